This is an optimization exercise on Yosys and OpenROAD, whose aim is small area, not a production implementation.
At most, simulation tests tie the RTL to the original design; equivalence was not proved.
Order is by start time. A run may have started before the one above it ended, and the first run may already hold edits.
The series may have gaps, and a smaller design here may also do less where the tests do not look.
No functional check of the RTL was part of runs 3, 7, 9 and 10.
Power is estimated from default activity; no workload was simulated.

`flow/run.sh`:
```
#!/bin/bash
# synth_recipe.tcl (not shown) runs the flow's synth.tcl, then flattens the netlist and writes it again
# the make line also repeats each setting of config.mk as NAME=value (left out here)
make -C /OpenROAD-flow-scripts/flow DESIGN_CONFIG=/design/flow/config.mk WORK_HOME=/design/flow/orfs CLKGATE_MAP_FILE= SYNTH_SCRIPT=/design/flow/synth_recipe.tcl finish
```
`flow/config.mk`:
```
export PLATFORM = sky130hd
export DESIGN_NAME = sys_ref_core
export DESIGN_NICKNAME = sys_ref_core
export VERILOG_FILES = /design/flow/design.v
export SDC_FILE = /design/flow/constraint.sdc
export NUM_CORES = 4
export LEC_CHECK = 0
export CAP_MARGIN = 20
export CORE_MARGIN = 2
export CORE_UTILIZATION = 40
export PLACE_DENSITY = 0.6
export SLEW_MARGIN = 20
```
`flow/constraint.sdc`:
```
create_clock -name core_clock -period 30.0 [get_ports {CLK}]
set_input_delay 6.0000 -clock core_clock [delete_from_list [all_inputs] [get_ports {CLK}]]
set_output_delay 6.0000 -clock core_clock [all_outputs]
set_load 0.01 [all_outputs]
```
`flow/design.v`:
```
module SYS_CTRL #( parameter ADDR_WIDTH = 4, DATA_WIDTH = 8) (
	input	wire							CLK,
	input	wire							RST,
	input	wire	[DATA_WIDTH-1:0]		UART_RX_DATA,   	 
	input	wire							UART_RX_Valid,		 
	input	wire							FIFO_FULL,
	output	reg		[DATA_WIDTH-1:0]		FIFO_WR_DATA,
	output	reg								FIFO_WR_INC,    
	input	wire	[DATA_WIDTH*2-1:0]		ALU_OUT,      
	input	wire							ALU_OUT_Valid, 
	output	reg								ALU_EN,  
	output	reg		[3:0]					ALU_FUN,     
	output	reg								CLKG_EN,    
	output	reg 							CLKDIV_EN,
	input	wire	[DATA_WIDTH-1:0]		Rd_Reg,       
	input	wire							Rd_Reg_Valid, 
	output	reg		[DATA_WIDTH-1:0]		Wr_Reg,   
	output	reg 	[ADDR_WIDTH-1:0]		Addr,  
	output	reg 							RdEn,  
	output	reg 							WrEn
	);
typedef enum bit [3:0] {
		IDLE        	= 4'b0000,
		RF_Wr_Addr 		= 4'b0001,
		RF_Wr_Data  	= 4'b0011,
		RF_Rd_Addr  	= 4'b0010,
		FIFO_WRITE_RF 	= 4'b0110,
		Operand_A   	= 4'b0111,
		Operand_B 		= 4'b0101,
		FUN_of_ALU  	= 4'b0100,
		ALU_Save_OUT    = 4'b1100,
		ALU_1st_Byte    = 4'b1101,
		ALU_2nd_Byte    = 4'b1111
} state;						
state 	current_state, next_state;
reg [ADDR_WIDTH-1:0] 	ADDR_REG; 
reg 					ADDR_REG_CHECK;   
reg [DATA_WIDTH*2-1:0]	ALU_OUT_REG;
reg 					ALU_OUT_REG_CHECK;   
always@(posedge CLK or negedge RST) 
 begin
	if (!RST) 
	 begin
	  current_state <= IDLE;		
	 end
	else 
	 begin
	  current_state <= next_state;
	 end
 end
always@(*)
 begin
 	next_state = IDLE;
 	WrEn        = 1'b0;
 	RdEn        = 1'b0;
 	CLKG_EN     = 1'b0;
 	CLKDIV_EN   = 1'b1;
 	ALU_EN      = 1'b0;
 	FIFO_WR_INC = 1'b0;
 	Addr          = 'b0;
 	Wr_Reg        = 'b0;
 	ALU_FUN       = 'b0;
 	FIFO_WR_DATA  = 'b0;
 	ALU_OUT_REG_CHECK = 1'b0;
 	ADDR_REG_CHECK    = 1'b0;
 	case (current_state)
 	 IDLE : begin
 	 		 if (UART_RX_Valid)
 	 		  begin
 	 		   case (UART_RX_DATA)
 	 		    'hAA : begin
 	 		  		    next_state = RF_Wr_Addr;
 	 		  		   end
 	 		    'hBB : begin
 	 		  		    next_state = RF_Rd_Addr; 
 	 		  		   end
 	 		    'hCC : begin
 	 		  		    next_state = Operand_A; 
 	 		  		   end
 	 		    'hDD : begin
 	 		  		    next_state = FUN_of_ALU; 
 	 		  		   end
 	 		  	default: begin
 	 		  			  next_state = IDLE;
 	 		  			 end
 	 		   endcase
 	 		  end
 	 		end
 	 RF_Wr_Addr : begin
 	 			   if (UART_RX_Valid)
 	 			    begin
 	 			     ADDR_REG_CHECK = 1'b1;
 	 			     next_state = RF_Wr_Data;
 	 			    end
 	 			   else
 	 			    begin
 	 			     ADDR_REG_CHECK = 1'b0;
 	 			     next_state = RF_Wr_Addr;
 	 			    end
 	 			  end
 	 RF_Wr_Data : begin
 	 			   if (UART_RX_Valid)
 	 			    begin
 	 			     WrEn = 1'b1;
 	 			     Addr = ADDR_REG;
 	 			     Wr_Reg = UART_RX_DATA;
 	 			     next_state = IDLE;	
 	 			    end
 	 			   else
 	 			    begin
 	 			     next_state = RF_Wr_Data;
 	 			    end
 	 			  end
 	 RF_Rd_Addr : begin
 	 			   if (UART_RX_Valid)
 	 			    begin
 	 			     RdEn = 1;
 	 			     Addr = UART_RX_DATA[ADDR_WIDTH-1:0];
 	 			     next_state = FIFO_WRITE_RF; 	 			     
 	 			    end
 	 			   else
 	 			    begin
 	 			     next_state = RF_Rd_Addr;
 	 			    end
 	 			  end
  	 FIFO_WRITE_RF : begin
 	 			   if (!FIFO_FULL)    
 	 			    begin
 	 			     FIFO_WR_DATA = Rd_Reg;
 	 			     FIFO_WR_INC = 1'b1;
 	 			     next_state = IDLE; 	 			     
 	 			    end
 	 			   else
 	 			    begin
 	 			     next_state = FIFO_WRITE_RF;
 	 			    end
 	 			  end
 	 Operand_A : begin
 	 			   if (UART_RX_Valid)
 	 			    begin
 	 			     WrEn = 1'b1;
 	 			     Addr = 'b0;
 	 			     Wr_Reg = UART_RX_DATA;
 	 			     next_state = Operand_B;	
 	 			    end
 	 			   else
 	 			    begin
 	 			     next_state = Operand_A;
 	 			    end
 	 			 end
 	 Operand_B : begin
 	 			   if (UART_RX_Valid)
 	 			    begin
 	 			     WrEn = 1'b1;
 	 			     Addr = 'b1;
 	 			     Wr_Reg = UART_RX_DATA;
 	 			     next_state = FUN_of_ALU;	
 	 			    end
 	 			   else
 	 			    begin
 	 			     next_state = Operand_B;
 	 			    end
 	 			 end
 	 FUN_of_ALU : begin
 	 			   CLKG_EN = 1'b1;
 	 			   if (UART_RX_Valid)
 	 			    begin
 	 			     ALU_EN = 1'b1;
 	 			     ALU_FUN = UART_RX_DATA[3:0];
 	 			     next_state = ALU_Save_OUT;
 	 			    end
 	 			   else
 	 			    begin
 	 			     next_state = FUN_of_ALU;
 	 			    end
 	 			 end
 	 ALU_Save_OUT : begin
	 	 			  CLKG_EN = 1'b1;
	 	 			  if (ALU_OUT_Valid)
	 	 			   begin
	 	 			    ALU_OUT_REG_CHECK = 1'b1;
	 	 			    next_state = ALU_1st_Byte;
	 	 			   end
	 	 			  else
	 	 			   begin
	 	 			   	ALU_OUT_REG_CHECK = 1'b0;
	 	 			    next_state = ALU_Save_OUT;
	 	 			   end
 	 			     end
 	 ALU_1st_Byte : begin
 	 				 CLKG_EN = 1'b1;
	 	 			 if (!FIFO_FULL)
	 	 			  begin
	 	 			   FIFO_WR_INC = 1'b1;
	 	 			   FIFO_WR_DATA = ALU_OUT_REG[DATA_WIDTH-1:0];
	 	 			   next_state = ALU_2nd_Byte;
	 	 			  end
	 	 			 else
	 	 			  begin
	 	 			   next_state = ALU_1st_Byte;
	 	 			  end
	 	 			end
 	 ALU_2nd_Byte : begin
 	 				 CLKG_EN = 1'b1;
	 	 			 if (!FIFO_FULL)
	 	 			  begin
	 	 			   FIFO_WR_INC = 1'b1;
	 	 			   FIFO_WR_DATA = ALU_OUT_REG[2*DATA_WIDTH-1:DATA_WIDTH];
	 	 			   next_state = IDLE;
	 	 			  end
	 	 			 else
	 	 			  begin
	 	 			   next_state = ALU_2nd_Byte;
	 	 			  end
	 	 			end
 	 default : begin
 	 			next_state = IDLE;
 	 		   end
 	endcase
 end
always@(posedge CLK or negedge RST)
 begin
 	if (!RST)
 	 begin
 	 	ADDR_REG <= 'b0;
 	 end
 	else if (ADDR_REG_CHECK)
 	 begin
 	 	ADDR_REG <= UART_RX_DATA[ADDR_WIDTH-1:0];
 	 end
 end
always@(posedge CLK or negedge RST)
 begin
 	if (!RST)
 	 begin
 	 	ALU_OUT_REG <= 'b0;
 	 end
 	else if (ALU_OUT_REG_CHECK)
 	 begin
 	 	ALU_OUT_REG <= ALU_OUT;
 	 end
 end
endmodule
module Register_File #( parameter ADDR_WIDTH = 4, DATA_WIDTH = 8, MEM_DEPTH = 16) (
	input	wire 	[DATA_WIDTH-1:0]		WrData,
	input	wire 	[ADDR_WIDTH-1:0]		Adresss,
	input 	wire 							WrEn,
	input	wire 							RdEn,
	input 	wire 							CLK,
	input 	wire 							RST,
	output 	reg 	[DATA_WIDTH-1:0]		RdData,
	output	reg 							RdData_Valid,
	output	wire 	[DATA_WIDTH-1:0]		REG0,
	output	wire 	[DATA_WIDTH-1:0]		REG1,
	output	wire 	[DATA_WIDTH-1:0]		REG2,
	output	wire 	[DATA_WIDTH-1:0]		REG3 
	);
reg [DATA_WIDTH-1:0] Memory [MEM_DEPTH-1:0];
integer i;
always@(posedge CLK or negedge RST)
 begin
 	if (!RST)
 	 begin
 	 	RdData <= 'b0;
 	 	RdData_Valid <= 1'b0;
 	 	for (i=0; i<MEM_DEPTH; i=i+1)
 	 	 begin
 	 	  if(i == 2)
 	 	  	Memory[i] <= 'b10000001;    
 	 	  else if (i == 3)
 	 	  	Memory[i] <= 'b00100000;      
 	 	  else
 	 	  	Memory[i] <= 'b0;
 	 	 end
 	 end
 	else
 	 begin
 	 	if (WrEn && !RdEn)
 	 	 begin
 	 	 	Memory[Adresss] <= WrData;
 	 	 end
 	 	else if (RdEn && !WrEn)
 	 	 begin
 	 	 	RdData <= Memory[Adresss];
 	 	 	RdData_Valid <= 1'b1;
 	 	 end
 	 	else
 	 	 begin
 	 	 	RdData_Valid <= 1'b0;
 	 	 end
 	 end
 end
assign REG0 = Memory[0];
assign REG1 = Memory[1];
assign REG2 = Memory[2];
assign REG3 = Memory[3];
 endmodule
module ALU_16B #( parameter OPER_WIDTH = 8, OUT_WIDTH = OPER_WIDTH*2) (
input		wire		[OPER_WIDTH-1:0]		A,
input		wire		[OPER_WIDTH-1:0]		B,
input		wire												EN,
input		wire		[3:0]								ALU_FUN,
input		wire												CLK,
input		wire												CLK_EN,    
input		wire												RST,
output	reg			[OUT_WIDTH-1:0]			ALU_OUT,
output	reg													OUT_VALID
	);
reg [OUT_WIDTH-1:0] ALU_OUT_Comb;
reg                 OUT_VALID_Comb;
always @(posedge CLK or negedge RST)
 begin
  if(!RST)
   begin
    ALU_OUT   <= 'b0;
    OUT_VALID <= 1'b0;	
   end
  else if (CLK_EN)
   begin  
    ALU_OUT   <= ALU_OUT_Comb;
    OUT_VALID <= OUT_VALID_Comb;
   end	
 end 
always@(*)
 begin
   OUT_VALID_Comb = 1'b0;
   ALU_OUT_Comb   = 'b0;
   if(EN)
    begin
     OUT_VALID_Comb = 1'b1;
		 case (ALU_FUN)
		 4'b0000 : begin
		 						ALU_OUT_Comb = A + B; 							 
		           end 
		4'b0001 : begin
		 						ALU_OUT_Comb = A - B;       				 
			      	end
		 4'b0010 : begin
								ALU_OUT_Comb = A * B;       				 
	   			  	 end
		 4'b0011 : begin
		 						ALU_OUT_Comb = (B == 8'b0) ? 16'b0 : A / B;       				 
		 	 	   		 end
		 4'b0100 : begin
								ALU_OUT_Comb = A & B;      				   
				   		 end
		 4'b0101 : begin
								ALU_OUT_Comb = A | B;       				 
			  	  	 end
		 4'b0110 : begin
								ALU_OUT_Comb = ~ (A & B);      			 
				   		 end
		 4'b0111 : begin
								ALU_OUT_Comb = ~ (A | B);      			 
			 	   		 end
		 4'b1000 : begin
								ALU_OUT_Comb = A ^ B;       				 
				   		 end
		 4'b1001 : begin
								ALU_OUT_Comb = ~(A ^ B);      			 
				   		 end
		 4'b1010 : begin
								if (A == B)             						 
								 begin
								  ALU_OUT_Comb = 'd1;
								 end
								else 
								 begin
								  ALU_OUT_Comb = 'd0;
								 end
				   		 end
		 4'b1011 : begin
								if (A > B)              						 
								 begin
								  ALU_OUT_Comb = 'd2;
								 end
								else
								 begin
								  ALU_OUT_Comb = 'd0;
								 end
				   		 end
		 4'b1100 : begin
						    if (A < B)              						 
							   begin
							    ALU_OUT_Comb = 'd3;
							   end
							  else
							   begin
							    ALU_OUT_Comb = 'd0;
							   end
				   	   end
		 4'b1101 : begin
						    ALU_OUT_Comb = A >> 1;      				 
						   end
		 4'b1110 : begin
								ALU_OUT_Comb = A << 1;     			 		 
						   end
		 default : begin
								ALU_OUT_Comb = 'b0;
							 end
		 endcase
		end
   else 
    begin
   	 OUT_VALID_Comb = 1'b0;
    end
 end
endmodule
module sys_ref_core #(parameter DATA_WIDTH = 8, ADDR_WIDTH = 4)
(
 input   wire                      CLK,
 input   wire                      RST,             
 input   wire  [DATA_WIDTH-1:0]    UART_RX_DATA,
 input   wire                      UART_RX_Valid,
 input   wire                      FIFO_FULL,
 output  wire  [DATA_WIDTH-1:0]    FIFO_WR_DATA,
 output  wire                      FIFO_WR_INC,
 output  wire  [DATA_WIDTH-1:0]    UART_Config,
 output  wire  [DATA_WIDTH-1:0]    Div_Ratio,
 output  wire                      CLKDIV_EN
);
wire                      WrEn;
wire                      RdEn;
wire  [ADDR_WIDTH-1:0]    Addr;
wire  [DATA_WIDTH-1:0]    Wr_Reg;
wire  [DATA_WIDTH-1:0]    Rd_Reg;
wire                      Rd_Reg_Valid;
wire  [DATA_WIDTH-1:0]    Operand_A;
wire  [DATA_WIDTH-1:0]    Operand_B;
wire  [3:0]               ALU_FUN;
wire                      ALU_EN;
wire                      CLKG_EN;
wire  [DATA_WIDTH*2-1:0]  ALU_OUT;
wire                      ALU_OUT_Valid;
SYS_CTRL U0_SYS_CTRL (
	.CLK(CLK),
	.RST(RST),
	.UART_RX_DATA(UART_RX_DATA),
	.UART_RX_Valid(UART_RX_Valid),
	.FIFO_FULL(FIFO_FULL),
	.FIFO_WR_DATA(FIFO_WR_DATA),
	.FIFO_WR_INC(FIFO_WR_INC),
	.ALU_OUT(ALU_OUT),
	.ALU_OUT_Valid(ALU_OUT_Valid),
	.ALU_EN(ALU_EN),
	.ALU_FUN(ALU_FUN),
	.CLKG_EN(CLKG_EN),
	.CLKDIV_EN(CLKDIV_EN),
	.Rd_Reg(Rd_Reg),
	.Rd_Reg_Valid(Rd_Reg_Valid),
	.Wr_Reg(Wr_Reg),
	.Addr(Addr),
	.RdEn(RdEn),
	.WrEn(WrEn)
	);
Register_File U0_Register_File (
	.WrData(Wr_Reg),
	.Adresss(Addr),
	.WrEn(WrEn),
	.RdEn(RdEn),
	.CLK(CLK),
	.RST(RST),
	.RdData(Rd_Reg),
	.RdData_Valid(Rd_Reg_Valid),
	.REG0(Operand_A),
	.REG1(Operand_B),
	.REG2(UART_Config),
	.REG3(Div_Ratio)
	);
ALU_16B U0_ALU_16B (
	.A(Operand_A),
	.B(Operand_B),
	.EN(ALU_EN),
	.ALU_FUN(ALU_FUN),
	.CLK(CLK),
	.CLK_EN(CLKG_EN),
	.RST(RST),
	.ALU_OUT(ALU_OUT),
	.OUT_VALID(ALU_OUT_Valid)
	);
endmodule
```
==> results of run 1 <==
tightest hold or removal path, cell delays in order, from the launching register on:
cell and delay (ps):
dfrtp_1 340, nand2_1 40, o21ai_0 60
cell usage after synthesis, types with 38 or more instances:
cell | instances | area (um^2)
nor2_1 | 170 | 638.1
dfrtp_1 | 174 | 4354
fa_1 | 38 | 760.7
nor3_1 | 60 | 300.3
a21oi_1 | 110 | 550.5
o21a_1 | 45 | 337.8
nand3_1 | 43 | 215.2
o21ai_0 | 223 | 1116
nand2_1 | 277 | 1040
inv_1 | 112 | 420.4
ha_1 | 162 | 2027
clkbuf_1 | 70 | 262.8
mux2_2 | 50 | 563.0
flip-flops by register name, indices dropped and copies added, names as in the netlist:
| name | flops |
|---|---|
| U0_ALU_16B.ALU_OUT | 16 |
| U0_Register_File.RdData | 8 |
| U0_SYS_CTRL.ADDR_REG | 4 |
| U0_ALU_16B.OUT_VALID | 1 |
| U0_SYS_CTRL.current_state | 4 |
| U0_SYS_CTRL.ALU_OUT_REG | 16 |
| U0_Register_File.Memory | 128 |
area by class of cell:
cell class | instances | area (um^2)
Multi-Input combinational cell | 1630 | 11430
Inverter | 113 | 424.2
Clock buffer | 19 | 442.9
Fill cell | 3984 | 22670
Clock inverter | 12 | 170.2
Sequential cell | 177 | 4437
Tap cell | 532 | 665.6
Timing Repair Buffer | 65 | 593.1
cells by family (layout without fill, tap and decap cells):
kind of cell	after synthesis	count (layout)	share of synthesized area [%]
mux	99	99	7.262
xor+xnor	56	56	3.007
fa+ha+maj	201	201	16.90
compound gates	600	600	23.18
flops	177	177	26.77
buf+inv	202	209	4.828
other cells	2	9	0.04535
simple gates	665	665	18.01
per-stage QoR:
stage          cell area (um^2)  hold WS [ps]  utilization (%)  worst slack, ps
2_1_floorplan             16580         444.4                -             4133
3_3_place_gp              17440         456.4            42.72             2045
3_5_place_dp              17450         468.3            42.75             1050
4_1_cts                   18070         485.0            44.25            969.2
5_1_grt                   18160         498.9            44.48           -101.6
6_report                  18160         481.0            44.48             2148
worst min path at each step:
stage | endpoint | slack (ps) | depth (start not counted)
after floorplan | U0_ALU_16B.ALU_OUT[2] | 440 | 2
after global placement | U0_Register_File.Memory[13][0] | 460 | 2
after detailed placement | U0_Register_File.Memory[15][7] | 470 | 2
after CTS | U0_Register_File.Memory[15][7] | 490 | 2
after global routing | U0_Register_File.Memory[7][0] | 500 | 2
final | U0_Register_File.Memory[9][6] | 480 | 2
metal layers:
| metal | part of all wire [%] | track usage (%) | vias to the layer above |
|---|---|---|---|
| met5 | 0 | 0 | - |
| met4 | 3.4 | 7.906 | 0 |
| met2 | 47 | 38.20 | 432 |
| li1 | - | - | 7182 |
| met3 | 4.6 | 3.253 | 98 |
| met1 | 45 | 31.64 | 7342 |
repair_timing:
action / in CTS / in global routing
setup endpoints to repair: 0 / 1
gates resized for setup: 0 / 14
buffers inserted: 0 / 2
==> qor.txt, run 1 <==
routed len/inst: 19.85 um
commonest non-fill, non-tap cell in the layout: nand2_1
worst setup path end: U0_ALU_16B.ALU_OUT[0]
via count: 15050
IO Pins: 38
Critical R2R Launch: U0_Register_File.Memory[1][2]
most used cell, CP: o21a_1
worst reg2reg endpoint: U0_ALU_16B.ALU_OUT[0]
Distinct cells, synth: 101
CP Max Fanout: 21
Post-Syn Area: 16560 um^2
Clock Tree Buf Depth: 2
type of origin of the critical path: flop
CTS Buf Count: 17
maximum number of pins on one net before global-route repair: 97
post-route DRC violation count: 0
Initial Util: 40.55%
outcome: timing/DRC/antenna clean
Critical Path Source: U0_Register_File.Memory[1][2]
Post-synth ARST share: 100.0%
Final Slew Violations: 0
Synthesis Warnings: 4
via count of the first global-routing pass: 14540
Vias/cell: 5.908
max-cap violations: 0
hold buffers post-CTS: 0
n_diodes: 0
first-pass GRT wire length: 81030 um
Worst path top cell family by delay: compound AO/OA/AOI/OAI gates
GR Overflow Total: 0
commonest cells after routing, fill and taps aside: nand2_1 (277), o21ai_0 (223), dfrtp_1 (171)
min cycle time layout: 27850 ps
data arrival time of the worst path: 28160 ps
nets@finish: 2216
Worst-path clk slew: 70 ps
Critical-path top delay cell: dfrtp_2
Worst Skew: 8.224 ps
hold path startpoint: U0_Register_File.Memory[9][6]
kind of critical path: flop to flop
initial DRC count: 1384
number of buffers and inverters on the critical path: 4
hpwl dp: 37430 um
Slew HR: 37.53%
CP Depth: 130
post-synthesis instance total: 2002
Routed WL: 50570 um
gr usage total: 23.32%
root buffer cell: clkbuf_16
Routed Antenna Nets: 0
Reg2Reg Setup Slack: 2150 ps
R2R cell count: 130
Critical Path RT: 30310 ps
max incr delay on CP: 490 ps
placement row count: 74
Primary FF master, synth: dfrtp_1
endpoints failing hold: 0
Least-Margin Pin Slew: 913.5 ps
CTS tree: done
sequential area share after synthesis: 26.77%
Synth Register Bits: 177
die area: 43040 um^2
Inst Count DP: 2515
initial antenna violation count: 0
core area: 40830 um^2
Avg Cell Area, Syn: 8.271 um^2
Max H-tree Level: 4
PortBufs: 36
gpl congestion: 0.9361
period utilisation layout: 92.84%
CTS sink cnt: 177
layout cells sized above 1: 8.631%
Crit. End Element: flop
Peak Freq: 0.03590 GHz
Die W: 207.5 um
worst hold path type: flop to flop
Clock Latency Late Sink: 440 ps
setup TNS: 0 ps
chip height: 207.5 um
Layout area overhead: 9.680%
Final Non-Filler Cells: 2548
number of synthesized flops with an enable pin: 0
# setup viols final: 0
drt pass-1 iters: 9
Power of run 1 is not shown: default switching activity piles up to over one toggle a cycle in this logic, so the estimate is an artifact.
==> inputs of run 2 (changes only) <==
==> flow/design.v (replaced) <==
module sys_ref_core
(
 input   wire        CLK,
 input   wire        RST,             
 input   wire  [7:0] UART_RX_DATA,
 input   wire        UART_RX_Valid,
 input   wire        FIFO_FULL,
 output  reg   [7:0] FIFO_WR_DATA,
 output  reg         FIFO_WR_INC,
 output  wire  [7:0] UART_Config,
 output  wire  [7:0] Div_Ratio,
 output  wire        CLKDIV_EN
);
localparam [3:0] S_IDLE = 4'd0,
                 S_WA   = 4'd1,
                 S_WD   = 4'd2,
                 S_RA   = 4'd3,
                 S_OA   = 4'd4,
                 S_OB   = 4'd5,
                 S_FN   = 4'd6,
                 S_BUSY = 4'd7,
                 S_R1   = 4'd8,
                 S_R2   = 4'd9,
                 S_RD   = 4'd10;
reg [3:0] st;
reg [3:0] ar;         
reg [2:0] cnt;
reg [7:0] H, L;       
reg [7:0] mem [0:15];
wire v = UART_RX_Valid;
wire [7:0] d = UART_RX_DATA;
wire [7:0] A = mem[0];
wire [7:0] B = mem[1];
assign UART_Config = mem[2];
assign Div_Ratio   = mem[3];
assign CLKDIV_EN   = 1'b1;
integer i;
always @(posedge CLK or negedge RST)
  if (!RST) begin
    for (i = 0; i < 16; i = i + 1)
      mem[i] <= (i == 2) ? 8'h81 : (i == 3) ? 8'h20 : 8'h00;
  end else if (v) begin
    if (st == S_WD) mem[ar] <= d;
    else if (st == S_OA) mem[0] <= d;
    else if (st == S_OB) mem[1] <= d;
  end
always @(posedge CLK)
  if (v) ar <= d[3:0];
wire [3:0] f    = ar;
wire f_mul = (f == 4'd2);
wire f_div = (f == 4'd3);
wire f_inv = (f == 4'd1) | f_div | (f == 4'd10) | (f == 4'd11) | (f == 4'd12);
wire [8:0] X  = f_div ? {H, L[7]} : {1'b0, H};
wire [8:0] Y  = {1'b0, B & {8{~f_mul | L[0]}}};
wire [8:0] S  = X + (Y ^ {9{f_inv}}) + {8'b0, f_inv};
wire       lt = S[8];
wire fn_mul = (d[3:0] == 4'd2);
wire fn_div = (d[3:0] == 4'd3);
always @(posedge CLK)
  if (st == S_FN) begin
    H <= (fn_mul | fn_div) ? 8'h00 : A;
    L <= A;
  end else if (st == S_BUSY) begin
    if (f_mul) begin
      H <= S[8:1];
      L <= {S[0], L[7:1]};
    end else if (f_div) begin
      H <= lt ? X[7:0] : S[7:0];
      L <= {L[6:0], ~lt};
    end
  end
always @(posedge CLK or negedge RST)
  if (!RST) cnt <= 3'd0;
  else if (st == S_BUSY) cnt <= cnt + 3'd1;
wire bz = (B == 8'h00);
wire eq = (A == B);
reg [7:0] lo, hi;
always @(*) begin
  lo = 8'h00;
  hi = 8'h00;
  case (f)
    4'd0:  begin lo = S[7:0]; hi = {7'b0, S[8]}; end
    4'd1:  begin lo = S[7:0]; hi = {8{S[8]}}; end
    4'd2:  begin lo = L; hi = H; end
    4'd3:  begin lo = bz ? 8'h00 : L; end
    4'd4:  lo = A & B;
    4'd5:  lo = A | B;
    4'd6:  begin lo = ~(A & B); hi = 8'hFF; end
    4'd7:  begin lo = ~(A | B); hi = 8'hFF; end
    4'd8:  lo = A ^ B;
    4'd9:  begin lo = ~(A ^ B); hi = 8'hFF; end
    4'd10: lo = {7'b0, eq};
    4'd11: lo = {6'b0, ~lt & ~eq, 1'b0};
    4'd12: lo = {6'b0, lt, lt};
    4'd13: lo = {1'b0, A[7:1]};
    4'd14: begin lo = {A[6:0], 1'b0}; hi = {7'b0, A[7]}; end
    default: ;
  endcase
end
always @(*) begin
  FIFO_WR_INC  = 1'b0;
  FIFO_WR_DATA = lo;
  case (st)
    S_R1: FIFO_WR_INC = ~FIFO_FULL;
    S_R2: begin FIFO_WR_INC = ~FIFO_FULL; FIFO_WR_DATA = hi; end
    S_RD: begin FIFO_WR_INC = ~FIFO_FULL; FIFO_WR_DATA = mem[ar]; end
    default: ;
  endcase
end
always @(posedge CLK or negedge RST)
  if (!RST) st <= S_IDLE;
  else case (st)
    S_IDLE: if (v) begin
              if (d == 8'hAA) st <= S_WA;
              else if (d == 8'hBB) st <= S_RA;
              else if (d == 8'hCC) st <= S_OA;
              else if (d == 8'hDD) st <= S_FN;
            end
    S_WA:   if (v) st <= S_WD;
    S_WD:   if (v) st <= S_IDLE;
    S_RA:   if (v) st <= S_RD;
    S_OA:   if (v) st <= S_OB;
    S_OB:   if (v) st <= S_FN;
    S_FN:   if (v) st <= S_BUSY;
    S_BUSY: if (cnt == 3'd7) st <= S_R1;
    S_R1:   if (!FIFO_FULL) st <= S_R2;
    S_R2:   if (!FIFO_FULL) st <= S_IDLE;
    S_RD:   if (!FIFO_FULL) st <= S_IDLE;
    default: st <= S_IDLE;
  endcase
endmodule
--- a/flow/config.mk
+++ b/flow/config.mk
@@ -5,6 +5,7 @@
 export SDC_FILE = /design/flow/constraint.sdc
 export NUM_CORES = 4
 export LEC_CHECK = 0
+export ABC_AREA = 1
 export CAP_MARGIN = 20
 export CORE_MARGIN = 2
 export CORE_UTILIZATION = 40
==> qor.txt, run 2 <==
most used cell, CP: clkdlybuf4s50_1
P per Cell Area: 98.50 nW/um^2
count leader, synth: nand2_1
largest registers: mem x128, H x8, L x8
Synthesis Warnings: 2
Distinct cells, synth: 46
Routed WL: 29230 um
GR Overflow Total: 0
worst hold path type: flop to flop
Least-Margin Pin Slew: 1038 ps
commonest non-fill, non-tap cell in the layout: nand2_1
outcome: timing/DRC/antenna clean
Clock Latency Late Sink: 430 ps
Vias/cell: 5.518
# setup viols final: 0
post-synthesis instance total: 1198
max-cap violations: 0
hold buffers post-CTS: 0
nets@finish: 1256
Worst path top cell family by delay: buffers and inverters
data arrival time of the worst path: 7120 ps
Routed Antenna Nets: 0
Worst Skew: 11.54 ps
die area: 23610 um^2
Synth Register Bits: 155
FF/Latch Area: 3983 um^2
CP Cell Sequence: clkdlybuf4s50_1 > a21oi_1 > clkdlybuf4s50_1
chip height: 153.7 um
kind of critical path: primary input to output port
min cycle time layout: 13120 ps
Die W: 153.7 um
part of the power in the clock network: 21.6%
Worst VDD drop: 0.00003735 V
Layout area overhead: 13.03%
Critical-path top delay cell: clkdlybuf4s50_1
commonest cells after routing, fill and taps aside: nand2_1 (338), o21ai_0 (178), inv_1 (145)
CTS sink cnt: 155
Static Leakage: 4.791 nW
Primary FF master, synth: dfrtp_1
initial DRC count: 811
RSZ-0062 raised after global routing: false
PortBufs: 36
via count of the first global-routing pass: 7914
type of origin of the critical path: primary input
Crit. End Element: output port
core area: 21890 um^2
IO Pins: 38
CTS tree: done
Max H-tree Level: 4
Yosys top cell area share: 36.87%
Final Slew Violations: 0
post-route DRC violation count: 0
routed len/inst: 19.37 um
sequential area share after synthesis: 44.45%
placement row count: 54
post-CTS setup buffer count: 0
Peak Freq: 0.07623 GHz
Post-Syn Area: 8960 um^2
setup slack at placement: 16880 ps
gr usage total: 25.29%
period utilisation layout: 43.73%
Pint: 0.5944 mW
# resized after CTS: 0
P_sw: 0.4031 mW
leading area contributor after synthesis: dfrtp_1
root buffer cell: clkbuf_16
setup TNS: 0 ps
Worst-path clk slew: 60 ps
CP Max Fanout: 2
Initial Util: 40.93%
area of the multi-input gates: 4230 um^2
endpoints failing hold: 0
maximum number of pins on one net before global-route repair: 72
Slew HR: 30.56%
Avg Cell Area, Syn: 7.479 um^2
number of buffers and inverters on the critical path: 2
switching share of total power: 40.41%
gpl congestion: 0.8964
max reg flops: 128
Synth area leaders: dfrtp_1 (37%), nand2_1 (14%), o21ai_0 (9.9%), edfxtp_1 (6.7%), inv_1 (6.1%)
Comb power frac: 41.4%
number of synthesized flops with an enable pin: 20
CTS Buf Count: 17
Most flops, register: mem
Reg power frac: 37.1%
initial antenna violation count: 0
Critical Path RT: 24000 ps
Clock Tree Buf Depth: 2
Fillers: 2247
drt pass-1 iters: 5
via count: 8327
layout cells sized above 1: 5.533%
max incr delay on CP: 560 ps
n_diodes: 0
final core occ: 46.26%
post-route setup slack: 16880 ps
Commonest cells post-synth: nand2_1 (338), o21ai_0 (178), inv_1 (145), dfrtp_1 (132), nor2_1 (77)
hpwl dp: 20720 um
Post-synth ARST share: 87.10%
first-pass GRT wire length: 46270 um
==> run 2: cell type report <==
class | instances | share of cell area (%)
Tap cell | 280 | 3.459
Inverter | 152 | 5.634
Clock inverter | 8 | 0.9266
Sequential cell | 155 | 39.33
Multi-Input combinational cell | 847 | 41.77
Timing Repair Buffer | 44 | 4.164
Clock buffer | 23 | 4.720
==> run 2: worst paths after layout <==
kind | slack, ps | depth (start not counted) | end | start
min in group asynchronous | 5560 | 1 | mem[9][6] | RST
min | 480 | 1 | cnt[0] | cnt[0]
max | 16880 | 3 | FIFO_WR_INC | FIFO_FULL
max reg2reg | 26260 | 18 | H[0] | ar[0]
max in group asynchronous | 23100 | 2 | mem[5][6] | RST
min reg2reg | 480 | 1 | cnt[0] | cnt[0]
==> run 2: cell families after synthesis <==
group | count (synthesis) | share of synthesized area, %
AO/OA/AOI/OAI | 295 | 18.39
XOR/XNOR | 12 | 1.173
adder cells (fa/ha/maj) | 27 | 3.854
buffers and inverters | 196 | 8.476
flip-flops | 155 | 44.45
other | 1 | 0.04185
AND/OR/NAND/NOR | 512 | 23.61
==> run 2: metrics by stage <==
step / power (mW) / hold WS, ps / instance area, um^2 / instances
floorplan: 0.6397 / 445.9 / 8960 / 1198
global placement: 0.7687 / 460.9 / 9548 / 1478
detailed placement: 0.7777 / 467.0 / 9550 / 1478
CTS: 0.9937 / 482.4 / 10120 / 1509
global route: 1.077 / 494.5 / 10130 / 1509
finish: 0.9975 / 476.8 / 10130 / 1509
==> run 2: power groups by stage <==
| stage | clock (mW) | combinational (mW) | sequential (mW) |
|---|---|---|---|
| floorplan | 0 | 0.282 | 0.358 |
| global placement | 0 | 0.399 | 0.370 |
| detailed placement | 0 | 0.406 | 0.371 |
| CTS | 0.216 | 0.409 | 0.369 |
| global route | 0.224 | 0.473 | 0.380 |
| finish | 0.215 | 0.413 | 0.370 |
==> run 2: per-layer routing <==
metal | GRT usage [%] | vias up | wire [um]
li1 | - | 3978 | -
met1 | 37.31 | 3998 | 13390
met2 | 38.35 | 313 | 13050
met3 | 4.791 | 38 | 2230
met4 | 6.422 | 0 | 563
met5 | 0 | - | 0
==> run 2: worst reg2reg max path, stage by stage (launching register included) <==
cell and delay (ps):
edfxtp_1 500, nand2_1 250, inv_2 60, nand2_2 400, nand2_1 160, nand2_1 140, nand2_1 80, and2_4 150
fa_1 470, nand3_1 100, nand3_1 130, a21oi_1 280, inv_1 90, nand2_1 110, nand2_2 140, nand2_1 90
nand3_1 110, nand3_1 100, o21ai_0 110
==> inputs of run 3 (changes only) <==
--- a/flow/design.v
+++ b/flow/design.v
@@ -21,29 +21,71 @@
                  S_BUSY = 4'd7,
                  S_R1   = 4'd8,
                  S_R2   = 4'd9,
-                 S_RD   = 4'd10;
+                 S_RD   = 4'd10,
+                 S_RW   = 4'd11;
 reg [3:0] st;
 reg [3:0] ar;         
 reg [2:0] cnt;
 reg [7:0] H, L;       
-reg [7:0] mem [0:15];
+reg [7:0] WB;         
+reg [1:0] pc;         
+reg [1:0] pp;         
+reg [7:0] r0, r1, r2, r3;
+reg [7:0] ring [0:11];
+reg [1:0] p3, p4;
 wire v = UART_RX_Valid;
 wire [7:0] d = UART_RX_DATA;
-wire [7:0] A = mem[0];
-wire [7:0] B = mem[1];
-assign UART_Config = mem[2];
-assign Div_Ratio   = mem[3];
+wire [7:0] A = r0;
+wire [7:0] B = r1;
+assign UART_Config = r2;
+assign Div_Ratio   = r3;
 assign CLKDIV_EN   = 1'b1;
-integer i;
+wire wfix = v & (st == S_WD) & (ar[3:2] == 2'b00);
 always @(posedge CLK or negedge RST)
   if (!RST) begin
-    for (i = 0; i < 16; i = i + 1)
-      mem[i] <= (i == 2) ? 8'h81 : (i == 3) ? 8'h20 : 8'h00;
-  end else if (v) begin
-    if (st == S_WD) mem[ar] <= d;
-    else if (st == S_OA) mem[0] <= d;
-    else if (st == S_OB) mem[1] <= d;
+    r0 <= 8'h00; r1 <= 8'h00; r2 <= 8'h81; r3 <= 8'h20;
+  end else begin
+    if ((wfix & (ar[1:0] == 2'd0)) | (v & (st == S_OA))) r0 <= d;
+    if ((wfix & (ar[1:0] == 2'd1)) | (v & (st == S_OB))) r1 <= d;
+    if (wfix & (ar[1:0] == 2'd2)) r2 <= d;
+    if (wfix & (ar[1:0] == 2'd3)) r3 <= d;
   end
+always @(posedge CLK or negedge RST)
+  if (!RST) begin
+    p3 <= 2'd0; p4 <= 2'd0;
+  end else begin
+    p3 <= (p3 == 2'd2) ? 2'd0 : p3 + 2'd1;
+    p4 <= p4 + 2'd1;
+  end
+wire       pend = (pc != 2'd0);
+wire [1:0] w3  = (ar[3:2] == 2'd3) ? 2'd0 : ar[3:2];
+wire [2:0] s3x = w3 + p3;
+wire [1:0] s3  = (s3x >= 3'd3) ? s3x - 3'd3 : s3x[1:0];   
+wire [1:0] s4  = ar[1:0] + p4;                           
+wire       at_port = (s3 == 2'd2);
+wire [1:0] port    = ~s4;                                
+wire       at_rd   = (s3 == 2'd1) & (s4 == 2'd1);
+integer k;
+always @(posedge CLK or negedge RST)
+  if (!RST) begin
+    for (k = 0; k < 12; k = k + 1) ring[k] <= 8'h00;
+  end else begin
+    for (k = 0; k < 12; k = k + 1)
+      if ((k % 3 == 0) && (pc == 2'd1) && (pp == k / 3))
+        ring[k] <= WB;
+      else
+        ring[k] <= ring[(k + 11) % 12];
+  end
+wire [1:0] dl  = (s3 == 2'd0) ? 2'd1 : (s3 == 2'd1) ? 2'd0 : 2'd2;
+always @(posedge CLK or negedge RST)
+  if (!RST) pc <= 2'd0;
+  else if (v & (st == S_WD) & (ar[3:2] != 2'b00)) pc <= dl + 2'd1;
+  else if (pend) pc <= pc - 2'd1;
+always @(posedge CLK)
+  if (v & (st == S_WD)) pp <= ~(s4 + dl + 2'd1);
+always @(posedge CLK)
+  if (v & (st == S_WD)) WB <= d;
+  else if ((st == S_RW) & at_rd & ~pend) WB <= ring[1];
 always @(posedge CLK)
   if (v) ar <= d[3:0];
 wire [3:0] f    = ar;
@@ -97,13 +139,21 @@
     default: ;
   endcase
 end
+reg [7:0] fixrd;
+always @(*)
+  case (ar[1:0])
+    2'd0: fixrd = r0;
+    2'd1: fixrd = r1;
+    2'd2: fixrd = r2;
+    default: fixrd = r3;
+  endcase
 always @(*) begin
   FIFO_WR_INC  = 1'b0;
   FIFO_WR_DATA = lo;
   case (st)
     S_R1: FIFO_WR_INC = ~FIFO_FULL;
     S_R2: begin FIFO_WR_INC = ~FIFO_FULL; FIFO_WR_DATA = hi; end
-    S_RD: begin FIFO_WR_INC = ~FIFO_FULL; FIFO_WR_DATA = mem[ar]; end
+    S_RD: begin FIFO_WR_INC = ~FIFO_FULL; FIFO_WR_DATA = (ar[3:2] == 2'b00) ? fixrd : WB; end
     default: ;
   endcase
 end
@@ -118,7 +168,8 @@
             end
     S_WA:   if (v) st <= S_WD;
     S_WD:   if (v) st <= S_IDLE;
-    S_RA:   if (v) st <= S_RD;
+    S_RA:   if (v) st <= (d[3:2] == 2'b00) ? S_RD : S_RW;
+    S_RW:   if (at_rd & ~pend) st <= S_RD;
     S_OA:   if (v) st <= S_OB;
     S_OB:   if (v) st <= S_FN;
     S_FN:   if (v) st <= S_BUSY;
==> qor.txt, run 3 <==
outcome: timing/DRC/antenna clean
min cycle time layout: 13170 ps
Synth Register Bits: 171
first-pass GRT wire length: 36270 um
Least-Margin Pin Slew: 892.5 ps
grt peak-use layer: met2
# setup viols final: 0
Routed WL: 23010 um
max reg flops: 96
Synth area leaders: dfrtp_1 (41%), nand2_1 (11%), edfxtp_1 (11%), o21ai_0 (6.6%), inv_1 (4.8%)
Die W: 148.7 um
Max H-tree Level: 4
Critical-path top delay cell: clkdlybuf4s50_1
core area: 20360 um^2
Synthesis Warnings: 2
Critical Path RT: 24000 ps
post-CTS setup buffer count: 0
CTS tree: done
sequential area share after synthesis: 52.94%
PortBufs: 36
chip height: 148.7 um
via count: 6711
n_diodes: 0
Final Slew Violations: 0
post-route DRC violation count: 0
kind of critical path: primary input to output port
endpoints failing hold: 0
maximum number of pins on one net before global-route repair: 79
Fillers: 1971
gpl congestion: 0.9804
gr usage total: 21.77%
commonest non-fill, non-tap cell in the layout: nand2_1
hpwl dp: 16590 um
root buffer cell: clkbuf_16
max-cap violations: 0
Post-synth ARST share: 82.46%
Static Leakage: 4.504 nW
Most flops, register: ring
setup slack at placement: 16830 ps
placement row count: 52
post-route setup slack: 16830 ps
met2 GRT Util: 32.92%
final core occ: 47.47%
IO Pins: 38
Critical Path Source: FIFO_FULL
Tot Pwr: 1.027 mW
hold buffers post-CTS: 0
Peak Freq: 0.07596 GHz
commonest cells after routing, fill and taps aside: nand2_1 (245), dfrtp_1 (138), o21ai_0 (110)
Worst VDD drop: 0.00004491 V
period utilisation layout: 43.89%
P per Cell Area: 106.2 nW/um^2
setup TNS: 0 ps
Yosys top cell area share: 41.24%
# resized after CTS: 0
GR Overflow Total: 0
Worst Skew: 13.16 ps
data arrival time of the worst path: 7170 ps
initial antenna violation count: 0
nets@finish: 1037
Post-Syn Area: 8374 um^2
worst hold path type: flop to flop
layout cells sized above 1: 6.368%
post-synthesis instance total: 956
routed len/inst: 18.05 um
Commonest cells post-synth: nand2_1 (245), dfrtp_1 (138), o21ai_0 (110), inv_1 (107), nor2_1 (62)
drt pass-1 iters: 5
CP Max Fanout: 2
CTS Buf Count: 17
Layout area overhead: 15.43%
met1 usage: 31.74%
initial DRC count: 653
Worst-path clk slew: 80 ps
via count of the first global-routing pass: 6307
Clock Latency Late Sink: 450 ps
most used cell, CP: clkdlybuf4s50_1
Primary FF master, synth: dfrtp_1
leading area contributor after synthesis: dfrtp_1
max incr delay on CP: 560 ps
count leader, synth: nand2_1
Critical R2R Launch: ar[1]
CP Cell Sequence: clkdlybuf4s50_1 > nor3_1 > clkdlybuf4s50_1
Vias/cell: 5.264
Routed Antenna Nets: 0
Initial Util: 41.12%
number of synthesized flops with an enable pin: 30
RSZ-0062 raised after global routing: false
type of origin of the critical path: primary input
met3 GRT Util: 3.834%
final hold slack: 339.9 ps
die area: 22110 um^2
hold path startpoint: ring[3][0]
Avg Cell Area, Syn: 8.760 um^2
Slew HR: 40.28%
CTS sink cnt: 171
Distinct cells, synth: 46
Crit. End Element: output port
Clock Tree Buf Depth: 2
run 3: cell count changes after synthesis, sizes merged, moves of 7 or more:
cell / previous run / this run
nand3: 52 / 44
o22ai: 26 / 11
a211oi: 13 / 6
nor3: 15 / 6
o21ai: 188 / 130
clkbuf: 30 / 17
a21oi: 35 / 28
nor2: 85 / 66
nand2: 346 / 247
xnor2: 0 / 12
inv: 148 / 112
edfxtp: 20 / 30
run 3: through the flow:
| step | area [um^2] | std cells |
|---|---|---|
| after floorplan | 8374 | 956 |
| after CTS | 9657 | 1275 |
| after global placement | 9015 | 1243 |
| final | 9667 | 1275 |
| after detailed placement | 9015 | 1243 |
| after global routing | 9667 | 1275 |
run 3: report_power, final:
group / internal, mW / switching [mW] / total [mW]
sequential: 0.337 / 0.0639 / 0.401
combinational: 0.152 / 0.243 / 0.395
clock: 0.116 / 0.114 / 0.230
total: 0.606 / 0.421 / 1.03
run 3: cells by family after synthesis:
group / after synthesis / synth area share, %
adder cells (fa/ha/maj): 33 / 5.110
multiplexers: 1 / 0.1345
flip-flops: 171 / 52.94
AO/OA/AOI/OAI: 208 / 13.98
other: 1 / 0.04478
buffers and inverters: 137 / 6.320
AND/OR/NAND/NOR: 382 / 18.89
XOR/XNOR: 23 / 2.585
run 3: critical path: cells and delay by family:
kind / cells / cell delay [ps]
buffers and inverters: 2 / 980
AND/OR/NAND/NOR: 1 / 190
run 3: path summary, 6_finish.rpt:
path                               end  slack (ps)  depth (start not counted)
max in group asynchronous   ring[6][5]       23380                          2
min reg2reg                 ring[4][0]         340                          0
min in group asynchronous  ring[10][2]        5530                          1
min                         ring[4][0]         340                          0
max reg2reg                       H[2]       25790                         16
max                        FIFO_WR_INC       16830                          3
run 3: per-layer routing:
| layer | wire length [um] | vias to the layer above | part of all wire [%] |
|---|---|---|---|
| li1 | - | 3241 | - |
| met1 | 10490 | 3190 | 46 |
| met2 | 10470 | 245 | 46 |
| met3 | 1521 | 35 | 6.6 |
| met4 | 524 | 0 | 2.3 |
| met5 | 0 | - | 0 |
run 3: cell type report:
type / instances / area (um^2) / share of cell area, %
clock buffer: 17 / 425.4 / 4.401
tap: 270 / 337.8 / 3.495
inverter: 112 / 420.4 / 4.349
timing repair buffer: 42 / 410.4 / 4.245
sequential: 171 / 4433 / 45.86
clock inverter: 15 / 216.5 / 2.239
multi-input combinational: 648 / 3423 / 35.41
==> inputs of run 4 (changes only) <==
==> flow/design.v (replaced) <==
module sys_ref_core
(
 input   wire        CLK,
 input   wire        RST,             
 input   wire  [7:0] UART_RX_DATA,
 input   wire        UART_RX_Valid,
 input   wire        FIFO_FULL,
 output  reg   [7:0] FIFO_WR_DATA,
 output  reg         FIFO_WR_INC,
 output  wire  [7:0] UART_Config,
 output  wire  [7:0] Div_Ratio,
 output  wire        CLKDIV_EN
);
localparam [3:0] S_IDLE = 4'd0,
                 S_WA   = 4'd1,
                 S_WD   = 4'd2,
                 S_RA   = 4'd3,
                 S_OA   = 4'd4,
                 S_OB   = 4'd5,
                 S_FN   = 4'd6,
                 S_BUSY = 4'd7,
                 S_R1   = 4'd8,
                 S_R2   = 4'd9,
                 S_RD   = 4'd10,
                 S_RW   = 4'd11;
reg [3:0] st;
reg [3:0] ar;         
reg [2:0] cnt;
reg [7:0] H, L;       
reg       C;          
reg [7:0] WB;         
reg [1:0] pc;         
reg [1:0] pp;         
reg [7:0] r0, r1, r2, r3;
reg [7:0] ring [0:11];
reg [1:0] p3, p4;
reg [1:0] clr;        
wire v = UART_RX_Valid;
wire [7:0] d = UART_RX_DATA;
wire [7:0] A = r0;
wire [7:0] B = r1;
assign UART_Config = r2;
assign Div_Ratio   = r3;
assign CLKDIV_EN   = 1'b1;
wire wfix = v & (st == S_WD) & (ar[3:2] == 2'b00);
always @(posedge CLK or negedge RST)
  if (!RST) begin
    r0 <= 8'h00; r1 <= 8'h00; r2 <= 8'h81; r3 <= 8'h20;
  end else begin
    if ((wfix & (ar[1:0] == 2'd0)) | (v & (st == S_OA))) r0 <= d;
    if ((wfix & (ar[1:0] == 2'd1)) | (v & (st == S_OB))) r1 <= d;
    if (wfix & (ar[1:0] == 2'd2)) r2 <= d;
    if (wfix & (ar[1:0] == 2'd3)) r3 <= d;
  end
always @(posedge CLK or negedge RST)
  if (!RST) begin
    p3 <= 2'd0; p4 <= 2'd0;
  end else begin
    p3 <= (p3 == 2'd2) ? 2'd0 : p3 + 2'd1;
    p4 <= p4 + 2'd1;
  end
wire [1:0] w3  = (ar[3:2] == 2'd3) ? 2'd0 : ar[3:2];
wire [2:0] s3x = w3 + p3;
wire [1:0] s3  = (s3x >= 3'd3) ? s3x - 3'd3 : s3x[1:0];   
wire [1:0] s4  = ar[1:0] + p4;                           
wire       at_rd = (s3 == 2'd1) & (s4 == 2'd1);          
wire       pend  = (pc != 2'd0);
wire [1:0] dl  = (s3 == 2'd0) ? 2'd1 : (s3 == 2'd1) ? 2'd0 : 2'd2;
always @(posedge CLK or negedge RST)
  if (!RST) clr <= 2'd0;
  else if (clr != 2'd3) clr <= clr + 2'd1;
wire clearing = (clr != 2'd3);
integer k;
always @(posedge CLK)
  begin
    for (k = 0; k < 12; k = k + 1)
      if ((k % 3 == 0) && (clearing || ((pc == 2'd1) && (pp == k / 3))))
        ring[k] <= WB;
      else
        ring[k] <= ring[(k + 11) % 12];
  end
always @(posedge CLK or negedge RST)
  if (!RST) pc <= 2'd0;
  else if (v & (st == S_WD) & (ar[3:2] != 2'b00)) pc <= dl + 2'd1;
  else if (pend) pc <= pc - 2'd1;
always @(posedge CLK or negedge RST)
  if (!RST) WB <= 8'h00;
  else if (v & (st == S_WD)) WB <= d;
always @(posedge CLK)
  if (v & (st == S_WD)) pp <= ~(s4 + dl + 2'd1);
always @(posedge CLK)
  if (v) ar <= d[3:0];
wire [3:0] f    = ar;
wire f_mul = (f == 4'd2);
wire f_div = (f == 4'd3);
wire f_sub = (f == 4'd1) | (f == 4'd10) | (f == 4'd11) | (f == 4'd12);
wire f_shl = (f == 4'd14);
wire f_shr = (f == 4'd13);
wire [8:0] X  = f_div ? {H, L[7]} : {1'b0, H};
wire [8:0] Y  = {1'b0, B & {8{f_div | (f_mul & L[0])}}};
wire [8:0] S  = X + (Y ^ {9{f_div}}) + {8'b0, f_div};
wire       lt = S[8];
wire a = L[0];
wire b = H[0] ^ f_sub;
reg  [3:0] tt;        
always @(*)
  case (f[2:0])
    3'd4:    tt = 4'b1000;    
    3'd5:    tt = 4'b1110;    
    3'd6:    tt = 4'b0111;    
    3'd7:    tt = 4'b0001;    
    3'd0:    tt = 4'b0110;    
    default: tt = 4'b1001;    
  endcase
wire last = (cnt == 3'd7);
reg  r;               
always @(*)
  if (f_mul)                               r = S[0];
  else if ((f == 4'd0) | f_sub)            r = a ^ b ^ C;
  else if (f_shl)                          r = C;
  else if (f_shr)                          r = L[1] & ~last;
  else if ((f[3:2] == 2'b01) | (f[3:1] == 3'b100)) r = tt[{a, b}];
  else                                     r = 1'b0;
wire fn_mul = (d[3:0] == 4'd2);
wire fn_div = (d[3:0] == 4'd3);
wire fn_sub = (d[3:0] == 4'd1) | (d[3:0] == 4'd10) | (d[3:0] == 4'd11) | (d[3:0] == 4'd12);
reg [7:0] fixrd;
always @(*)
  case (ar[1:0])
    2'd0: fixrd = r0;
    2'd1: fixrd = r1;
    2'd2: fixrd = r2;
    default: fixrd = r3;
  endcase
always @(posedge CLK)
  if (st == S_FN) begin
    H <= (fn_mul | fn_div) ? 8'h00 : B;
    L <= A;
    C <= fn_sub;
  end else if (st == S_BUSY) begin
    if (f_div) begin
      H <= lt ? X[7:0] : S[7:0];
      L <= {L[6:0], ~lt};
    end else begin
      H <= S[8:1];
      L <= {r, L[7:1]};
      C <= f_shl ? a : ((a & b) | (a & C) | (b & C));
    end
  end else if (st == S_RW) begin
    if (ar[3:2] == 2'b00) L <= fixrd;
    else L <= ring[1];
  end
always @(posedge CLK or negedge RST)
  if (!RST) cnt <= 3'd0;
  else if (st == S_BUSY) cnt <= cnt + 3'd1;
wire bz = (B == 8'h00);
wire eq = (L == 8'h00) & C;      
wire kill = (f == 4'd15) | (f_div & bz) | (f[3:2] == 2'b10 & f[1]) | (f == 4'd12);
wire [7:0] lo = ({8{~kill}} & L)
              | {6'b0, (f == 4'd11) & C & ~eq, ((f == 4'd10) & eq) | ((f == 4'd12) & ~C)}
              | {6'b0, (f == 4'd12) & ~C, 1'b0};
wire hfill = (f == 4'd6) | (f == 4'd7) | (f == 4'd9) | ((f == 4'd1) & ~C);
wire [7:0] hi = {8{hfill}} | ({8{f_mul}} & H) | {7'b0, ((f == 4'd0) | f_shl) & C};
always @(*) begin
  FIFO_WR_INC  = 1'b0;
  FIFO_WR_DATA = lo;
  case (st)
    S_R1: FIFO_WR_INC = ~FIFO_FULL;
    S_R2: begin FIFO_WR_INC = ~FIFO_FULL; FIFO_WR_DATA = hi; end
    S_RD: begin FIFO_WR_INC = ~FIFO_FULL; FIFO_WR_DATA = L; end
    default: ;
  endcase
end
always @(posedge CLK or negedge RST)
  if (!RST) st <= S_IDLE;
  else case (st)
    S_IDLE: if (v) begin
              if (d == 8'hAA) st <= S_WA;
              else if (d == 8'hBB) st <= S_RA;
              else if (d == 8'hCC) st <= S_OA;
              else if (d == 8'hDD) st <= S_FN;
            end
    S_WA:   if (v) st <= S_WD;
    S_WD:   if (v) st <= S_IDLE;
    S_RA:   if (v) st <= S_RW;
    S_RW:   if ((ar[3:2] == 2'b00) | (at_rd & ~pend)) st <= S_RD;
    S_OA:   if (v) st <= S_OB;
    S_OB:   if (v) st <= S_FN;
    S_FN:   if (v) st <= S_BUSY;
    S_BUSY: if (last) st <= S_R1;
    S_R1:   if (!FIFO_FULL) st <= S_R2;
    S_R2:   if (!FIFO_FULL) st <= S_IDLE;
    S_RD:   if (!FIFO_FULL) st <= S_IDLE;
    default: st <= S_IDLE;
  endcase
endmodule
==> qor.txt, run 4 <==
layout cells sized above 1: 7.269%
# resized after CTS: 0
initial DRC count: 593
via count: 5967
period utilisation layout: 43.95%
post-synthesis instance total: 856
Least-Margin Pin Slew: 858.6 ps
data arrival time of the worst path: 7190 ps
Placed Area: 8013 um^2
R2R cell count: 16
Die W: 140.3 um
maximum number of pins on one net before global-route repair: 56
Worst-path clk slew: 70 ps
Routed Antenna Nets: 0
commonest cells after routing, fill and taps aside: nand2_1 (143), inv_1 (101), nor2_1 (96), dfxtp_1 (96), a21oi_1 (85)
Yosys top cell area share: 25.88%
Critical-path top delay cell: clkdlybuf4s50_1
Most flops, register: ring
Slew HR: 42.55%
setup TNS: 0 ps
Synth area leaders: dfxtp_1 (26%), dfrtp_1 (18%), edfxtp_1 (9.3%), nand2_1 (7.2%), a21oi_1 (5.7%)
type of origin of the critical path: primary input
P per Cell Area: 103.1 nW/um^2
kind of critical path: primary input to output port
Critical Path Source: FIFO_FULL
n_diodes: 0
count leader, synth: nand2_1
Primary FF master, synth: dfxtp_1
Post-Syn Area: 7427 um^2
Layout area overhead: 16.56%
Tot Pwr: 0.8929 mW
CTS Buf Count: 17
core area: 18090 um^2
CP Cell Sequence: clkdlybuf4s50_1 > nor3_1 > clkdlybuf4s50_1
Worst VDD drop: 0.00006059 V
Synth Register Bits: 174
hpwl dp: 13730 um
Fillers: 1733
routed len/inst: 16.76 um
Final Slew Violations: 0
CTS sink cnt: 174
Commonest cells post-synth: nand2_1 (143), inv_1 (101), dfxtp_1 (96), nor2_1 (96), a21oi_1 (85)
max reg flops: 96
area of the multi-input gates: 2952 um^2
chip height: 140.3 um
CTS tree: done
Routed WL: 19050 um
most used cell, CP: clkdlybuf4s50_1
final core occ: 47.87%
hold path startpoint: ring[0][1]
worst hold path type: flop to flop
PortBufs: 36
gpl congestion: 0.8880
Avg Cell Area, Syn: 8.677 um^2
endpoints failing hold: 0
gr usage total: 19.86%
via count of the first global-routing pass: 5577
Crit. End Element: output port
hold buffers post-CTS: 0
outcome: timing/DRC/antenna clean
sequential area share after synthesis: 53.76%
max-cap violations: 0
FF/Latch Area: 3993 um^2
commonest non-fill, non-tap cell in the layout: nand2_1
Distinct cells, synth: 55
Max H-tree Level: 4
post-CTS setup buffer count: 0
Clock Tree Buf Depth: 2
fin area: 8657 um^2
number of synthesized flops with an enable pin: 23
CP Max Fanout: 2
worst setup path end: FIFO_WR_INC
worst reg2reg endpoint: H[0]
die area: 19670 um^2
nets@finish: 926
Static Leakage: 3.843 nW
Vias/cell: 5.248
IO Pins: 38
Synthesis Warnings: 2
Clock Latency Late Sink: 430 ps
Peak Freq: 0.07584 GHz
Reg2Reg Setup Slack: 25650 ps
Initial Util: 41.07%
Worst Skew: 7.870 ps
first-pass GRT wire length: 30320 um
max incr delay on CP: 550 ps
initial antenna violation count: 0
post-route DRC violation count: 0
drt pass-1 iters: 5
leading area contributor after synthesis: dfxtp_1
GR Overflow Total: 0
final hold slack: 325.1 ps
Critical R2R Launch: ar[0]
root buffer cell: clkbuf_16
min cycle time layout: 13190 ps
RSZ-0062 raised after global routing: false
placement row count: 49
# setup viols final: 0
Post-synth ARST share: 31.61%
Critical Path RT: 24000 ps
[run 4: cell count changes after synthesis, moves of 7 or more]
cell,before,now
nor2_1,62,96
edfxtp_1,30,23
nand3_1,42,35
a21oi_1,27,85
nand2_1,245,143
dfxtp_1,0,96
o21ai_0,110,83
ha_1,31,16
xnor2_1,11,3
o21ai_1,19,2
dfrtp_1,138,52
[run 4: kinds of logic after synthesis]
logic type	after synthesis	synth area share, %
AOI/OAI and AO/OA	217	16.53
xor gates and xnor gates	14	1.853
adders and majority gates	19	3.504
buffers and inverters	125	6.553
DFF	174	53.76
muxes	2	0.3032
other	1	0.05049
and+or+nand+nor	304	17.45
[run 4: worst min-delay path by stage]
stage	end	slack, ps	depth (start not counted)
finish	ring[1][1]	330	0
global route	ring[4][0]	330	0
CTS	ring[4][0]	330	0
detailed placement	ring[1][6]	310	0
global placement	ring[11][5]	310	0
floorplan	ring[10][0]	310	0
[run 4: cell type report]
cell class | count | area share [%]
clock buffers | 17 | 4.914
flip-flops and latches | 174 | 46.12
inverters | 105 | 4.625
clock inverters | 15 | 2.486
well taps | 229 | 3.310
repair buffers | 40 | 4.452
multi-input cells | 557 | 34.09
[run 4: per-layer routing]
layer	vias up	global-route usage [%]	part of all wire (%)
met5	-	0	0
met4	0	4.838	1.1
met3	18	3.795	4.8
met2	168	31.35	46
met1	2838	28.32	48
li1	2943	-	-
[run 4: metrics by stage]
stage                     worst slack, ps  cells
after CTS                           16800   1137
after global routing                16760   1137
after floorplan                     17700    856
after detailed placement            16810   1105
final                               16810   1137
after global placement              16810   1105
[run 4: report_power, final]
group	total, mW	internal [mW]	leakage, nW	switching (mW)
combinational	0.251	0.0974	1.83	0.154
clock	0.235	0.130	0.310	0.105
sequential	0.407	0.352	1.70	0.0549
total	0.893	0.579	3.84	0.314
[run 4: worst max-delay path: cells and delay by family]
family                 cells  cell delay, ps
buffers and inverters      2             990
and+or+nand+nor            1             190
==> inputs of run 5 (changes only) <==
==> flow/flow/run.sh (new file) <==
#!/bin/bash
# The standard layout (standard.sh), with two changes:
#  - the port buffers are sky130_fd_sc_hd__buf_1 instead of the flow's
#    default choice (every input and output still gets its buffer);
#  - clock tree synthesis inserts no dummy loads.
# The full output of the flow goes to standard.log in this folder.
set -euo pipefail
export BUFFER_PORTS_ARGS="-buffer_cell sky130_fd_sc_hd__buf_1"
export CTS_ARGS="-sink_clustering_enable -repair_clock_nets -dont_use_dummy_load"
bash standard.sh > standard.log 2>&1
==> flow/standard.sh (new file) <==
#!/bin/bash
# synth_recipe.tcl (not shown) runs the flow's synth.tcl, then flattens the netlist and writes it again
# the make line also repeats each setting of config.mk as NAME=value (left out here)
make -C /OpenROAD-flow-scripts/flow DESIGN_CONFIG=/design/flow/config.mk WORK_HOME=/design/flow/orfs CLKGATE_MAP_FILE= SYNTH_SCRIPT=/design/flow/synth_recipe.tcl "${@:-finish}"
removed: flow/run.sh
==> qor.txt, run 5 <==
outcome: timing/DRC/antenna clean
endpoints failing hold: 0
CTS Buf Count: 17
Yosys top cell area share: 25.88%
fin area: 8219 um^2
# setup viols final: 0
Synthesis Warnings: 2
area of the multi-input gates: 2948 um^2
die area: 19670 um^2
gr usage total: 20.41%
via count: 5953
kind of critical path: primary input to output port
Post-Syn Area: 7427 um^2
max reg flops: 96
commonest cells after routing, fill and taps aside: nand2_1 (143), inv_1 (101), nor2_1 (96), dfxtp_1 (96), a21oi_1 (85)
RSZ-0062 raised after global routing: false
count leader, synth: nand2_1
Peak Freq: 0.08045 GHz
Most flops, register: ring
Slew HR: 30.25%
GR Overflow Total: 0
Worst-path clk slew: 60 ps
part of the power in the clock network: 21.4%
max-cap violations: 0
drt pass-1 iters: 5
Reg power frac: 49.8%
post-route setup slack: 17570 ps
commonest non-fill, non-tap cell in the layout: nand2_1
Least-Margin Pin Slew: 1039 ps
post-CTS setup buffer count: 0
Placed Area: 7794 um^2
leading area contributor after synthesis: dfxtp_1
Critical Path RT: 24000 ps
worst hold path type: flop to flop
chip height: 140.3 um
switching share of total power: 34.85%
Worst Skew: 26.03 ps
Comb power frac: 28.7%
placement row count: 49
Fillers: 1809
Pint: 0.5333 mW
layout cells sized above 1: 5.599%
first-pass GRT wire length: 31170 um
# resized after CTS: 0
Max H-tree Level: 4
Synth Register Bits: 174
CTS sink cnt: 174
setup slack at placement: 17570 ps
Routed Antenna Nets: 0
n_diodes: 0
Static Leakage: 3.654 nW
hold path cells: 0
P_sw: 0.2852 mW
Routed WL: 18880 um
FF/Latch Area: 3993 um^2
Avg Cell Area, Syn: 8.677 um^2
post-route DRC violation count: 0
setup TNS: 0 ps
CP Max Fanout: 2
data arrival time of the worst path: 6430 ps
period utilisation layout: 41.44%
Clock Latency Late Sink: 430 ps
initial DRC count: 612
Vias/cell: 5.306
Worst VDD drop: 0.00006199 V
nets@finish: 926
CTS tree: done
Final Slew Violations: 0
root buffer cell: clkbuf_16
Synth area leaders: dfxtp_1 (26%), dfrtp_1 (18%), edfxtp_1 (9.3%), nand2_1 (7.2%), a21oi_1 (5.7%)
gpl congestion: 0.9007
core area: 18090 um^2
P per Cell Area: 99.58 nW/um^2
Initial Util: 41.07%
Die W: 140.3 um
Layout area overhead: 10.66%
Post-synth ARST share: 31.61%
routed len/inst: 16.82 um
number of synthesized flops with an enable pin: 23
sequential area share after synthesis: 53.76%
hold buffers post-CTS: 0
Commonest cells post-synth: nand2_1 (143), inv_1 (101), dfxtp_1 (96), nor2_1 (96), a21oi_1 (85)
min cycle time layout: 12430 ps
initial antenna violation count: 0
via count of the first global-routing pass: 5802
Tot Pwr: 0.8185 mW
Distinct cells, synth: 55
Clock Tree Buf Depth: 2
hpwl dp: 13740 um
Primary FF master, synth: dfxtp_1
PortBufs: 36
IO Pins: 38
maximum number of pins on one net before global-route repair: 56
type of origin of the critical path: primary input
Crit. End Element: output port
R2R cell count: 16
post-synthesis instance total: 856
final core occ: 45.44%
[run 5: cell count changes in the layout (fill, tap and decap cells not counted), sizes merged]
cell,previous run,this run
clkinvlp,1,0
bufinv,2,0
clkbuf,17,18
clkinv,6,3
clkdlybuf4s50,35,0
buf,5,39
inv,111,102
[run 5: kinds of logic (layout without fill, tap and decap cells)]
family	after synthesis	count (layout)	share of synthesized area (%)
and+or+nand+nor	304	304	17.45
AOI/OAI and AO/OA	217	217	16.53
DFF	174	174	53.76
buffers and inverters	125	162	6.553
adders and majority gates	19	19	3.504
xor gates and xnor gates	14	14	1.853
muxes	2	2	0.3032
other	1	1	0.05049
[run 5: power by group through the flow]
stage / sequential (mW) / clock, mW / combinational [mW]
6_report: 0.408 / 0.175 / 0.235
5_1_grt: 0.420 / 0.191 / 0.270
2_1_floorplan: 0.393 / 0 / 0.169
3_3_place_gp: 0.408 / 0 / 0.231
4_1_cts: 0.408 / 0.180 / 0.235
3_5_place_dp: 0.411 / 0 / 0.234
[run 5: final timing paths]
path / from / endpoint / slack, ps
hold / removal: ring[4][0] / ring[5][0] / 320
min in group asynchronous: RST / st[2] / 5710
max in group asynchronous: RST / r0[3] / 23770
hold reg to reg: ring[4][0] / ring[5][0] / 320
setup reg to reg: ar[2] / H[0] / 25590
setup / recovery: FIFO_FULL / FIFO_WR_INC / 17570
[run 5: metal layers]
layer	GRT usage [%]	share of wire (%)	wire length (um)
met1	28.85	47	8901
met2	31.32	45	8402
met3	4.274	6.5	1234
met4	6.805	1.8	338
met5	0	0	0
[run 5: worst max-delay path, cell delays in order]
cell and delay (ps):
buf_1 90, nor3_1 170, buf_1 170
[run 5: stage by stage]
| stage | hold slack [ps] | std cells |
|---|---|---|
| after detailed placement | 312.1 | 1105 |
| after CTS | 318.8 | 1122 |
| after floorplan | 309.6 | 856 |
| after global routing | 329.9 | 1122 |
| final | 321.6 | 1122 |
| after global placement | 310.0 | 1105 |
[run 5: final cells by class]
class | count | area share [%]
multi-input cells | 557 | 35.87
clock buffers | 17 | 5.176
repair buffers | 40 | 2.025
well taps | 229 | 3.486
inverters | 105 | 4.871
flip-flops and latches | 174 | 48.58
==> inputs of run 6 (changes only) <==
--- a/flow/flow/run.sh
+++ b/flow/flow/run.sh
@@ -6,5 +6,5 @@
 # The full output of the flow goes to standard.log in this folder.
 set -euo pipefail
 export BUFFER_PORTS_ARGS="-buffer_cell sky130_fd_sc_hd__buf_1"
-export CTS_ARGS="-sink_clustering_enable -repair_clock_nets -dont_use_dummy_load"
+export CTS_ARGS="-sink_clustering_enable -repair_clock_nets -dont_use_dummy_load -buf_list sky130_fd_sc_hd__clkbuf_8 -root_buf sky130_fd_sc_hd__clkbuf_8"
 bash standard.sh > standard.log 2>&1
==> qor.txt, run 6 <==
outcome: timing/DRC/antenna clean
Avg Cell Area, Syn: 8.677 um^2
via count: 5953
# resized after CTS: 0
Clock Tree Buf Depth: 2
data arrival time of the worst path: 6430 ps
final hold slack: 316.9 ps
Routed Antenna Nets: 0
leading area contributor after synthesis: dfxtp_1
Yosys top cell area share: 25.88%
routed len/inst: 16.85 um
Routed WL: 18910 um
first-pass GRT wire length: 31080 um
period utilisation layout: 41.44%
chip height: 140.3 um
placement row count: 49
number of synthesized flops with an enable pin: 23
Slew HR: 31.83%
min cycle time layout: 12430 ps
P per Cell Area: 95.08 nW/um^2
Layout area overhead: 8.086%
PortBufs: 36
type of origin of the critical path: primary input
final core occ: 44.39%
Post-Syn Area: 7427 um^2
gr usage total: 20.33%
IO Pins: 38
CTS tree: done
CP Max Fanout: 2
Synthesis Warnings: 2
most used cell, CP: buf_1
gpl congestion: 0.9007
Synth Register Bits: 174
initial antenna violation count: 0
max incr delay on CP: 170 ps
setup slack at placement: 17570 ps
Critical Path RT: 24000 ps
setup TNS: 0 ps
count leader, synth: nand2_1
via count of the first global-routing pass: 5760
die area: 19670 um^2
Worst path top cell family by delay: buffers and inverters
Worst Skew: 37.89 ps
GR Overflow Total: 0
root buffer cell: clkbuf_8
Static Leakage: 3.567 nW
# setup viols final: 0
maximum number of pins on one net before global-route repair: 56
Initial Util: 41.07%
n_diodes: 0
nets@finish: 926
Peak Freq: 0.08044 GHz
initial DRC count: 609
Synth area leaders: dfxtp_1 (26%), dfrtp_1 (18%), edfxtp_1 (9.3%), nand2_1 (7.2%), a21oi_1 (5.7%)
Worst-path clk slew: 80 ps
drt pass-1 iters: 6
Post-synth ARST share: 31.61%
commonest cells after routing, fill and taps aside: nand2_1 (143), inv_1 (101), nor2_1 (96), dfxtp_1 (96), a21oi_1 (85)
endpoints failing hold: 0
core area: 18090 um^2
Commonest cells post-synth: nand2_1 (143), inv_1 (101), dfxtp_1 (96), nor2_1 (96), a21oi_1 (85)
Least-Margin Pin Slew: 1016 ps
number of buffers and inverters on the critical path: 2
Vias/cell: 5.306
post-synthesis instance total: 856
sequential area share after synthesis: 53.76%
Most flops, register: ring
CP Cell Sequence: buf_1 > nor3_1 > buf_1
Clock Latency Late Sink: 470 ps
Worst VDD drop: 0.00004794 V
Critical-path top delay cell: nor3_1
CTS Buf Count: 17
max-cap violations: 0
Reg2Reg Setup Slack: 25560 ps
hold buffers post-CTS: 0
kind of critical path: primary input to output port
Distinct cells, synth: 55
post-route DRC violation count: 0
Primary FF master, synth: dfxtp_1
RSZ-0062 raised after global routing: false
CTS sink cnt: 174
worst hold path type: flop to flop
post-route setup slack: 17570 ps
post-CTS setup buffer count: 0
Final Slew Violations: 0
Crit. End Element: output port
max reg flops: 96
Max H-tree Level: 4
commonest non-fill, non-tap cell in the layout: nand2_1
Die W: 140.3 um
hpwl dp: 13740 um
layout cells sized above 1: 5.599%
run 6: cell counts after synthesis:
Identical to the previous run, type by type.
run 6: layout make-up:
cell class                      count  area (um^2)
Sequential cell                   174         3993
Fill cell                        1838        10060
Multi-Input combinational cell    557         2948
Inverter                          105        400.4
Timing Repair Buffer               40        166.4
Clock buffer                       17        234.0
Tap cell                          229        286.5
run 6: cell families (layout without fill, tap and decap cells):
group / after synthesis / count (layout) / synth area share (%)
simple gates: 304 / 304 / 17.45
compound gates: 217 / 217 / 16.53
flops: 174 / 174 / 53.76
buf+inv: 125 / 162 / 6.553
fa+ha+maj: 19 / 19 / 3.504
xor+xnor: 14 / 14 / 1.853
mux: 2 / 2 / 0.3032
other cells: 1 / 1 / 0.05049
run 6: through the flow:
stage               cell area, um^2  cells  power, mW
detailed placement             7794   1105     0.6446
global placement               7794   1105     0.6395
global route                   8028   1122     0.8241
finish                         8028   1122     0.7633
floorplan                      7427    856     0.5618
CTS                            8028   1122     0.7674
run 6: metal layers:
metal  track usage [%]  wire length (um)
met1             28.93              8973
met2             31.09              8340
met3             3.932              1183
met4             7.071               411
met5                 0                 0
run 6: where the power goes:
| group | switching, mW | internal, mW | leakage [nW] |
|---|---|---|---|
| Clock | 0.0706 | 0.0501 | 0.122 |
| Sequential | 0.0554 | 0.352 | 1.70 |
| Combinational | 0.153 | 0.0825 | 1.74 |
run 6: worst paths after layout:
check	from	to	depth (start not counted)
max in group asynchronous	RST	r0[3]	2
worst max-delay path	FIFO_FULL	FIFO_WR_INC	3
worst max register to register	ar[2]	H[0]	16
min in group asynchronous	RST	st[2]	2
worst min register to register	ring[4][0]	ring[5][0]	0
worst min-delay path	ring[4][0]	ring[5][0]	0
==> inputs of run 7 (changes only) <==
--- a/flow/design.v
+++ b/flow/design.v
@@ -6,7 +6,7 @@
  input   wire        UART_RX_Valid,
  input   wire        FIFO_FULL,
  output  reg   [7:0] FIFO_WR_DATA,
- output  reg         FIFO_WR_INC,
+ output  wire        FIFO_WR_INC,
  output  wire  [7:0] UART_Config,
  output  wire  [7:0] Div_Ratio,
  output  wire        CLKDIV_EN
@@ -18,23 +18,23 @@
                  S_OA   = 4'd4,
                  S_OB   = 4'd5,
                  S_FN   = 4'd6,
-                 S_BUSY = 4'd7,
-                 S_R1   = 4'd8,
-                 S_R2   = 4'd9,
-                 S_RD   = 4'd10,
-                 S_RW   = 4'd11;
+                 S_RW   = 4'd7,
+                 S_PRE  = 4'd8,
+                 S_BUSY = 4'd9,
+                 S_R1   = 4'd12,
+                 S_R2   = 4'd13,
+                 S_RD   = 4'd14;
 reg [3:0] st;
 reg [3:0] ar;         
 reg [2:0] cnt;
 reg [7:0] H, L;       
 reg       C;          
-reg [7:0] WB;         
 reg [1:0] pc;         
 reg [1:0] pp;         
 reg [7:0] r0, r1, r2, r3;
 reg [7:0] ring [0:11];
 reg [1:0] p3, p4;
-reg [1:0] clr;        
+reg       rdy;        
 wire v = UART_RX_Valid;
 wire [7:0] d = UART_RX_DATA;
 wire [7:0] A = r0;
@@ -54,10 +54,11 @@
   end
 always @(posedge CLK or negedge RST)
   if (!RST) begin
-    p3 <= 2'd0; p4 <= 2'd0;
+    p3 <= 2'd0; p4 <= 2'd0; rdy <= 1'b0;
   end else begin
     p3 <= (p3 == 2'd2) ? 2'd0 : p3 + 2'd1;
     p4 <= p4 + 2'd1;
+    if (p3 == 2'd2) rdy <= 1'b1;
   end
 wire [1:0] w3  = (ar[3:2] == 2'd3) ? 2'd0 : ar[3:2];
 wire [2:0] s3x = w3 + p3;
@@ -66,16 +67,13 @@
 wire       at_rd = (s3 == 2'd1) & (s4 == 2'd1);          
 wire       pend  = (pc != 2'd0);
 wire [1:0] dl  = (s3 == 2'd0) ? 2'd1 : (s3 == 2'd1) ? 2'd0 : 2'd2;
-always @(posedge CLK or negedge RST)
-  if (!RST) clr <= 2'd0;
-  else if (clr != 2'd3) clr <= clr + 2'd1;
-wire clearing = (clr != 2'd3);
+wire [7:0] wdat = H & {8{rdy}};
 integer k;
 always @(posedge CLK)
   begin
     for (k = 0; k < 12; k = k + 1)
-      if ((k % 3 == 0) && (clearing || ((pc == 2'd1) && (pp == k / 3))))
-        ring[k] <= WB;
+      if ((k % 3 == 0) && (!rdy || ((pc == 2'd1) && (pp == k / 3))))
+        ring[k] <= wdat;
       else
         ring[k] <= ring[(k + 11) % 12];
   end
@@ -83,9 +81,6 @@
   if (!RST) pc <= 2'd0;
   else if (v & (st == S_WD) & (ar[3:2] != 2'b00)) pc <= dl + 2'd1;
   else if (pend) pc <= pc - 2'd1;
-always @(posedge CLK or negedge RST)
-  if (!RST) WB <= 8'h00;
-  else if (v & (st == S_WD)) WB <= d;
 always @(posedge CLK)
   if (v & (st == S_WD)) pp <= ~(s4 + dl + 2'd1);
 always @(posedge CLK)
@@ -121,22 +116,24 @@
   else if (f_shr)                          r = L[1] & ~last;
   else if ((f[3:2] == 2'b01) | (f[3:1] == 3'b100)) r = tt[{a, b}];
   else                                     r = 1'b0;
-wire fn_mul = (d[3:0] == 4'd2);
-wire fn_div = (d[3:0] == 4'd3);
-wire fn_sub = (d[3:0] == 4'd1) | (d[3:0] == 4'd10) | (d[3:0] == 4'd11) | (d[3:0] == 4'd12);
+wire [1:0] idx = (st == S_PRE) ? 2'd0 : ar[1:0];
 reg [7:0] fixrd;
 always @(*)
-  case (ar[1:0])
+  case (idx)
     2'd0: fixrd = r0;
     2'd1: fixrd = r1;
     2'd2: fixrd = r2;
     default: fixrd = r3;
   endcase
 always @(posedge CLK)
-  if (st == S_FN) begin
-    H <= (fn_mul | fn_div) ? 8'h00 : B;
-    L <= A;
-    C <= fn_sub;
+  if (v & (st == S_WD)) begin
+    H <= d;
+  end else if (st == S_PRE) begin
+    if (!pend) begin
+      H <= (f_mul | f_div) ? 8'h00 : B;
+      L <= fixrd;
+      C <= f_sub;
+    end
   end else if (st == S_BUSY) begin
     if (f_div) begin
       H <= lt ? X[7:0] : S[7:0];
@@ -161,16 +158,13 @@
               | {6'b0, (f == 4'd12) & ~C, 1'b0};
 wire hfill = (f == 4'd6) | (f == 4'd7) | (f == 4'd9) | ((f == 4'd1) & ~C);
 wire [7:0] hi = {8{hfill}} | ({8{f_mul}} & H) | {7'b0, ((f == 4'd0) | f_shl) & C};
-always @(*) begin
-  FIFO_WR_INC  = 1'b0;
-  FIFO_WR_DATA = lo;
+assign FIFO_WR_INC = (st[3:2] == 2'b11) & ~FIFO_FULL;
+always @(*)
   case (st)
-    S_R1: FIFO_WR_INC = ~FIFO_FULL;
-    S_R2: begin FIFO_WR_INC = ~FIFO_FULL; FIFO_WR_DATA = hi; end
-    S_RD: begin FIFO_WR_INC = ~FIFO_FULL; FIFO_WR_DATA = L; end
-    default: ;
+    S_R2:    FIFO_WR_DATA = hi;
+    S_RD:    FIFO_WR_DATA = L;
+    default: FIFO_WR_DATA = lo;
   endcase
-end
 always @(posedge CLK or negedge RST)
   if (!RST) st <= S_IDLE;
   else case (st)
@@ -186,7 +180,8 @@
     S_RW:   if ((ar[3:2] == 2'b00) | (at_rd & ~pend)) st <= S_RD;
     S_OA:   if (v) st <= S_OB;
     S_OB:   if (v) st <= S_FN;
-    S_FN:   if (v) st <= S_BUSY;
+    S_FN:   if (v) st <= S_PRE;
+    S_PRE:  if (!pend) st <= S_BUSY;
     S_BUSY: if (last) st <= S_R1;
     S_R1:   if (!FIFO_FULL) st <= S_R2;
     S_R2:   if (!FIFO_FULL) st <= S_IDLE;
--- a/flow/flow/run.sh
+++ b/flow/flow/run.sh
@@ -6,5 +6,5 @@
 # The full output of the flow goes to standard.log in this folder.
 set -euo pipefail
 export BUFFER_PORTS_ARGS="-buffer_cell sky130_fd_sc_hd__buf_1"
-export CTS_ARGS="-sink_clustering_enable -repair_clock_nets -dont_use_dummy_load -buf_list sky130_fd_sc_hd__clkbuf_8 -root_buf sky130_fd_sc_hd__clkbuf_8"
+export CTS_ARGS="-sink_clustering_enable -repair_clock_nets -dont_use_dummy_load -buf_list {sky130_fd_sc_hd__clkbuf_4 sky130_fd_sc_hd__clkbuf_8} -root_buf sky130_fd_sc_hd__clkbuf_8 -sink_clustering_size 24 -sink_clustering_max_diameter 80"
 bash standard.sh > standard.log 2>&1
==> qor.txt, run 7 <==
Worst Skew: 40.95 ps
CTS Buf Count: 17
worst reg2reg endpoint: H[3]
layout cells sized above 1: 5.811%
Post-Syn Area: 7322 um^2
endpoints failing hold: 0
worst hold path type: flop to flop
Reg2Reg Setup Slack: 25570 ps
gr usage total: 19.52%
leading area contributor after synthesis: dfxtp_1
Peak Freq: 0.08110 GHz
Clock Tree Buf Depth: 2
kind of critical path: primary input to output port
sequential area share after synthesis: 51.45%
outcome: timing/DRC/antenna clean
CTS sink cnt: 165
n_diodes: 0
Post-synth ARST share: 27.88%
commonest cells after routing, fill and taps aside: nand2_1 (173), o21ai_0 (116), inv_1 (103)
via count: 6038
root buffer cell: clkbuf_8
post-synthesis instance total: 882
P per Cell Area: 86.71 nW/um^2
Final Slew Violations: 0
Static Leakage: 3.638 nW
GR Overflow Total: 0
max-cap violations: 0
Routed Antenna Nets: 0
Initial Util: 40.76%
Synth Register Bits: 165
hold buffers post-CTS: 0
PortBufs: 36
chip height: 139.3 um
hpwl dp: 13870 um
Commonest cells post-synth: nand2_1 (173), o21ai_0 (116), inv_1 (103), dfxtp_1 (96), nand3_1 (71)
Routed WL: 18960 um
CTS tree: done
routed len/inst: 16.61 um
Critical Path RT: 24000 ps
Fillers: 1791
R2R cell count: 17
# resized after CTS: 0
Least-Margin Pin Slew: 980.5 ps
placement row count: 49
IO Pins: 38
# setup viols final: 0
Crit. End Element: output port
Max H-tree Level: 4
min cycle time layout: 12330 ps
commonest non-fill, non-tap cell in the layout: nand2_1
Layout area overhead: 7.656%
Synth area leaders: dfxtp_1 (26%), dfrtp_1 (15%), edfxtp_1 (9.4%), nand2_1 (8.9%), o21ai_0 (7.9%)
via count of the first global-routing pass: 5578
type of origin of the critical path: primary input
hold path startpoint: ring[4][6]
die area: 19400 um^2
Die W: 139.3 um
count leader, synth: nand2_1
hold path cells: 0
Primary FF master, synth: dfxtp_1
nets@finish: 944
hold endpoint: ring[5][6]
post-CTS setup buffer count: 0
first-pass GRT wire length: 29840 um
Most flops, register: ring
data arrival time of the worst path: 6330 ps
Synthesis Warnings: 2
RSZ-0062 raised after global routing: false
Avg Cell Area, Syn: 8.302 um^2
final core occ: 43.88%
Critical R2R Launch: ar[2]
Vias/cell: 5.292
Slew HR: 34.19%
Yosys top cell area share: 26.25%
maximum number of pins on one net before global-route repair: 47
period utilisation layout: 41.10%
Clock Latency Late Sink: 470 ps
initial antenna violation count: 0
core area: 17960 um^2
Distinct cells, synth: 52
drt pass-1 iters: 7
gpl congestion: 0.9085
initial DRC count: 554
setup TNS: 0 ps
CP Max Fanout: 2
post-route DRC violation count: 0
number of synthesized flops with an enable pin: 23
Worst-path clk slew: 100 ps
Worst VDD drop: 0.00004665 V
max reg flops: 96
## run 7: changes by cell type after synthesis, sizes merged, moves of 8 or more
cell and delta:
nand2 +34, a21oi -50, o21ai +36, nor2 -32
dfrtp -9, inv +8, a31oi +8, nand3 +33
## run 7: worst max path at each step
stage,start,to,cells after the start
global placement,FIFO_FULL,FIFO_WR_INC,3
detailed placement,FIFO_FULL,FIFO_WR_INC,3
finish,FIFO_FULL,FIFO_WR_INC,3
CTS,FIFO_FULL,FIFO_WR_INC,3
global route,FIFO_FULL,FIFO_WR_INC,3
floorplan,FIFO_FULL,FIFO_WR_INC,1
## run 7: cell families after synthesis
kind of cell               count (synthesis)  synth area share, %
AOI/OAI and AO/OA                        195                14.56
DFF                                      165                51.45
muxes                                      7               0.9740
xor gates and xnor gates                  11                1.316
other                                      1              0.05122
and+or+nand+nor                          348                20.90
buffers and inverters                    137                7.365
adders and majority gates                 18                3.383
## run 7: per-layer routing
| layer | share of wire, % | GRT usage [%] | up-vias |
|---|---|---|---|
| met5 | 0 | 0 | - |
| met4 | 1.2 | 4.997 | 0 |
| met3 | 5.3 | 4.370 | 20 |
| met2 | 47 | 31.73 | 190 |
| met1 | 47 | 26.49 | 2848 |
| li1 | - | - | 2980 |
## run 7: critical path, cell delays in order
cell and delay [ps]:
buf_1 80, nor2_1 90, buf_1 150
## run 7: final cells by class
cell class | instances | area [um^2] | share of cell area (%)
flip-flops and latches | 165 | 3767 | 47.79
multi-input cells | 580 | 3015 | 38.25
inverters | 110 | 412.9 | 5.238
well taps | 229 | 286.5 | 3.635
clock buffers | 17 | 234.0 | 2.968
repair buffers | 40 | 166.4 | 2.111
## run 7: metrics by stage
| stage | worst slack [ps] | hold slack, ps | instances | power, mW | cell area, um^2 |
|---|---|---|---|---|---|
| after global routing | 17620 | 293.8 | 1141 | 0.7316 | 7883 |
| after floorplan | 17830 | 309.6 | 882 | 0.4981 | 7322 |
| after global placement | 17660 | 309.6 | 1124 | 0.5614 | 7649 |
| final | 17670 | 297.6 | 1141 | 0.6835 | 7883 |
| after detailed placement | 17660 | 312.1 | 1124 | 0.5641 | 7649 |
| after CTS | 17660 | 298.1 | 1141 | 0.6853 | 7883 |
## run 7: report_power, final
part	leakage [nW]	switching (mW)	internal, mW
logic	1.94	0.133	0.0696
registers	1.57	0.0424	0.318
clock network	0.122	0.0704	0.0500
total	3.64	0.246	0.438
==> inputs of run 8 (changes only) <==
--- a/flow/design.v
+++ b/flow/design.v
@@ -56,8 +56,8 @@
   if (!RST) begin
     p3 <= 2'd0; p4 <= 2'd0; rdy <= 1'b0;
   end else begin
-    p3 <= (p3 == 2'd2) ? 2'd0 : p3 + 2'd1;
-    p4 <= p4 + 2'd1;
+    p3 <= {p3[0], ~p3[1] & ~p3[0]};           
+    p4 <= {p4[1] ^ p4[0], ~p4[0]};
     if (p3 == 2'd2) rdy <= 1'b1;
   end
 wire [1:0] w3  = (ar[3:2] == 2'd3) ? 2'd0 : ar[3:2];
@@ -93,7 +93,15 @@
 wire f_shr = (f == 4'd13);
 wire [8:0] X  = f_div ? {H, L[7]} : {1'b0, H};
 wire [8:0] Y  = {1'b0, B & {8{f_div | (f_mul & L[0])}}};
-wire [8:0] S  = X + (Y ^ {9{f_div}}) + {8'b0, f_div};
+wire [8:0] Yx = Y ^ {9{f_div}};
+wire [9:0] cy;
+wire [8:0] S;
+assign cy[0] = f_div;
+genvar gi;
+generate for (gi = 0; gi < 9; gi = gi + 1) begin : rca
+  assign S[gi]    = X[gi] ^ Yx[gi] ^ cy[gi];
+  assign cy[gi+1] = (X[gi] & Yx[gi]) | (X[gi] & cy[gi]) | (Yx[gi] & cy[gi]);
+end endgenerate
 wire       lt = S[8];
 wire a = L[0];
 wire b = H[0] ^ f_sub;
@@ -149,7 +157,7 @@
   end
 always @(posedge CLK or negedge RST)
   if (!RST) cnt <= 3'd0;
-  else if (st == S_BUSY) cnt <= cnt + 3'd1;
+  else if (st == S_BUSY) cnt <= {cnt[2] ^ (cnt[1] & cnt[0]), cnt[1] ^ cnt[0], ~cnt[0]};
 wire bz = (B == 8'h00);
 wire eq = (L == 8'h00) & C;      
 wire kill = (f == 4'd15) | (f_div & bz) | (f[3:2] == 2'b10 & f[1]) | (f == 4'd12);
==> flow/flow/run.sh (replaced) <==
#!/bin/bash
# The standard layout (standard.sh), with two changes:
#  - the port buffers are sky130_fd_sc_hd__buf_1 instead of the flow's
#    default choice (every input and output still gets its buffer);
#  - clock tree synthesis inserts no dummy loads and uses clkbuf_8 buffers.
# The full output of the flow goes to standard.log in this folder.
set -euo pipefail
export BUFFER_PORTS_ARGS="-buffer_cell sky130_fd_sc_hd__buf_1"
export CTS_ARGS="-sink_clustering_enable -repair_clock_nets -dont_use_dummy_load -buf_list sky130_fd_sc_hd__clkbuf_8 -root_buf sky130_fd_sc_hd__clkbuf_8"
bash standard.sh > standard.log 2>&1
==> qor.txt, run 8 <==
Avg Cell Area, Syn: 8.768 um^2
maximum number of pins on one net before global-route repair: 47
Most flops, register: ring
worst setup path end: FIFO_WR_INC
IO Pins: 38
final hold slack: 290.3 ps
CTS Buf Count: 17
worst reg2reg endpoint: H[7]
max-cap violations: 0
kind of critical path: primary input to output port
Synthesis Warnings: 2
min cycle time layout: 12330 ps
Routed Antenna Nets: 0
Worst Skew: 34.33 ps
gr usage total: 20.17%
die area: 18630 um^2
fin area: 7580 um^2
hold path cells: 0
drt pass-1 iters: 5
Slew HR: 33.79%
data arrival time of the worst path: 6330 ps
Primary FF master, synth: dfxtp_1
sequential area share after synthesis: 53.64%
post-synthesis instance total: 801
core area: 17240 um^2
initial DRC count: 468
commonest cells after routing, fill and taps aside: o21ai_0 (148), nand2_1 (117), dfxtp_1 (96)
Initial Util: 40.74%
initial antenna violation count: 0
chip height: 136.5 um
Synth area leaders: dfxtp_1 (27%), dfrtp_1 (15%), o21ai_0 (11%), edfxtp_1 (9.8%), nand2_1 (6.3%)
count leader, synth: o21ai_0
RSZ-0062 raised after global routing: false
root buffer cell: clkbuf_8
# setup viols final: 0
Final Slew Violations: 0
CTS sink cnt: 165
Vias/cell: 5.238
period utilisation layout: 41.09%
endpoints failing hold: 0
gpl congestion: 0.8688
Distinct cells, synth: 49
post-CTS setup buffer count: 0
placement row count: 48
Worst VDD drop: 0.00004055 V
Max H-tree Level: 4
Clock Latency Late Sink: 470 ps
post-route DRC violation count: 0
CTS tree: done
max reg flops: 96
P per Cell Area: 104.0 nW/um^2
hpwl dp: 12990 um
Post-synth ARST share: 27.88%
layout cells sized above 1: 6.498%
outcome: timing/DRC/antenna clean
Reg2Reg Setup Slack: 24220 ps
Synth Register Bits: 165
routed len/inst: 16.60 um
Clock Tree Buf Depth: 2
Yosys top cell area share: 27.37%
Die W: 136.5 um
hold buffers post-CTS: 0
Worst-path clk slew: 110 ps
Placed Area: 7346 um^2
PortBufs: 36
via count of the first global-routing pass: 5209
Critical Path Source: FIFO_FULL
Least-Margin Pin Slew: 986.5 ps
commonest non-fill, non-tap cell in the layout: o21ai_0
leading area contributor after synthesis: dfxtp_1
Critical Path RT: 24000 ps
Routed WL: 17530 um
CP Max Fanout: 2
Crit. End Element: output port
R2R cell count: 23
nets@finish: 862
Layout area overhead: 7.928%
first-pass GRT wire length: 28440 um
type of origin of the critical path: primary input
Fillers: 1725
Peak Freq: 0.08112 GHz
Critical R2R Launch: ar[2]
Post-Syn Area: 7023 um^2
Static Leakage: 3.270 nW
Commonest cells post-synth: o21ai_0 (148), nand2_1 (117), dfxtp_1 (96), inv_1 (85), nor2_1 (55)
setup TNS: 0 ps
via count: 5531
number of synthesized flops with an enable pin: 23
n_diodes: 0
worst hold path type: flop to flop
GR Overflow Total: 0
# resized after CTS: 0
## run 8: worst max-delay path, stage by stage
cell and delay [ps]:
buf_1 80, nor2_1 90, buf_1 150
## run 8: per-stage QoR
stage / setup slack (ps) / std cells / util (%) / total power [mW]
global route: 17600 / 1056 / 43.97 / 0.8551
floorplan: 17830 / 801 / - / 0.5794
finish: 17670 / 1056 / 43.97 / 0.7879
detailed placement: 17670 / 1039 / 42.62 / 0.6698
global placement: 17660 / 1039 / 42.62 / 0.6658
CTS: 17670 / 1056 / 43.97 / 0.7908
## run 8: report_power, final
part / switching (mW) / total (mW) / leakage [nW] / internal, mW
combinational: 0.186 / 0.288 / 1.57 / 0.102
clock: 0.0700 / 0.120 / 0.122 / 0.0500
sequential: 0.0474 / 0.380 / 1.58 / 0.333
total: 0.303 / 0.788 / 3.27 / 0.485
## run 8: cell families (layout without fill, tap and decap cells)
logic type	count (synthesis)	count (layout)	synth area share [%]
fa+ha+maj	17	17	3.991
xor+xnor	9	9	1.122
simple gates	257	257	16.30
buf+inv	119	149	6.645
flops	165	165	53.64
compound gates	233	233	18.24
other cells	1	1	0.05340
## run 8: final cells by class
type,count,area (um^2),area share (%)
flip-flops and latches,165,3767,49.70
inverters,93,349.1,4.605
clock buffers,17,234.0,3.087
well taps,225,281.5,3.714
repair buffers,39,158.9,2.096
multi-input cells,517,2789,36.79
## run 8: worst min-delay path by stage
stage,slack (ps),startpoint,to
2_1_floorplan,310,ring[9][0],ring[10][0]
3_3_place_gp,310,ring[6][0],ring[7][0]
3_5_place_dp,310,ring[0][7],ring[1][7]
4_1_cts,290,ring[4][7],ring[5][7]
5_1_grt,290,ring[4][7],ring[5][7]
6_report,290,ring[4][7],ring[5][7]
## run 8: per-layer routing
layer / part of all wire [%] / up-vias / track usage, %
met1: 47 / 2603 / 28.47
met4: 2.4 / 0 / 6.829
met2: 45 / 160 / 30.72
li1: - / 2738 / -
met5: 0 / - / 0
met3: 4.8 / 30 / 4.407
==> inputs of run 9 (changes only) <==
--- a/flow/design.v
+++ b/flow/design.v
@@ -67,13 +67,12 @@
 wire       at_rd = (s3 == 2'd1) & (s4 == 2'd1);          
 wire       pend  = (pc != 2'd0);
 wire [1:0] dl  = (s3 == 2'd0) ? 2'd1 : (s3 == 2'd1) ? 2'd0 : 2'd2;
-wire [7:0] wdat = H & {8{rdy}};
 integer k;
 always @(posedge CLK)
   begin
     for (k = 0; k < 12; k = k + 1)
       if ((k % 3 == 0) && (!rdy || ((pc == 2'd1) && (pp == k / 3))))
-        ring[k] <= wdat;
+        ring[k] <= H;
       else
         ring[k] <= ring[(k + 11) % 12];
   end
@@ -133,21 +132,19 @@
     2'd2: fixrd = r2;
     default: fixrd = r3;
   endcase
+always @(posedge CLK or negedge RST)
+  if (!RST) H <= 8'h00;
+  else if (v & (st == S_WD)) H <= d;
+  else if ((st == S_PRE) & !pend) H <= (f_mul | f_div) ? 8'h00 : B;
+  else if (st == S_BUSY) H <= f_div ? (lt ? X[7:0] : S[7:0]) : S[8:1];
 always @(posedge CLK)
-  if (v & (st == S_WD)) begin
-    H <= d;
-  end else if (st == S_PRE) begin
-    if (!pend) begin
-      H <= (f_mul | f_div) ? 8'h00 : B;
-      L <= fixrd;
-      C <= f_sub;
-    end
+  if ((st == S_PRE) & !pend) begin
+    L <= fixrd;
+    C <= f_sub;
   end else if (st == S_BUSY) begin
     if (f_div) begin
-      H <= lt ? X[7:0] : S[7:0];
       L <= {L[6:0], ~lt};
     end else begin
-      H <= S[8:1];
       L <= {r, L[7:1]};
       C <= f_shl ? a : ((a & b) | (a & C) | (b & C));
     end
--- a/flow/flow/run.sh
+++ b/flow/flow/run.sh
@@ -6,5 +6,5 @@
 # The full output of the flow goes to standard.log in this folder.
 set -euo pipefail
 export BUFFER_PORTS_ARGS="-buffer_cell sky130_fd_sc_hd__buf_1"
-export CTS_ARGS="-sink_clustering_enable -repair_clock_nets -dont_use_dummy_load -buf_list sky130_fd_sc_hd__clkbuf_8 -root_buf sky130_fd_sc_hd__clkbuf_8"
+export CTS_ARGS="-sink_clustering_enable -repair_clock_nets -dont_use_dummy_load -buf_list sky130_fd_sc_hd__clkbuf_16 -root_buf sky130_fd_sc_hd__clkbuf_8 -sink_clustering_size 40 -sink_clustering_max_diameter 300 -sink_clustering_levels 1"
 bash standard.sh > standard.log 2>&1
==> qor.txt, run 9 <==
CTS sink cnt: 165
layout cells sized above 1: 5.990%
endpoints failing hold: 0
Critical R2R Launch: ar[1]
via count: 5482
Synth Area in XOR/XNOR: 0.8851%
min cycle time layout: 12340 ps
CTS tree: done
# setup viols final: 0
root buffer cell: clkbuf_8
hold buffers post-CTS: 0
# resized after CTS: 0
CP Cell Sequence: buf_1 > nor2_1 > buf_1
Slew HR: 35.03%
most used cell, CP: buf_1
grt peak-use layer: met2
kind of critical path: primary input to output port
Worst path top cell family by delay: buffers and inverters
Synthesis Warnings: 2
post-route DRC violation count: 0
core area: 17120 um^2
Die W: 135.6 um
post-route setup slack: 17660 ps
Max H-tree Level: 4
gr usage total: 20.50%
Yosys top cell area share: 27.75%
initial antenna violation count: 0
worst hold path type: flop to flop
period utilisation layout: 41.13%
hpwl dp: 13050 um
part of the power in the clock network: 22.4%
post-synthesis instance total: 781
P per Cell Area: 100.1 nW/um^2
routed len/inst: 17.00 um
data arrival time of the worst path: 6340 ps
Initial Util: 40.47%
leading area contributor after synthesis: dfxtp_1
IO Pins: 38
commonest non-fill, non-tap cell in the layout: nand2_1
setup slack at placement: 17670 ps
Commonest cells post-synth: nand2_1 (133), dfxtp_1 (96), inv_1 (86), nor2_1 (79), o21ai_0 (79)
Synth area leaders: dfxtp_1 (28%), dfrtp_1 (18%), nand2_1 (7.2%), edfxtp_1 (6.5%), o21ai_0 (5.7%)
Compound-Gate Fraction of Synth Area: 16.69%
Least-Margin Pin Slew: 969.3 ps
Routed Antenna Nets: 0
Worst Skew: 16.69 ps
Routed WL: 17730 um
CP Max Fanout: 2
met2 GRT Util: 31.96%
sequential area share after synthesis: 53.81%
Reg power frac: 47.1%
commonest cells after routing, fill and taps aside: nand2_1 (133), dfxtp_1 (96), inv_1 (86)
P_sw: 0.2715 mW
Critical Path Source: FIFO_FULL
switching share of total power: 35.34%
simple-gate share of the synthesized area: 18.23%
via count of the first global-routing pass: 5134
max-cap violations: 0
Worst-path clk slew: 70 ps
initial DRC count: 446
maximum number of pins on one net before global-route repair: 55
type of origin of the critical path: primary input
adder-cell share of the synthesized area: 4.046%
met3 GRT Util: 4.714%
Final Slew Violations: 0
placement row count: 48
Worst VDD drop: 0.00004189 V
n_diodes: 0
Peak Freq: 0.08104 GHz
CTS Buf Count: 17
mux share of post-synthesis cell area: 0%
number of synthesized flops with an enable pin: 15
Clock Latency Late Sink: 560 ps
chip height: 135.6 um
Static Leakage: 3.335 nW
drt pass-1 iters: 5
number of buffers and inverters on the critical path: 2
Critical-path top delay cell: buf_1
Comb power frac: 30.5%
Synth Register Bits: 165
outcome: timing/DRC/antenna clean
Distinct cells, synth: 47
Pint: 0.4967 mW
PortBufs: 36
first-pass GRT wire length: 28390 um
nets@finish: 849
RSZ-0062 raised after global routing: false
max reg flops: 96
Clock Tree Buf Depth: 2
met1 usage: 28.31%
Post-synth ARST share: 32.73%
Layout area overhead: 10.77%
GR Overflow Total: 0
count leader, synth: nand2_1
Avg Cell Area, Syn: 8.869 um^2
Crit. End Element: output port
post-CTS setup buffer count: 0
gpl congestion: 0.9037
Critical Path RT: 24000 ps
Post-Syn Area: 6927 um^2
largest family of logic cells by synthesized area: simple AND/OR/NAND/NOR gates
setup TNS: 0 ps
Most flops, register: ring
die area: 18380 um^2
Vias/cell: 5.256
max incr delay on CP: 150 ps
Primary FF master, synth: dfxtp_1
hold path startpoint: ring[6][4]
run 9: area by class of cell:
class / instances / area, um^2
Fill cell: 1727 / 9444
Sequential cell: 165 / 3727
Multi-Input combinational cell: 509 / 2764
Clock buffer: 17 / 414.1
Inverter: 89 / 334.1
Tap cell: 225 / 281.5
Timing Repair Buffer: 38 / 151.4
run 9: cell families (layout without fill, tap and decap cells):
group / count (synthesis) / after routing
xor+xnor: 7 / 7
fa+ha+maj: 17 / 17
flops: 165 / 165
simple gates: 290 / 290
other cells: 1 / 1
buf+inv: 107 / 144
compound gates: 194 / 194
run 9: worst paths after layout:
kind	endpoint	slack, ps	depth (start not counted)
worst max-delay path	FIFO_WR_INC	17660	3
min in group asynchronous	st[3]	5590	2
worst min register to register	ring[7][4]	310	0
max in group asynchronous	H[3]	23920	2
worst min-delay path	ring[7][4]	310	0
worst max register to register	H[6]	24270	24
run 9: power by group through the flow:
stage / clock [mW] / sequential (mW) / combinational, mW
floorplan: 0 / 0.354 / 0.168
global placement: 0 / 0.364 / 0.230
detailed placement: 0 / 0.365 / 0.232
CTS: 0.175 / 0.362 / 0.234
global route: 0.184 / 0.371 / 0.267
finish: 0.172 / 0.362 / 0.234
run 9: metal layers:
metal	wire [um]	vias to the layer above
li1	-	2686
met1	8303	2602
met2	8186	172
met3	962	22
met4	274	0
met5	0	-
run 9: per-stage QoR:
step | power (mW) | hold WS [ps] | instance area [um^2] | util (%) | instances
after floorplan | 0.5222 | 309.6 | 6927 | - | 781
after global placement | 0.5946 | 309.9 | 7258 | 42.41 | 1026
after detailed placement | 0.5972 | 312.1 | 7258 | 42.41 | 1026
after CTS | 0.7712 | 311.5 | 7672 | 44.82 | 1043
after global routing | 0.8226 | 313.8 | 7672 | 44.82 | 1043
final | 0.7682 | 314.0 | 7672 | 44.82 | 1043
==> inputs of run 10 (changes only) <==
==> flow/flow/run.sh (replaced) <==
#!/bin/bash
# The standard layout (standard.sh), with two changes:
#  - the port buffers are sky130_fd_sc_hd__buf_1 instead of the flow's
#    default choice (every input and output still gets its buffer);
#  - clock tree synthesis inserts no dummy loads and uses clkbuf_8 buffers.
# The full output of the flow goes to standard.log in this folder.
set -euo pipefail
export BUFFER_PORTS_ARGS="-buffer_cell sky130_fd_sc_hd__buf_1"
export CTS_ARGS="-sink_clustering_enable -repair_clock_nets -dont_use_dummy_load -buf_list sky130_fd_sc_hd__clkbuf_8 -root_buf sky130_fd_sc_hd__clkbuf_8"
bash standard.sh > standard.log 2>&1
==> qor.txt, run 10 <==
post-route setup slack: 17660 ps
Synthesis Warnings: 2
hold buffers post-CTS: 0
IO Pins: 38
layout cells sized above 1: 5.990%
Synth Register Bits: 165
PortBufs: 36
gpl congestion: 0.9037
Worst Skew: 29.07 ps
Clock Tree Buf Depth: 2
Final Slew Violations: 0
Routed Antenna Nets: 0
post-synthesis instance total: 781
Distinct cells, synth: 47
Post-synth ARST share: 32.73%
gr usage total: 20.34%
Worst VDD drop: 0.00003236 V
Placed Area: 7258 um^2
commonest non-fill, non-tap cell in the layout: nand2_1
P per Cell Area: 95.38 nW/um^2
placement row count: 48
count leader, synth: nand2_1
Static Leakage: 3.253 nW
Clock Latency Late Sink: 480 ps
sequential area share after synthesis: 53.81%
root buffer cell: clkbuf_8
first-pass GRT wire length: 28300 um
Fillers: 1750
RSZ-0062 raised after global routing: false
setup TNS: 0 ps
max-cap violations: 0
Routed WL: 17630 um
Worst-path clk slew: 90 ps
CTS tree: done
post-route DRC violation count: 0
nets@finish: 849
hpwl dp: 13050 um
via count of the first global-routing pass: 5123
maximum number of pins on one net before global-route repair: 55
Primary FF master, synth: dfxtp_1
outcome: timing/DRC/antenna clean
Post-Syn Area: 6927 um^2
Initial Util: 40.47%
kind of critical path: primary input to output port
data arrival time of the worst path: 6340 ps
endpoints failing hold: 0
setup slack at placement: 17670 ps
# resized after CTS: 0
max reg flops: 96
min cycle time layout: 12340 ps
Most flops, register: ring
fin area: 7492 um^2
number of synthesized flops with an enable pin: 15
via count: 5521
Die W: 135.6 um
type of origin of the critical path: primary input
CP Max Fanout: 2
Slew HR: 34.99%
chip height: 135.6 um
CTS Buf Count: 17
# setup viols final: 0
Least-Margin Pin Slew: 969.9 ps
Max H-tree Level: 4
worst hold path type: flop to flop
area of the multi-input gates: 2764 um^2
Yosys top cell area share: 27.75%
Synth area leaders: dfxtp_1 (28%), dfrtp_1 (18%), nand2_1 (7.2%), edfxtp_1 (6.5%), o21ai_0 (5.7%)
die area: 18380 um^2
routed len/inst: 16.90 um
CTS sink cnt: 165
Critical Path RT: 24000 ps
Crit. End Element: output port
core area: 17120 um^2
initial antenna violation count: 0
Layout area overhead: 8.165%
period utilisation layout: 41.13%
leading area contributor after synthesis: dfxtp_1
n_diodes: 0
initial DRC count: 443
drt pass-1 iters: 5
FF/Latch Area: 3727 um^2
commonest cells after routing, fill and taps aside: nand2_1 (133), dfxtp_1 (96), inv_1 (86)
GR Overflow Total: 0
Avg Cell Area, Syn: 8.869 um^2
Peak Freq: 0.08105 GHz
Commonest cells post-synth: nand2_1 (133), dfxtp_1 (96), inv_1 (86), nor2_1 (79), o21ai_0 (79)
final hold slack: 306.3 ps
post-CTS setup buffer count: 0
Vias/cell: 5.293
-- run 10: cell counts after synthesis --
No cell type changed its count.
-- run 10: worst max-delay path, stage by stage --
cell    delay (ps)
buf_1           90
nor2_1         100
buf_1          150
-- run 10: area by class of cell --
class                   instances  share of cell area (%)
clock buffers                  17                   3.123
inverters                      89                   4.459
repair buffers                 38                   2.021
flip-flops and latches        165                   49.75
multi-input cells             509                   36.89
well taps                     225                   3.758
-- run 10: metrics by stage --
step	utilization [%]	std cells	total power, mW
4_1_cts	43.77	1043	0.7184
6_report	43.77	1043	0.7146
3_5_place_dp	42.41	1026	0.5972
3_3_place_gp	42.41	1026	0.5946
2_1_floorplan	-	781	0.5222
5_1_grt	43.77	1043	0.7691
-- run 10: cell families after synthesis --
family,count (synthesis),share of synthesized area (%)
AND/OR/NAND/NOR,290,18.23
AO/OA/AOI/OAI,194,16.69
flip-flops,165,53.81
buffers and inverters,107,6.286
adder cells (fa/ha/maj),17,4.046
XOR/XNOR,7,0.8851
other,1,0.05414
-- run 10: routing by layer --
layer | share of wire (%) | routed length (um) | track usage (%)
met1 | 46 | 8168 | 28.18
met2 | 46 | 8143 | 31.82
met3 | 5.6 | 987 | 4.265
met4 | 1.9 | 327 | 6.771
met5 | 0 | 0 | 0
-- run 10: report_power, final --
group | internal (mW) | leakage [nW] | switching [mW]
sequential | 0.321 | 1.61 | 0.0402
combinational | 0.0815 | 1.53 | 0.153
clock | 0.0500 | 0.122 | 0.0696
-- run 10: worst paths after layout --
check | slack (ps) | cells past startpoint | startpoint | endpoint
max | 17660 | 3 | FIFO_FULL | FIFO_WR_INC
min | 310 | 0 | ring[4][6] | ring[5][6]
max reg2reg | 24270 | 24 | ar[1] | H[6]
min reg2reg | 310 | 0 | ring[4][6] | ring[5][6]
max in group asynchronous | 23830 | 2 | RST | H[3]
min in group asynchronous | 5680 | 2 | RST | cnt[2]
==> inputs of run 11 (changes only) <==
--- a/flow/design.v
+++ b/flow/design.v
@@ -26,7 +26,6 @@
                  S_RD   = 4'd14;
 reg [3:0] st;
 reg [3:0] ar;         
-reg [2:0] cnt;
 reg [7:0] H, L;       
 reg       C;          
 reg [1:0] pc;         
@@ -114,7 +113,8 @@
     3'd0:    tt = 4'b0110;    
     default: tt = 4'b1001;    
   endcase
-wire last = (cnt == 3'd7);
+wire start = (p3 == 2'd2) & (p4 == 2'd3);    
+wire last  = (p3 == 2'd1) & (p4 == 2'd3);    
 reg  r;               
 always @(*)
   if (f_mul)                               r = S[0];
@@ -135,10 +135,10 @@
 always @(posedge CLK or negedge RST)
   if (!RST) H <= 8'h00;
   else if (v & (st == S_WD)) H <= d;
-  else if ((st == S_PRE) & !pend) H <= (f_mul | f_div) ? 8'h00 : B;
+  else if ((st == S_PRE) & !pend & start) H <= (f_mul | f_div) ? 8'h00 : B;
   else if (st == S_BUSY) H <= f_div ? (lt ? X[7:0] : S[7:0]) : S[8:1];
 always @(posedge CLK)
-  if ((st == S_PRE) & !pend) begin
+  if ((st == S_PRE) & !pend & start) begin
     L <= fixrd;
     C <= f_sub;
   end else if (st == S_BUSY) begin
@@ -152,9 +152,6 @@
     if (ar[3:2] == 2'b00) L <= fixrd;
     else L <= ring[1];
   end
-always @(posedge CLK or negedge RST)
-  if (!RST) cnt <= 3'd0;
-  else if (st == S_BUSY) cnt <= {cnt[2] ^ (cnt[1] & cnt[0]), cnt[1] ^ cnt[0], ~cnt[0]};
 wire bz = (B == 8'h00);
 wire eq = (L == 8'h00) & C;      
 wire kill = (f == 4'd15) | (f_div & bz) | (f[3:2] == 2'b10 & f[1]) | (f == 4'd12);
@@ -186,7 +183,7 @@
     S_OA:   if (v) st <= S_OB;
     S_OB:   if (v) st <= S_FN;
     S_FN:   if (v) st <= S_PRE;
-    S_PRE:  if (!pend) st <= S_BUSY;
+    S_PRE:  if (!pend & start) st <= S_BUSY;
     S_BUSY: if (last) st <= S_R1;
     S_R1:   if (!FIFO_FULL) st <= S_R2;
     S_R2:   if (!FIFO_FULL) st <= S_IDLE;
==> qor.txt, run 11 <==
outcome: timing/DRC/antenna clean
switching share of total power: 36.64%
routed len/inst: 16.96 um
via count: 5508
die area: 18230 um^2
mux share of post-synthesis cell area: 0.1640%
Most flops, register: ring
period utilisation layout: 41.11%
Slew HR: 48.98%
worst reg2reg endpoint: H[6]
Post-synth ARST share: 31.48%
hpwl dp: 12890 um
maximum number of pins on one net before global-route repair: 52
GR Overflow Total: 0
final core occ: 44.40%
core area: 16700 um^2
Comb power frac: 32.5%
leading area contributor after synthesis: dfxtp_1
via count of the first global-routing pass: 5204
Synth area leaders: dfxtp_1 (28%), dfrtp_1 (17%), edfxtp_1 (6.6%), nand2_1 (6.5%), o21ai_0 (6.1%)
Clock Latency Late Sink: 460 ps
Post-Syn Area: 6865 um^2
largest family of logic cells by synthesized area: simple AND/OR/NAND/NOR gates
count leader, synth: nand2_1
sequential area share after synthesis: 53.20%
FF/Latch Area: 3652 um^2
adder-cell share of the synthesized area: 3.900%
Peak Freq: 0.08108 GHz
endpoints failing hold: 0
P_sw: 0.2530 mW
Clock Tree Buf Depth: 2
Crit. End Element: output port
Routed WL: 17510 um
placement row count: 47
Static Leakage: 3.173 nW
Reg2Reg Setup Slack: 23720 ps
Initial Util: 41.11%
first-pass GRT wire length: 28350 um
Compound-Gate Fraction of Synth Area: 17.30%
PortBufs: 36
type of origin of the critical path: primary input
root buffer cell: clkbuf_8
nets@finish: 842
worst setup path end: FIFO_WR_INC
worst hold path type: flop to flop
min cycle time layout: 12330 ps
Worst Skew: 36.90 ps
# setup viols final: 0
area of the multi-input gates: 2769 um^2
data arrival time of the worst path: 6330 ps
Max H-tree Level: 4
Yosys top cell area share: 27.99%
setup slack at placement: 17660 ps
setup TNS: 0 ps
Avg Cell Area, Syn: 8.813 um^2
CP Max Fanout: 2
R2R cell count: 23
Worst VDD drop: 0.00003494 V
hold buffers post-CTS: 0
Vias/cell: 5.337
Synth Register Bits: 162
Routed Antenna Nets: 0
Pint: 0.4375 mW
Critical Path RT: 24000 ps
commonest non-fill, non-tap cell in the layout: nand2_1
chip height: 135.0 um
initial DRC count: 384
Fillers: 1694
Synthesis Warnings: 2
n_diodes: 0
Synth Area in XOR/XNOR: 0.6379%
part of the power in the clock network: 17.0%
Final Slew Violations: 0
# resized after CTS: 0
post-route DRC violation count: 0
simple-gate share of the synthesized area: 18.28%
CTS Buf Count: 17
Worst-path clk slew: 70 ps
number of synthesized flops with an enable pin: 15
P per Cell Area: 93.10 nW/um^2
post-CTS setup buffer count: 0
Layout area overhead: 8.019%
Reg power frac: 50.5%
final hold slack: 317.0 ps
initial antenna violation count: 0
max-cap violations: 0
gr usage total: 20.56%
Least-Margin Pin Slew: 764.5 ps
Critical R2R Launch: ar[2]
max reg flops: 96
Placed Area: 7182 um^2
Primary FF master, synth: dfxtp_1
Die W: 135.0 um
Distinct cells, synth: 53
Critical Path Source: FIFO_FULL
commonest cells after routing, fill and taps aside: nand2_1 (119), dfxtp_1 (96), nor2_1 (90)
RSZ-0062 raised after global routing: false
post-synthesis instance total: 779
gpl congestion: 0.9186
IO Pins: 38
kind of critical path: primary input to output port
post-route setup slack: 17670 ps
layout cells sized above 1: 7.143%
drt pass-1 iters: 5
CTS sink cnt: 162
CTS tree: done
Commonest cells post-synth: nand2_1 (119), dfxtp_1 (96), nor2_1 (90), o21ai_0 (83), inv_1 (78)
fin area: 7416 um^2
[run 11: changes by cell type after synthesis, sizes merged, moves of 7 or more]
cell / before / now
nand2: 139 / 125
nor2: 85 / 95
o211ai: 13 / 3
o21ai: 80 / 90
o221ai: 8 / 15
[run 11: critical path: stages]
cell and delay (ps):
buf_1 80, nor2_1 100, buf_1 160
[run 11: routing by layer]
| metal | vias to the layer above | track usage (%) | wire length [um] |
|---|---|---|---|
| met5 | - | 0 | 0 |
| met4 | 0 | 8.160 | 425 |
| met3 | 29 | 5.068 | 906 |
| met2 | 153 | 32.23 | 8316 |
| met1 | 2650 | 27.44 | 7859 |
| li1 | 2676 | - | - |
[run 11: worst min-delay path by stage]
| stage | startpoint | end | slack, ps | cells after the start |
|---|---|---|---|---|
| final | ring[10][0] | ring[11][0] | 320 | 0 |
| after global routing | ring[10][0] | ring[11][0] | 320 | 0 |
| after CTS | ring[10][0] | ring[11][0] | 320 | 0 |
| after detailed placement | ring[4][2] | ring[5][2] | 310 | 0 |
| after global placement | ring[0][7] | ring[1][7] | 310 | 0 |
| after floorplan | ring[9][0] | ring[10][0] | 310 | 0 |
[run 11: area by class of cell]
| class | count | share of cell area, % |
|---|---|---|
| inverters | 89 | 4.505 |
| repair buffers | 38 | 2.042 |
| flip-flops and latches | 162 | 49.25 |
| clock buffers | 17 | 3.155 |
| multi-input cells | 506 | 37.34 |
| well taps | 220 | 3.712 |
[run 11: power groups by stage]
| stage | registers, mW | logic [mW] | clock network (mW) |
|---|---|---|---|
| after global placement | 0.352 | 0.221 | 0 |
| final | 0.349 | 0.224 | 0.117 |
| after detailed placement | 0.354 | 0.223 | 0 |
| after floorplan | 0.342 | 0.162 | 0 |
| after global routing | 0.358 | 0.254 | 0.131 |
| after CTS | 0.350 | 0.224 | 0.122 |
[run 11: per-stage QoR]
stage | power, mW | instances
floorplan | 0.5040 | 779
global placement | 0.5722 | 1015
detailed placement | 0.5766 | 1015
CTS | 0.6950 | 1032
global route | 0.7434 | 1032
finish | 0.6904 | 1032
[run 11: logic make-up after synthesis]
logic type	after synthesis
AO/OA/AOI/OAI	199
AND/OR/NAND/NOR	284
adder cells (fa/ha/maj)	16
other	1
multiplexers	1
XOR/XNOR	5
flip-flops	162
buffers and inverters	111

==> static timing again, ports no longer ideal <==
Ports are ideal in the flow. The routed layouts listed here were re-timed in OpenROAD. Step 1 assumes that a clkbuf_16 drives the clock port and a buf_2 every other input. Step 2 also shifts input and output timing later by t, the mid clock arrival at the registers, as if the neighbouring blocks saw the same clock. Slacks: ideal / step 1 / step 2; pairs: ideal / step 1.
run | t, ns | setup slack, ns | slew at the worst register clock pin (ns) | worst slew at a driven data input, ns | pins driven straight from the clock port
run 1 | 0.478 | 2.148 / 2.148 / 2.148 | 0.07 / 0.07 | 0.04 | 1
run 2 | 0.470 | 16.882 / 16.861 / 16.861 | 0.07 / 0.07 | 0.04 | 1
run 3 | 0.482 | 16.834 / 16.814 / 16.814 | 0.08 / 0.08 | 0.04 | 1
run 4 | 0.463 | 16.815 / 16.794 / 16.794 | 0.07 / 0.07 | 0.03 | 1
run 5 | 0.463 | 17.569 / 17.549 / 17.549 | 0.07 / 0.07 | 0.03 | 1
run 6 | 0.485 | 17.569 / 17.549 / 17.549 | 0.10 / 0.10 | 0.03 | 1
run 7 | 0.487 | 17.670 / 17.649 / 17.649 | 0.10 / 0.10 | 0.03 | 1
run 8 | 0.488 | 17.673 / 17.654 / 17.654 | 0.11 / 0.11 | 0.03 | 1
run 9 | 0.585 | 17.661 / 17.639 / 17.639 | 0.07 / 0.07 | 0.03 | 1
run 10 | 0.494 | 17.662 / 17.640 / 17.640 | 0.10 / 0.10 | 0.03 | 1
run 11 | 0.484 | 17.666 / 17.646 / 17.646 | 0.09 / 0.09 | 0.03 | 1
After both steps every run listed still meets setup and hold.
